This design comes from an exercise in tuning for small area on the open sky130 flow, not from production work. Where RTL was checked, it was by simulation tests only, not by an equivalence proof against the original. Order is by start time. A run may have started before the one above it ended, and the first run may already hold edits. The series may have gaps, and a smaller design here may also do less where the tests do not look. For runs 1 and 2, only the layout was checked, not whether the RTL still works. Power figures rest on the tool's default switching activity, not on a simulated workload.

### flow/run.sh
#!/bin/bash
# synth_recipe.tcl (not shown) runs the flow's synth.tcl, then flattens the netlist and writes it again
# the make line also repeats each setting of config.mk as NAME=value (left out here)
make -C /OpenROAD-flow-scripts/flow DESIGN_CONFIG=/design/flow/config.mk WORK_HOME=/design/flow/orfs CLKGATE_MAP_FILE= SYNTH_SCRIPT=/design/flow/synth_recipe.tcl finish
### flow/config.mk
export PLATFORM = sky130hd
export DESIGN_NAME = apb_slave
export DESIGN_NICKNAME = apb_slave
export VERILOG_FILES = /design/flow/design.v
export SDC_FILE = /design/flow/constraint.sdc
export NUM_CORES = 8
export LEC_CHECK = 0
export CAP_MARGIN = 35
export CORE_AREA = 2.3 2.72 847.7 845.92
export DIE_AREA = 0 0 850 850
export MAX_ROUTING_LAYER = met4
export SLEW_MARGIN = 35
### flow/constraint.sdc
create_clock -name core_clock -period 12.0 [get_ports {clk}]
set_input_delay 2.4000 -clock core_clock [delete_from_list [all_inputs] [get_ports {clk}]]
set_output_delay 2.4000 -clock core_clock [all_outputs]
set_load 0.01 [all_outputs]
### flow/design.v
`timescale 1ns/1ps
module apb_slave (clk,
                  rst,
                  p_sel,
                  p_en,
                  p_write,
                  addr,
                  rdata,
                  wdata,
                  p_ready);
    input clk,rst,p_sel,p_write,p_en;
    input       [8-1:0]   addr;
    input       [32-1:0]   wdata;
    output reg  [32-1:0]   rdata;
    output reg                  p_ready;
    reg [32-1:0] ram [0:2**8-1];
    integer i;
    always @ (posedge clk or negedge rst)
    begin
        if(!rst) 
        begin
            p_ready <= 0;
            rdata <= 0;
            for(i=0;i<2**8;i=i+1)    ram[i] <= 0;
        end
        else if (p_sel && p_en) 
        begin
            if(p_write) ram[addr] <= wdata;
            else        rdata <= ram[addr];
            p_ready <= 1;
        end
        else    p_ready <= 0;
    end
endmodule
==> results of run 1 <==
-- cells in the final DEF, fill, tap and decap left out, types with 219 or more instances in the layout --
master / instances
clkbuf_16: 880
buf_4: 1244
o22ai_1: 465
nor2_4: 303
clkbuf_1: 219
diode_2: 737
a21oi_1: 321
nand4_1: 317
mux2_2: 8078
a22o_1: 451
dfrtp_1: 8224
clkbuf_8: 231
nand2_1: 510
a22oi_1: 3086
-- registers in the layout (all words and copies together) (netlist names) --
signal,count
ram,8192
p_ready,1
rdata,32
-- power groups by stage --
stage / clock (mW) / sequential (mW) / combinational [mW]
after floorplan: 0 / 28.8 / 0.938
after global placement: 0 / 29.0 / 2.62
after detailed placement: 0 / 29.0 / 2.67
after CTS: 27.9 / 28.5 / 2.68
after global routing: 29.0 / 28.5 / 2.84
final: 28.1 / 28.6 / 2.85
-- worst paths after layout --
check | from | slack (ns) | cells after the start | end
max in group asynchronous | rst | 7.60 | 5 | ram[103][28]$_DFFE_PN0P_
hold / removal | ram[73][28]$_DFFE_PN0P_ | 0.49 | 1 | ram[73][28]$_DFFE_PN0P_
setup / recovery | addr[0] | 2.90 | 14 | rdata[13]$_DFFE_PN0P_
hold reg to reg | ram[73][28]$_DFFE_PN0P_ | 0.49 | 1 | ram[73][28]$_DFFE_PN0P_
min in group asynchronous | rst | 1.02 | 1 | ram[91][24]$_DFFE_PN0P_
setup reg to reg | ram[142][13]$_DFFE_PN0P_ | 7.04 | 8 | rdata[13]$_DFFE_PN0P_
-- cells by family (layout without fill, tap and decap cells) --
logic type             after synthesis  count (layout)  synth area share
AO/OA/AOI/OAI                     5009            5009             0.104
flip-flops                        8225            8225             0.575
buffers and inverters             2764            3306            0.0328
multiplexers                      8193            8193             0.258
other                                0             737                 0
AND/OR/NAND/NOR                   2142            2142            0.0307
-- routing by layer --
metal  share of wire  routed length [um]  up-vias
met1            0.34              744000   155149
met5               0                   0        -
met3            0.18              381000     9368
li1                -                   -    99027
met2            0.37              799000    29558
met4            0.11              244000        0
-- layout make-up --
| class | count | share of cell area |
|---|---|---|
| sequential | 8225 | 0.500 |
| multi-input combinational | 15344 | 0.354 |
| clock buffer | 1326 | 0.0631 |
| timing repair buffer | 1709 | 0.0420 |
| tap | 9516 | 0.0289 |
| clock inverter | 268 | 0.00735 |
| antenna | 737 | 0.00448 |
| inverter | 3 | 0.0000273 |
-- synth_stat cells (17+ instances only) --
master	number
dfrtp_1	8225
mux2_2	8078
a22oi_1	3086
clkbuf_1	1654
buf_2	782
nand2_1	520
o22ai_1	504
a22o_1	451
nor2_1	401
a21oi_1	331
nand4_1	317
nor3_1	302
buf_1	246
nor4_1	220
a221oi_1	190
nand3_1	166
a222oi_1	123
mux2_1	114
o21ai_0	105
buf_4	59
o211ai_1	51
or4_1	50
and3_1	36
a32oi_1	34
o21ai_1	27
nor2_2	21
buf_6	19
a31oi_1	18
o2111ai_1	17
o22a_1	17
-- worst register-to-register path: cells and delay by family (launching register included) --
| family | cells | cell delay, ns |
|---|---|---|
| simple gates | 5 | 3.22 |
| compound gates | 2 | 0.71 |
| buf+inv | 1 | 0.50 |
| flops | 1 | 0.40 |
==> Flow_metrics.wiki, run 1 <==
{| class="wikitable"
! Metric !! Value
|-
| Detail Route Antenna Nets || 0
|-
| First-iteration detailed-routing DRC count || just under 60000
|-
| Proportion of synthesized flip-flops having asynchronous set or reset || 1.00
|-
| Synth-to-layout area growth || 15.1%
|-
| Type of destination of the critical path || register
|-
| Ports placed on the boundary || just under 80
|-
| Share of total power in combinational logic || 0.048
|-
| Total Routed Length || approximately 2200000 um
|-
| Netlist cell types || 70
|-
| Die footprint || slightly above 0.7 mm2
|-
| Final net count || between 20000 and 30000
|-
| Outcome || timing/DRC/antenna clean
|-
| Routed WL per cell || between 50 and 60 um
|-
| Largest incremental delay on the critical path || around 0.9 ns
|-
| Most frequently used flop master after synthesis || dfrtp_1
|-
| Fin crit period || between 9 and 10 ns
|-
| Crit path required time || 13.16 ns
|-
| Data arrival time of the worst path || approximately 10 ns
|-
| Top area cells in the synthesized netlist || dfrtp_1 (58%), mux2_2 (25%), a22oi_1 (6.5%)
|-
| Fin Hold WS || ~0.49 ns
|-
| Synth warn || 2
|-
| Startpoint class of the critical path || primary input
|-
| Finished Layout Cells || 37128
|-
| Post-Synthesis Cells || 26333
|-
| Total GRT Usage || 0.602
|-
| Standard cell area after detailed placement || between 0.3 and 0.4 mm2
|-
| Fraction of met3 tracks used by global routing || 0.377
|-
| Area used by sequential logic in the layout || just over 0.2 mm2
|-
| Sw Pwr || around 15 mW
|-
| Most numerous cell on the critical path || buf_4
|-
| Number of buffers on the longest clock path || 4
|-
| Setup skew after layout || ~0.066 ns
|-
| Critical path class || in2reg
|-
| Count of pins over their slew limit || 0
|-
| Part of the Yosys area used for sequential elements || 0.575
|-
| Buffer cell driving the clock tree root || clkbuf_16
|-
| Clock Sinks || roughly 8200
|-
| Netlist area before placement || roughly 0.36 mm2
|-
| Clock group share of total power || 0.472
|-
| Fin. Hold Viols || 0
|-
| Number of synthesized flops with an enable pin || 0
|-
| Internal power component || between 40 and 50 mW
|-
| Achievable frequency || around 110 MHz
|-
| Detailed-route DRC error count || 0
|-
| Via-per-instance ratio || 7.89
|-
| Mean post-synth cell area || between 10 and 15 um2
|-
| Worst min path class || reg2reg
|-
| Share of Yosys cell area claimed by the top area cell type || 0.575
|-
| Row cnt || 310
|-
| Met2 demand-to-capacity share in global routing || 0.723
|-
| Layout fillers || 57568
|-
| Post-DP HPWL || 1430000 um
|-
| Unrepaired setup endpoints after global routing || false
|-
| Busiest grt layer || met2
|-
| Placed cell count || around 35000
|-
| Period utilisation layout || 0.759
|-
| Multi-input logic area || approximately 0.15 mm2
|-
| Worst path setup slack after routing || roughly 2.9 ns
|-
| Number of setup buffers added after CTS || 0
|-
| Met1 global-route usage || 0.685
|-
| H-tree levels || 6
|-
| Synthesized netlist net count || around 26000
|-
| CP Max Fanout || 39
|-
| Effective utilization at floorplan || 0.502
|-
| Floorplan core area || around 0.7 mm2
|-
| Post-Place Setup Slack || about 2.7 ns
|-
| Share of cells above drive strength 1 || 0.444
|-
| CTS tree || yes
|-
| Overall overflow remaining after global route || 0
|-
| Floorplan die height || roughly 850 um
|-
| Slew at the pin with the worst max-slew slack || between 1 and 1.5 ns
|-
| Leak Pwr || between 150 and 200 nW
|-
| Clock latency on the worst-skew pair || between 1 and 1.5 ns
|-
| Die extent in x || between 800 and 900 um
|-
| Cell type with the largest total area after synthesis || dfrtp_1
|-
| Vias after detailed routing || approximately 300k
|-
| Slowest stage cell on the critical path || and4_1
|-
| Setup violation total in the final timing report || 0
|-
| Clock edge transition at the registers on the reported setup and hold paths || ~0.060 ns
|-
| Number of buffers added on ports || 77
|-
| Total CTS buffers || ~870
|-
| Initial antenna violation count || between 400 and 500
|-
| Placer congestion estimate || around 1.1
|-
| Via count of the first global-routing pass || ~260k
|-
| Post-layout util || 0.578
|-
| Peak supply drop || around 0.00018 V
|-
| Cell class contributing the biggest share of worst-path delay || simple AND/OR/NAND/NOR gates
|-
| Maximum number of pins on one net before global-route repair || around 160
|-
| Worst path bufs/invs || 5
|-
| Non-Filler Cell Area, Final || 0.412 mm2
|-
| Power share of the sequential group || 0.480
|-
| Setup TNS || 0 ns
|-
| Cell area power density || roughly 140 mW/mm2
|-
| Proportion of total power due to net switching || 0.250
|-
| Worst slew margin || 0.163
|-
| Total of cells resized after clock tree synthesis || 0
|-
| Wire length of the first global-routing pass || ~2800000 um
|-
| Maxcap violations || 0
|-
| Hold buffers post-CTS || 0
|-
| Total design power || ~60 mW
|-
| Synth Register Bits || 8225
|-
| First-pass detailed-route iteration total || 10
|-
| Crit-path cells || buf_2 > buf_4 > or4b_4 > buf_4 > nor2_4 > buf_4 > a22oi_1 > nand3_1 > nor3_1 > and4_1 > nand4_1 > buf_4 > nor3_1 > o21ai_1
|}
==> run 2: changes to the inputs <==
==> flow/design.v (replaced) <==
`timescale 1ns/1ps
module apb_slave_hold (q, h, e, d, y);
    input  q, h, e, d;
    output y;
    assign y = (q & h) | (e & d);
endmodule
module apb_slave_rd3 (q, s, y);
    input  [2:0] q, s;
    output       y;
    assign y = ~|(q & s);
endmodule
module apb_slave_rcol (q, s, y);
    input  [255:0] q, s;
    output         y;
    wire   [85:0]  n;
    genvar g;
    generate
        for (g = 0; g < 85; g = g + 1) begin : g_rd
            apb_slave_rd3 u_rd3 (.q(q[3*g+2:3*g]), .s(s[3*g+2:3*g]), .y(n[g]));
        end
    endgenerate
    assign n[85] = ~(q[255] & s[255]);
    assign y = ~&n;
endmodule
module apb_slave (clk,
                  rst,
                  p_sel,
                  p_en,
                  p_write,
                  addr,
                  rdata,
                  wdata,
                  p_ready);
    input clk,rst,p_sel,p_write,p_en;
    input       [7:0]   addr;
    input       [31:0]  wdata;
    output reg  [31:0]  rdata;
    output reg          p_ready;
    wire acc = p_sel & p_en;
    wire wr  = acc & p_write;
    wire rd  = acc & ~p_write;
    reg  [255:0] valid;
    wire [15:0] lo  = 16'd1 << addr[3:0];
    wire [15:0] hi  = 16'd1 << addr[7:4];
    wire [15:0] wlo = lo & {16{wr}};
    wire [255:0] we, hold, rsel;
    genvar w, b;
    generate
        for (w = 0; w < 256; w = w + 1) begin : g_dec
            assign we[w]   = hi[w/16] & wlo[w%16];
            assign hold[w] = ~we[w];
            assign rsel[w] = hi[w/16] & lo[w%16] & valid[w];
        end
    endgenerate
    always @(posedge clk or negedge rst) begin
        if (!rst) valid <= 256'd0;
        else      valid <= valid | we;
    end
    wire [255:0] col [0:31];
    generate
        for (w = 0; w < 256; w = w + 1) begin : g_word
            reg  [31:0] q;
            wire [31:0] nxt;
            for (b = 0; b < 32; b = b + 1) begin : g_bit
                apb_slave_hold u_hold (.q(q[b]), .h(hold[w]), .e(we[w]),
                                       .d(wdata[b]), .y(nxt[b]));
                assign col[b][w] = q[b];
            end
            always @(posedge clk)
                q <= nxt;
        end
    endgenerate
    wire [31:0] rword;
    generate
        for (b = 0; b < 32; b = b + 1) begin : g_rcol
            apb_slave_rcol u_rcol (.q(col[b]), .s(rsel), .y(rword[b]));
        end
    endgenerate
    always @(posedge clk or negedge rst) begin
        if (!rst) begin
            p_ready <= 1'b0;
            rdata   <= 32'd0;
        end else begin
            p_ready <= acc;
            if (rd) rdata <= rword;
        end
    end
endmodule
==> flow/config.mk (replaced) <==
export PLATFORM = sky130hd
export DESIGN_NAME = apb_slave
export DESIGN_NICKNAME = apb_slave
export VERILOG_FILES = /design/flow/design.v
export SDC_FILE = /design/flow/constraint.sdc
export NUM_CORES = 8
export LEC_CHECK = 0
export CAP_MARGIN = 20
export CORE_MARGIN = 2
export CORE_UTILIZATION = 60
export MAX_ROUTING_LAYER = met4
export SLEW_MARGIN = 20
export SYNTH_HIERARCHICAL = 1
==> Flow_metrics.wiki, run 2 <==
{| class="wikitable"
! Metric !! Value
|-
| Startpoint class of the critical path || primary input
|-
| End of the worst register-to-register path || rdata[17]$_DFFE_PN0P_
|-
| Hold buffers post-CTS || 0
|-
| Total CTS buffers || 803
|-
| Detailed-route DRC error count || 0
|-
| Maximum number of pins on one net before global-route repair || 149
|-
| Maxcap violations || 0
|-
| Period utilisation layout || 0.598
|-
| Synth-to-layout area growth || 15.4%
|-
| Peak supply drop || 0.000173 V
|-
| Worst-case register-to-register setup slack || about 7.3 ns
|-
| Multi-input logic area || around 0.12 mm2
|-
| Proportion of total power due to net switching || 0.221
|-
| Cell type with the largest total area after synthesis || dfxtp_1
|-
| Number of synthesized flops with an enable pin || 0
|-
| Met2 demand-to-capacity share in global routing || 0.637
|-
| Most frequently used flop master after synthesis || dfxtp_1
|-
| CTS tree || yes
|-
| Via count of the first global-routing pass || 225360
|-
| WHS Path Cells || 1
|-
| Floorplan die height || approximately 690 um
|-
| Largest incremental delay on the critical path || 1.10 ns
|-
| Top area cells in the synthesized netlist || dfxtp_1 (57%), a22o_1 (25%), a222oi_1 (9.5%)
|-
| Internal power component || about 44 mW
|-
| Fin crit period || approximately 7.2 ns
|-
| Vias after detailed routing || 243567
|-
| Data arrival time of the worst path || just over 8 ns
|-
| Hold Path Sink || valid[136]$_DFF_PN0_
|-
| Row cnt || 253
|-
| Synthesized netlist net count || ~22000
|-
| Synth top cells by count || a22o_1 (8192), dfxtp_1 (8192), a222oi_1 (2720)
|-
| Initial antenna violation count || between 70 and 80
|-
| Effective utilization at floorplan || 0.603
|-
| Synth warn || 7
|-
| Number of buffers on the longest clock path || 4
|-
| Crit path required time || approximately 13 ns
|-
| Placer congestion estimate || about 1
|-
| Wire length of the first global-routing pass || 1660000 um
|-
| Clock edge transition at the registers on the reported setup and hold paths || about 0.060 ns
|-
| Netlist area before placement || approximately 0.29 mm2
|-
| Unrepaired setup endpoints after global routing || false
|-
| Outcome || timing/DRC/antenna clean
|-
| Buffer cell driving the clock tree root || clkbuf_16
|-
| Floorplan core area || around 0.47 mm2
|-
| Count of pins over their slew limit || 0
|-
| Crit-path cells || buf_2 > and4bb_2 > buf_4 > and3_1 > buf_4 > a222oi_1 > nand4_1 > or4_1 > nor4_2 > nand4_1 > mux2_2
|-
| Post-layout util || 0.696
|-
| Total GRT Usage || 0.474
|-
| Critical path class || in2reg
|-
| Mean post-synth cell area || around 13 um2
|-
| Part of the Yosys area used for sequential elements || 0.598
|-
| Overall overflow remaining after global route || 0
|-
| Setup violation total in the final timing report || 0
|-
| Placed cell count || ~29000
|-
| Area used by sequential logic in the layout || 0.171 mm2
|-
| Largest registers || g_word.q (8192), valid (256), rdata (32)
|-
| Max reg flops || between 8000 and 9000
|-
| Fin. Hold Viols || 0
|-
| Fraction of met3 tracks used by global routing || 0.161
|-
| Power share of the sequential group || 0.509
|-
| Setup skew after layout || 0.0326 ns
|-
| Total of cells resized after clock tree synthesis || 0
|-
| Leak Pwr || between 100 and 150 nW
|-
| Clock Sinks || 8481
|-
| Layout fillers || between 30000 and 40000
|-
| Detail Route Antenna Nets || 0
|-
| H-tree levels || 6
|-
| Share of cells above drive strength 1 || 0.133
|-
| Worst hold path startpoint || valid[136]$_DFF_PN0_
|-
| Share of Yosys cell area claimed by the top area cell type || 0.573
|-
| Number of setup buffers added after CTS || 0
|-
| Total Routed Length || 1170000 um
|-
| Post-DP HPWL || 675000 um
|-
| First-pass detailed-route iteration total || 22
|-
| Synth Register Bits || ~8500
|-
| Share of total power in combinational logic || 0.027
|-
| Slew at the pin with the worst max-slew slack || 1.38 ns
|-
| Ports placed on the boundary || approximately 80
|-
| Proportion of synthesized flip-flops having asynchronous set or reset || 0.0341
|-
| First-iteration detailed-routing DRC count || between 40000 and 50000
|-
| Worst slew margin || 0.0742
|-
| Worst min path class || reg2reg
|-
| Busiest grt layer || met2
|-
| Slowest stage cell on the critical path || nor4_2
|-
| Most flops, register || g_word.q
|-
| Achievable frequency || ~140 MHz
|-
| Sw Pwr || ~13 mW
|-
| Number of buffers added on ports || between 70 and 80
|-
| Via-per-instance ratio || roughly 8.1
|-
| Clock latency on the worst-skew pair || around 1.2 ns
|-
| Cell area power density || between 150 and 200 mW/mm2
|-
| Reg2Reg Launch Point || valid[192]$_DFF_PN0_
|-
| FF-to-FF path depth || 8
|-
| Most frequent cells in the layout || a22o_1 (8192), dfxtp_1 (8192), a222oi_1 (2720)
|-
| CP Max Fanout || 48
|-
| Routed WL per cell || 38.8 um
|-
| Finished Layout Cells || between 30000 and 40000
|-
| Setup TNS || 0 ns
|-
| Die extent in x || 695 um
|-
| Die footprint || between 0.4 and 0.5 mm2
|-
| Clock group share of total power || 0.464
|-
| Final net count || ~23000
|-
| Type of destination of the critical path || register
|-
| Netlist cell types || 33
|-
| Post-Synthesis Cells || between 20000 and 25000
|-
| Met1 global-route usage || 0.608
|}
## run 2: cell families (layout without fill, tap and decap cells)
family | count (synthesis) | count (layout) | share of synthesized area
buffers and inverters | 326 | 2413 | 0.00625
other | 0 | 66 | 0
muxes | 32 | 32 | 0.00126
DFF | 8481 | 8481 | 0.598
and+or+nand+nor | 1732 | 1732 | 0.0387
AOI/OAI and AO/OA | 11200 | 11200 | 0.355
## run 2: layer usage
metal,vias to the layer above,part of all wire
met5,-,0
met4,0,0.075
met3,3229,0.15
met2,18484,0.40
met1,122123,0.37
li1,99731,-
## run 2: layout make-up
cell class | count | share of cell area
antenna | 66 | 0.000500
clock buffer | 1230 | 0.0740
clock inverter | 255 | 0.00861
multi-input combinational | 12964 | 0.352
sequential | 8481 | 0.518
tap | 6247 | 0.0237
timing repair buffer | 928 | 0.0227
## run 2: worst max path at each step
| stage | cells after the start | startpoint | end |
|---|---|---|---|
| after floorplan | 12 | addr[1] | rdata[0]$_DFFE_PN0P_ |
| after global placement | 10 | addr[1] | rdata[21]$_DFFE_PN0P_ |
| after detailed placement | 11 | addr[4] | rdata[7]$_DFFE_PN0P_ |
| after CTS | 11 | addr[4] | rdata[7]$_DFFE_PN0P_ |
| after global routing | 11 | addr[5] | rdata[17]$_DFFE_PN0P_ |
| final | 11 | addr[4] | rdata[17]$_DFFE_PN0P_ |
## run 2: critical path, delay by kind of cell
family	cells	cell delay, ns
buffers and inverters	3	1.31
AND/OR/NAND/NOR	6	3.33
AO/OA/AOI/OAI	1	0.69
multiplexers	1	0.33
## run 2: per-module statistics from Yosys, one instance, submodules excluded
| module | times used | cells | flip-flops and latches |
|---|---|---|---|
| apb_slave | 1 | 9931 | 8481 |
| apb_slave_rd3 | 2720 | 1 | 0 |
| apb_slave_hold | 8192 | 1 | 0 |
| apb_slave_rcol | 32 | 29 | 0 |
## run 2: power groups by stage
stage          Clock [mW]  Combinational (mW)  Sequential (mW)
6_report             26.3                1.54             28.9
5_1_grt              27.4                1.56             28.9
4_1_cts              26.3                1.47             28.9
3_5_place_dp            0                1.47             29.5
3_3_place_gp            0                1.44             29.5
2_1_floorplan           0               0.562             29.4
## run 2: through the flow
step	area (um2)	hold slack, ns	power, mW	setup WS, ns
floorplan	286000	0.433	30.0	6.55
global placement	303000	0.439	30.9	4.07
detailed placement	303000	0.444	30.9	4.04
CTS	330000	0.458	56.6	5.22
global route	330000	0.468	57.9	4.88
finish	330000	0.456	56.7	4.82
==> run 3: changes to the inputs <==
==> flow/design.v (replaced) <==
`timescale 1ns/1ps
module apb_slave_ins (qb, h, e1, x1, e2, x2, y);
    input  qb, h, e1, x1, e2, x2;
    output y;
    assign y = ~((qb & h) | (e1 & x1) | (e2 & x2));
endmodule
module apb_slave_rd2 (q, ns, y);
    input  [1:0] q, ns;
    output       y;
    assign y = ~((q[0] | ns[0]) & (q[1] | ns[1]));
endmodule
module apb_slave_rcol (q, ns, y);
    input  [255:0] q, ns;
    output         y;
    wire   [127:0] n;
    genvar g;
    generate
        for (g = 0; g < 128; g = g + 1) begin : g_rd
            apb_slave_rd2 u_rd2 (.q(q[2*g+1:2*g]), .ns(ns[2*g+1:2*g]), .y(n[g]));
        end
    endgenerate
    assign y = |n;
endmodule
module apb_slave (clk,
                  rst,
                  p_sel,
                  p_en,
                  p_write,
                  addr,
                  rdata,
                  wdata,
                  p_ready);
    input clk,rst,p_sel,p_write,p_en;
    input       [7:0]   addr;
    input       [31:0]  wdata;
    output reg  [31:0]  rdata;
    output reg          p_ready;
    wire acc = p_sel & p_en;
    wire wr  = acc & p_write;
    wire rd  = acc & ~p_write;
    reg [1:0] ph;
    always @(posedge clk or negedge rst) begin
        if (!rst) ph <= 2'd0;
        else      ph <= ph + 2'd1;
    end
    wire dir = wr & (addr[0] ^ ph[0]);
    wire dfr = wr & ~(addr[0] ^ ph[0]);
    reg        pv;            
    reg [7:0]  pa;            
    reg [31:0] pd;            
    always @(posedge clk or negedge rst) begin
        if (!rst) pv <= 1'b0;
        else      pv <= dfr;
    end
    always @(posedge clk) begin
        pa <= addr;
        pd <= wdata;
    end
    wire [31:0] x1 = wdata ^ {32{ph[1]}};
    wire [31:0] x2 = pd    ^ {32{ph[1]}};
    wire [127:0] dec_a = 128'd1 << addr[7:1];
    wire [127:0] dec_p = 128'd1 << pa[7:1];
    wire [127:0] e1 = dec_a & {128{dir}};
    wire [127:0] e2 = dec_p & {128{pv}} & ~e1;
    wire [127:0] h  = ~(e1 | e2);
    reg  [127:0] va, vb;
    always @(posedge clk or negedge rst) begin
        if (!rst) begin
            va <= 128'd0;
            vb <= 128'd0;
        end else begin
            va <= vb | e1 | e2;
            vb <= va;
        end
    end
    wire ina = ~(addr[0] ^ ph[0]);      
    wire [255:0] nsel;
    wire [255:0] cq [0:31];
    genvar r, b;
    generate
        for (r = 0; r < 128; r = r + 1) begin : g_ring
            reg  [31:0] qa, qb;
            wire [31:0] na;
            for (b = 0; b < 32; b = b + 1) begin : g_bit
                apb_slave_ins u_ins (.qb(qb[b]), .h(h[r]), .e1(e1[r]), .x1(x1[b]),
                                     .e2(e2[r]), .x2(x2[b]), .y(na[b]));
                assign cq[b][2*r]   = qa[b];
                assign cq[b][2*r+1] = qb[b];
            end
            always @(posedge clk) begin
                qa <= na;
                qb <= qa;
            end
            assign nsel[2*r]   = ~(dec_a[r] &  ina & va[r]);
            assign nsel[2*r+1] = ~(dec_a[r] & ~ina & vb[r]);
        end
    endgenerate
    wire [31:0] zero;
    generate
        for (b = 0; b < 32; b = b + 1) begin : g_rcol
            apb_slave_rcol u_rcol (.q(cq[b]), .ns(nsel), .y(zero[b]));
        end
    endgenerate
    wire vsel = ~&nsel;
    wire pol  = ph[1] ^ (ph[0] & addr[0]);
    wire fwd  = pv & (pa == addr);
    wire [31:0] rval = fwd ? pd : ({32{vsel}} & ~(zero ^ {32{pol}}));
    always @(posedge clk or negedge rst) begin
        if (!rst) begin
            p_ready <= 1'b0;
            rdata   <= 32'd0;
        end else begin
            p_ready <= acc;
            if (rd) rdata <= rval;
        end
    end
endmodule
--- a/flow/config.mk
+++ b/flow/config.mk
@@ -6,8 +6,10 @@
 export NUM_CORES = 8
 export LEC_CHECK = 0
-export CAP_MARGIN = 20
+export CAP_MARGIN = 35
 export CORE_MARGIN = 2
-export CORE_UTILIZATION = 60
-export MAX_ROUTING_LAYER = met4
-export SLEW_MARGIN = 20
+export CORE_UTILIZATION = 62
+export CTS_CLUSTER_DIAMETER = 100
+export CTS_CLUSTER_SIZE = 24
+export MAX_ROUTING_LAYER = met5
+export SLEW_MARGIN = 35
 export SYNTH_HIERARCHICAL = 1
==> Flow_metrics.wiki, run 3 <==
{| class="wikitable"
! Metric !! Value
|-
| Buffer cell driving the clock tree root || clkbuf_16
|-
| Largest registers || g_ring.qa (4096), g_ring.qb (4096)
|-
| Unrepaired setup endpoints after global routing || false
|-
| Startpoint class of the critical path || primary input
|-
| First-pass detailed-route iteration total || 19
|-
| Vias after detailed routing || ~240k
|-
| Multi-input logic area || slightly above 0.09 mm2
|-
| Slew at the pin with the worst max-slew slack || about 1.2 ns
|-
| Netlist cell types || ~70
|-
| Worst path setup slack after routing || 2.91 ns
|-
| Worst min path class || reg2reg
|-
| Layout fillers || 29966
|-
| Routed WL per cell || ~46 um
|-
| Fin crit period || 9.09 ns
|-
| Synth-to-layout area growth || 13.3%
|-
| Total GRT Usage || 0.567
|-
| CTS tree || yes
|-
| Number of buffers added on ports || 77
|-
| Synth top cells by count || dfxtp_1 (8232), o22ai_1 (4108), a222oi_1 (4097)
|-
| Die footprint || around 0.42 mm2
|-
| Top area cells in the synthesized netlist || dfxtp_1 (64%), a222oi_1 (16%), o22ai_1 (10%)
|-
| Post-layout util || 0.706
|-
| Share of Yosys cell area claimed by the top area cell type || 0.640
|-
| Most frequent cells in the layout || dfxtp_1 (8230), o22ai_1 (4106), a222oi_1 (4097)
|-
| Met2 demand-to-capacity share in global routing || 0.762
|-
| Fin. Hold Viols || 0
|-
| Fraction of met3 tracks used by global routing || 0.267
|-
| Row cnt || 236
|-
| Detail Route Antenna Nets || 0
|-
| Placer congestion estimate || around 1.1
|-
| Post-Place Setup Slack || 2.72 ns
|-
| Wire length of the first global-routing pass || ~1700000 um
|-
| Most frequently used flop master after synthesis || dfxtp_1
|-
| Clock group share of total power || 0.328
|-
| Met1 global-route usage || 0.664
|-
| Total of cells resized after clock tree synthesis || 0
|-
| Number of buffers on the longest clock path || 4
|-
| Share of total power in combinational logic || 0.038
|-
| Worst-case register-to-register setup slack || approximately 4.7 ns
|-
| Mean post-synth cell area || 13.0 um2
|-
| Busiest grt layer || met2
|-
| Total design power || about 46 mW
|-
| H-tree levels || 5
|-
| Peak supply drop || ~0.00016 V
|-
| Part of the Yosys area used for sequential elements || 0.668
|-
| Setup skew after layout || between 0.05 and 0.06 ns
|-
| Cell area power density || roughly 160 mW/mm2
|-
| Synthesized netlist net count || roughly 20000
|-
| Power share of the sequential group || 0.633
|-
| Effective utilization at floorplan || 0.623
|-
| Standard cell area after detailed placement || roughly 0.28 mm2
|-
| Overall overflow remaining after global route || 0
|-
| Clock Sinks || 8524
|-
| Hold buffers post-CTS || 0
|-
| First-iteration detailed-routing DRC count || about 61000
|-
| Synth Register Bits || ~8500
|-
| Non-Filler Cell Area, Final || roughly 0.29 mm2
|-
| Clock edge transition at the registers on the reported setup and hold paths || roughly 0.10 ns
|-
| Leak Pwr || about 100 nW
|-
| Via-per-instance ratio || just under 9
|-
| Achievable frequency || 110 MHz
|-
| Period utilisation layout || 0.757
|-
| Most frequent cell after synthesis || dfxtp_1
|-
| Initial antenna violation count || 92
|-
| Worst slew margin || 0.198
|-
| Proportion of total power due to net switching || 0.234
|-
| Maximum number of pins on one net before global-route repair || about 130
|-
| Clock latency on the worst-skew pair || roughly 1.1 ns
|-
| Type of destination of the critical path || register
|-
| Cell type with the largest total area after synthesis || dfxtp_1
|-
| Floorplan die height || about 650 um
|-
| Crit path required time || ~13 ns
|-
| Share of cells above drive strength 1 || 0.122
|-
| CP Max Fanout || 59
|-
| Post-DP HPWL || 761000 um
|-
| Die extent in x || between 600 and 700 um
|-
| Total Routed Length || 1240000 um
|-
| Netlist area before placement || 0.258 mm2
|-
| Data arrival time of the worst path || ~10 ns
|-
| Most common cell after layout, fill and taps aside || dfxtp_1
|-
| Detailed-route DRC error count || 0
|-
| Ports placed on the boundary || between 70 and 80
|-
| Synth warn || 7
|-
| Number of synthesized flops with an enable pin || 0
|-
| Sw Pwr || between 10 and 15 mW
|-
| Maxcap violations || 0
|-
| Total CTS buffers || roughly 400
|-
| Proportion of synthesized flip-flops having asynchronous set or reset || 0.0343
|-
| Count of pins over their slew limit || 0
|-
| Via count of the first global-routing pass || 225127
|-
| Final net count || 21368
|-
| Number of setup buffers added after CTS || 0
|-
| Setup violation total in the final timing report || 0
|-
| Outcome || timing/DRC/antenna clean
|-
| Area used by sequential logic in the layout || 0.172 mm2
|-
| Post-Synthesis Cells || about 20000
|-
| Setup TNS || 0 ns
|-
| Critical path class || in2reg
|-
| Internal power component || approximately 36 mW
|-
| Floorplan core area || 0.413 mm2
|}
==> run 3: changes by cell type after synthesis, moves of 119 or more <==
cell and change:
a21oi_1 +119, nor2_1 +311, a222oi_1 +1377, nor4_1 +971, and3_1 -247, a22o_1 -8185
a31o_2 -256, o22ai_1 +4108, nand4_1 -331
==> run 3: cell families after synthesis <==
logic type | count (synthesis) | share of synthesized area
flip-flops | 8524 | 0.668
AO/OA/AOI/OAI | 8408 | 0.264
AND/OR/NAND/NOR | 2516 | 0.0568
buffers and inverters | 193 | 0.00334
XOR/XNOR | 106 | 0.00360
multiplexers | 100 | 0.00415
adder cells (fa/ha/maj) | 1 | 0.0000486
==> run 3: through the flow <==
step	hold slack [ns]	instances
floorplan	0.332	19848
global placement	0.332	26285
detailed placement	0.337	26370
CTS	0.323	26835
global route	0.334	26874
finish	0.316	26918
==> run 3: layer usage <==
metal | vias up | share of wire
met5 | - | 0.0011
met4 | 80 | 0.12
met3 | 6353 | 0.18
met2 | 24421 | 0.38
met1 | 116073 | 0.31
li1 | 91796 | -
==> run 3: power groups by stage <==
stage	logic (mW)	clock network, mW	registers [mW]
floorplan	0.748	0	29.8
global placement	1.58	0	30.0
detailed placement	1.61	0	30.0
CTS	1.62	15.0	29.3
global route	1.72	16.0	29.4
finish	1.78	15.2	29.4
==> run 3: final cells by class <==
type	count	area share
Tap cell	5474	0.0235
Timing Repair Buffer	1263	0.0376
Clock buffer	440	0.0350
Antenna cell	55	0.000472
Clock inverter	25	0.00139
Inverter	6	0.0000857
Multi-Input combinational cell	11131	0.312
Sequential cell	8524	0.590
==> run 3: modules after synthesis, one instance, submodules excluded <==
module | cell area, um2 | times used | flops+latches
apb_slave_rcol | 273 | 32 | 0
apb_slave_rd2 | 6.26 | 4096 | 0
apb_slave_ins | 10.0 | 4096 | 0
apb_slave | 182000 | 1 | 8524
==> run 3: final timing paths <==
kind,endpoint,cells past startpoint,start
min,g_ring[4].qb[7]$_DFF_P_,0,g_ring[4].qa[7]$_DFF_P_
max reg2reg,rdata[12]$_DFFE_PN0P_,15,ph[0]$_DFF_PN0_
max,rdata[12]$_DFFE_PN0P_,16,addr[0]
min in group asynchronous,p_ready$_DFF_PN0_,1,rst
min reg2reg,g_ring[4].qb[7]$_DFF_P_,0,g_ring[4].qa[7]$_DFF_P_
max in group asynchronous,rdata[22]$_DFFE_PN0P_,3,rst
==> run 3: critical path, stage by stage <==
cell	delay, ns
clkdlybuf4s50_1	0.77
ha_4	0.73
buf_12	0.43
nor3b_2	0.19
nand4_1	0.82
buf_4	0.40
o22ai_1	0.15
nor4_2	0.87
nand4_1	1.16
nor4_2	1.21
nand2_1	0.16
xnor2_1	0.18
mux2i_1	0.15
nor2_1	0.06
a21oi_1	0.14
a21oi_1	0.05
==> run 4: changes to the inputs <==
--- a/flow/design.v
+++ b/flow/design.v
@@ -63,15 +63,10 @@
     wire [127:0] e1 = dec_a & {128{dir}};
     wire [127:0] e2 = dec_p & {128{pv}} & ~e1;
-    wire [127:0] h  = ~(e1 | e2);
-    reg  [127:0] va, vb;
+    reg [1:0] cnt;
     always @(posedge clk or negedge rst) begin
-        if (!rst) begin
-            va <= 128'd0;
-            vb <= 128'd0;
-        end else begin
-            va <= vb | e1 | e2;
-            vb <= va;
-        end
+        if (!rst)         cnt <= 2'd0;
+        else if (!cnt[1]) cnt <= cnt + 2'd1;
     end
+    wire [127:0] h  = ~(e1 | e2) & {128{cnt[1]}};
     wire ina = ~(addr[0] ^ ph[0]);      
     wire [255:0] nsel;
@@ -92,6 +87,6 @@
                 qb <= qa;
             end
-            assign nsel[2*r]   = ~(dec_a[r] &  ina & va[r]);
-            assign nsel[2*r+1] = ~(dec_a[r] & ~ina & vb[r]);
+            assign nsel[2*r]   = ~(dec_a[r] &  ina);
+            assign nsel[2*r+1] = ~(dec_a[r] & ~ina);
         end
     endgenerate
@@ -102,5 +97,5 @@
         end
     endgenerate
-    wire vsel = ~&nsel;
+    wire vsel = cnt[1] | (cnt[0] & ina);
     wire pol  = ph[1] ^ (ph[0] & addr[0]);
     wire fwd  = pv & (pa == addr);
--- a/flow/config.mk
+++ b/flow/config.mk
@@ -8,5 +8,5 @@
 export CAP_MARGIN = 35
 export CORE_MARGIN = 2
-export CORE_UTILIZATION = 62
+export CORE_UTILIZATION = 55
 export CTS_CLUSTER_DIAMETER = 100
 export CTS_CLUSTER_SIZE = 24
==> Flow_metrics.wiki, run 4 <==
{| class="wikitable"
! Metric !! Value
|-
| Share of cells above drive strength 1 || 0.124
|-
| Synth Register Bits || 8270
|-
| Cell area power density || between 150 and 200 mW/mm2
|-
| Wire length of the first global-routing pass || around 1700000 um
|-
| Number of buffers on the longest clock path || 4
|-
| Post-layout util || 0.631
|-
| CTS tree || yes
|-
| Largest registers || g_ring.qa (4096), g_ring.qb (4096)
|-
| Power share of the sequential group || 0.624
|-
| Total GRT Usage || 0.505
|-
| Number of setup buffers added after CTS || 0
|-
| Setup TNS || 0 ns
|-
| Number of buffers added on ports || 77
|-
| Most frequent cells in the layout || dfxtp_1 (8229), o22ai_1 (4096), a222oi_1 (4096)
|-
| Startpoint class of the critical path || primary input
|-
| Most numerous cell on the critical path || buf_4
|-
| Layout fillers || approximately 36000
|-
| Initial antenna violation count || slightly above 100
|-
| Number of synthesized flops with an enable pin || 0
|-
| Proportion of synthesized flip-flops having asynchronous set or reset || 0.00459
|-
| Area used by sequential logic in the layout || 0.166 mm2
|-
| Clock latency on the worst-skew pair || between 1 and 1.5 ns
|-
| Via count of the first global-routing pass || around 210k
|-
| Maximum number of pins on one net before global-route repair || 110
|-
| CP Max Fanout || 22
|-
| First-pass detailed-route iteration total || 17
|-
| Most common cell after layout, fill and taps aside || dfxtp_1
|-
| Floorplan core area || approximately 0.45 mm2
|-
| Floorplan die height || about 680 um
|-
| Internal power component || around 35 mW
|-
| Total CTS buffers || 383
|-
| First-iteration detailed-routing DRC count || around 52000
|-
| Worst path setup slack after routing || approximately 3.3 ns
|-
| WHS Path Cells || 0
|-
| Clock edge transition at the registers on the reported setup and hold paths || around 0.1 ns
|-
| Post-Synthesis Cells || roughly 19000
|-
| Type of destination of the critical path || register
|-
| Total Routed Length || about 1200000 um
|-
| Leak Pwr || between 100 and 150 nW
|-
| H-tree levels || 5
|-
| Achievable frequency || 114 MHz
|-
| Outcome || timing/DRC/antenna clean
|-
| Row cnt || 246
|-
| Overall overflow remaining after global route || 0
|-
| Count of pins over their slew limit || 0
|-
| Critical path class || in2reg
|-
| Via-per-instance ratio || 8.41
|-
| Largest incremental delay on the critical path || around 1.1 ns
|-
| Vias after detailed routing || 225181
|-
| Synth top cells by count || dfxtp_1 (8232), a222oi_1 (4096), o22ai_1 (4096)
|-
| Die footprint || between 0.4 and 0.5 mm2
|-
| Part of the Yosys area used for sequential elements || 0.668
|-
| Finished Layout Cells || approximately 27000
|-
| Hold buffers post-CTS || 0
|-
| FF-to-FF path depth || 14
|-
| Placer congestion estimate || between 1 and 1.5
|-
| Buffer cell driving the clock tree root || clkbuf_16
|-
| Clock group share of total power || 0.324
|-
| Ports placed on the boundary || 78
|-
| Top area cells in the synthesized netlist || dfxtp_1 (66%), a222oi_1 (17%), o22ai_1 (10%)
|-
| Routed WL per cell || roughly 45 um
|-
| Effective utilization at floorplan || 0.553
|-
| Fin crit period || just under 9 ns
|-
| Clock Sinks || 8270
|-
| Synthesized netlist net count || about 19000
|-
| Cell type with the largest total area after synthesis || dfxtp_1
|-
| Unrepaired setup endpoints after global routing || false
|-
| Most frequent cell after synthesis || dfxtp_1
|-
| Post-Place Setup Slack || around 3.0 ns
|-
| Period utilisation layout || 0.728
|-
| Synth-to-layout area growth || 14.1%
|-
| Most frequently used flop master after synthesis || dfxtp_1
|-
| Detailed-route DRC error count || 0
|-
| Fin. Hold Viols || 0
|-
| Worst slew margin || 0.134
|-
| Netlist cell types || between 50 and 60
|-
| Maxcap violations || 0
|-
| Placed cell count || about 26000
|-
| Crit path required time || 12.93 ns
|-
| Proportion of total power due to net switching || 0.241
|-
| Final net count || ~21000
|-
| Die extent in x || 676 um
|-
| Worst min path class || reg2reg
|-
| Slowest stage cell on the critical path || clkdlybuf4s50_1
|-
| Data arrival time of the worst path || 9.67 ns
|-
| Total design power || between 40 and 50 mW
|-
| Peak supply drop || 0.000129 V
|-
| Sw Pwr || 11.0 mW
|-
| Post-DP HPWL || a little over 700000 um
|-
| Mean post-synth cell area || roughly 13 um2
|-
| Multi-input logic area || between 0.08 and 0.09 mm2
|-
| Total of cells resized after clock tree synthesis || 0
|-
| Slew at the pin with the worst max-slew slack || ~1.3 ns
|-
| Setup violation total in the final timing report || 0
|-
| Share of total power in combinational logic || 0.052
|-
| Netlist area before placement || around 0.25 mm2
|-
| Setup skew after layout || a little over 0.05 ns
|-
| Synth warn || 7
|-
| Detail Route Antenna Nets || 0
|-
| Crit-path cells || clkdlybuf4s50_1 > buf_4 > inv_2 > nand2_1 > nor2_2 > buf_4 > nand2_1 > buf_4 > o22ai_1 > nor4_1 > nand4_1 > nor4_4 > buf_4 > buf_4 > nand2_1 > xnor2_1 > o221ai_2
|-
| Share of Yosys cell area claimed by the top area cell type || 0.664
|}
==> run 4: cell families (layout without fill, tap and decap cells) <==
group,Yosys count,after routing,share of synthesized area
DFF,8270,8270,0.668
AOI/OAI and AO/OA,8226,8226,0.270
and+or+nand+nor,2439,2439,0.0546
buffers and inverters,162,1710,0.00308
xor gates and xnor gates,107,107,0.00384
adders and majority gates,1,1,0.0000504
other,0,63,0
==> run 4: path summary, 6_finish.rpt <==
check | start | endpoint | slack, ns
worst min-delay path | g_ring[34].qa[5]$_DFF_P_ | g_ring[34].qb[5]$_DFF_P_ | 0.33
min in group asynchronous | rst | rdata[6]$_DFFE_PN0P_ | 1.48
worst min register to register | g_ring[34].qa[5]$_DFF_P_ | g_ring[34].qb[5]$_DFF_P_ | 0.33
worst max-delay path | addr[5] | rdata[29]$_DFFE_PN0P_ | 3.26
max in group asynchronous | rst | ph[1]$_DFF_PN0_ | 9.81
worst max register to register | ph[0]$_DFF_PN0_ | rdata[24]$_DFFE_PN0P_ | 5.29
==> run 4: power by group through the flow <==
stage	registers, mW	logic [mW]	clock network [mW]
finish	28.4	2.38	14.7
floorplan	28.9	0.866	0
detailed placement	29.1	2.14	0
global route	28.5	2.28	15.5
CTS	28.4	2.15	14.6
global placement	29.0	2.09	0
==> run 4: layout make-up <==
type                            count  share of cell area
Timing Repair Buffer             1253              0.0417
Clock buffer                      406              0.0350
Tap cell                         5952              0.0263
Inverter                           35            0.000464
Sequential cell                  8270               0.585
Clock inverter                     16            0.000751
Multi-Input combinational cell  10773               0.310
Antenna cell                       63            0.000557
==> run 4: metal layers <==
metal | GRT usage | up-vias | part of all wire
met3 | 0.238 | 4226 | 0.18
met4 | 0.394 | 92 | 0.095
met2 | 0.676 | 19574 | 0.39
li1 | - | 88972 | -
met5 | 0.0186 | - | 0.0015
met1 | 0.620 | 112317 | 0.34
==> run 4: worst max-delay path: cells and delay by family <==
kind                   cells  cell delay [ns]
XOR/XNOR                   1             0.21
buffers and inverters      7             2.75
AND/OR/NAND/NOR            7             3.97
AO/OA/AOI/OAI              2             0.26
==> run 4: Yosys stat by module (local to each module, per instance) <==
module	copies in the design	flip-flops and latches	cell area, um2	cells
apb_slave	1	8270	173000	9637
apb_slave_rcol	32	0	273	43
apb_slave_ins	4096	0	10.0	1
apb_slave_rd2	4096	0	6.26	1
==> run 4: per-stage QoR <==
stage          instance area (um2)  hold slack [ns]
5_1_grt                     283000            0.325
4_1_cts                     282000            0.332
6_report                    283000            0.331
3_5_place_dp                272000            0.337
3_3_place_gp                268000            0.332
2_1_floorplan               248000            0.332
==> run 5: changes to the inputs <==
--- a/flow/config.mk
+++ b/flow/config.mk
@@ -10,5 +10,5 @@
 export CORE_UTILIZATION = 55
 export CTS_CLUSTER_DIAMETER = 100
-export CTS_CLUSTER_SIZE = 24
+export CTS_CLUSTER_SIZE = 26
 export MAX_ROUTING_LAYER = met5
 export SLEW_MARGIN = 35
==> Flow_metrics.wiki, run 5 <==
{| class="wikitable"
! Metric !! Value
|-
| Setup skew after layout || 0.0619 ns
|-
| Largest family of logic cells by synthesized area || compound AO/OA/AOI/OAI gates
|-
| Reg2Reg Launch Point || ph[0]$_DFF_PN0_
|-
| Synth top cells by count || dfxtp_1 (8232), a222oi_1 (4096), o22ai_1 (4096)
|-
| Part of the Yosys area used for sequential elements || 0.668
|-
| Length of routed met3 wiring || around 210000 um
|-
| Slew at the pin with the worst max-slew slack || about 1.2 ns
|-
| Crit path required time || around 13 ns
|-
| Synth warn || 7
|-
| Unrepaired setup endpoints after global routing || false
|-
| Initial antenna violation count || 98
|-
| Setup violation total in the final timing report || 0
|-
| Worst path setup slack after routing || around 3.4 ns
|-
| Area used by sequential logic in the layout || 0.166 mm2
|-
| Number of setup buffers added after CTS || 0
|-
| Number of synthesized flops with an enable pin || 0
|-
| Setup TNS || 0 ns
|-
| Synth-to-layout area growth || 13.9%
|-
| Detail Route Antenna Nets || 0
|-
| First-pass detailed-route iteration total || 17
|-
| Post-layout util || 0.630
|-
| Leak Pwr || approximately 100 nW
|-
| Post-Synthesis Cells || between 15000 and 20000
|-
| Most frequent cells in the layout || dfxtp_1 (8229), o22ai_1 (4096), a222oi_1 (4096)
|-
| Peak supply drop || around 0.00012 V
|-
| Netlist area before placement || between 0.2 and 0.25 mm2
|-
| Compound-gate portion of the synthesized area || 0.270
|-
| Data arrival time of the worst path || between 9 and 10 ns
|-
| Wire length of the first global-routing pass || roughly 1700000 um
|-
| Highest metal used || met5
|-
| Synthesized netlist net count || between 15000 and 20000
|-
| Worst slew margin || 0.200
|-
| Largest registers || g_ring.qa (4096), g_ring.qb (4096)
|-
| Clock Sinks || slightly above 8000
|-
| Hold buffers post-CTS || 0
|-
| Placer congestion estimate || between 1 and 1.5
|-
| Via-per-instance ratio || around 8.4
|-
| Worst min path class || reg2reg
|-
| CP Max Fanout || 22
|-
| Routed WL per cell || 45.2 um
|-
| Largest incremental delay on the critical path || between 1 and 1.5 ns
|-
| Finished Layout Cells || 26753
|-
| Total GRT Usage || 0.505
|-
| Most numerous cell on the critical path || buf_4
|-
| Most frequently used flop master after synthesis || dfxtp_1
|-
| Clock edge transition at the registers on the reported setup and hold paths || 0.12 ns
|-
| Via count of the first global-routing pass || between 200k and 250k
|-
| Multi-input logic area || between 0.08 and 0.09 mm2
|-
| Number of buffers on the longest clock path || 4
|-
| Fin Hold WS || 0.325 ns
|-
| Met2 routed wirelength || between 400000 and 500000 um
|-
| FF-to-FF path depth || 14
|-
| Count of pins over their slew limit || 0
|-
| Period utilisation layout || 0.715
|-
| Worst-case register-to-register setup slack || about 5.4 ns
|-
| Netlist cell types || 54
|-
| Most frequent cell after synthesis || dfxtp_1
|-
| Final net count || 20735
|-
| Layout fillers || approximately 36000
|-
| First-iteration detailed-routing DRC count || about 51000
|-
| Critical path class || in2reg
|-
| Slowest stage cell on the critical path || clkdlybuf4s50_1
|-
| Detailed-route DRC error count || 0
|-
| Routed length on met1 || approximately 400000 um
|-
| Worst path bufs/invs || 6
|-
| Cell type with the largest total area after synthesis || dfxtp_1
|-
| Fin crit period || 8.58 ns
|-
| Mean post-synth cell area || roughly 13 um2
|-
| Number of buffers added on ports || just under 80
|-
| Post-DP HPWL || between 700000 and 800000 um
|-
| Overall overflow remaining after global route || 0
|-
| CTS tree || yes
|-
| Most common cell after layout, fill and taps aside || dfxtp_1
|-
| Standard cell area after detailed placement || about 0.27 mm2
|-
| Crit. Startpoint || addr[5]
|-
| Stages on worst setup path || 16
|-
| Die extent in x || 676 um
|-
| Cell area power density || 160 mW/mm2
|-
| End point of the critical path || rdata[29]$_DFFE_PN0P_
|-
| Non-Filler Cell Area, Final || about 0.28 mm2
|-
| Crit-path cells || clkdlybuf4s50_1 > buf_4 > inv_2 > nand2_1 > nor2_2 > buf_4 > nand2_1 > buf_4 > o22ai_1 > nor4_1 > nand4_1 > nor4_4 > buf_4 > nand2_1 > xnor2_1 > o221ai_2
|-
| Synth Register Bits || about 8300
|-
| Xor and xnor fraction of the mapped netlist area || 0.00384
|-
| End of the worst register-to-register path || rdata[24]$_DFFE_PN0P_
|-
| Total CTS buffers || 356
|-
| Outcome || timing/DRC/antenna clean
|-
| Ports placed on the boundary || 78
|-
| Floorplan die height || just under 700 um
|-
| Buffer cell driving the clock tree root || clkbuf_16
|-
| Share of synthesized cell area in and, or, nand and nor gates || 0.0546
|-
| Effective utilization at floorplan || 0.553
|-
| Maximum number of pins on one net before global-route repair || 110
|-
| Total of cells resized after clock tree synthesis || 0
|-
| Placed cell count || between 20000 and 30000
|-
| Multiplexer area fraction after synthesis || 0
|-
| Row cnt || 246
|-
| Total Routed Length || between 1000000 and 1500000 um
|-
| Startpoint class of the critical path || primary input
|-
| Fin. Hold Viols || 0
|-
| Clock latency on the worst-skew pair || about 1.1 ns
|-
| Share of Yosys cell area claimed by the top area cell type || 0.664
|-
| Post-Place Setup Slack || approximately 3 ns
|-
| Floorplan core area || roughly 0.45 mm2
|-
| Share of cells above drive strength 1 || 0.123
|-
| Die footprint || approximately 0.46 mm2
|-
| Cell class contributing the biggest share of worst-path delay || simple AND/OR/NAND/NOR gates
|-
| Adder-cell share of the synthesized area || 0.0000504
|-
| Top area cells in the synthesized netlist || dfxtp_1 (66%), a222oi_1 (17%), o22ai_1 (10%)
|-
| Proportion of synthesized flip-flops having asynchronous set or reset || 0.00459
|-
| Maxcap violations || 0
|-
| Total design power || around 45 mW
|-
| H-tree levels || 5
|-
| Vias after detailed routing || about 220k
|-
| Achievable frequency || roughly 120 MHz
|-
| Type of destination of the critical path || register
|}
run 5: cell counts after synthesis:
No cell type changed its count.
run 5: cell families (layout without fill, tap and decap cells):
group	Yosys count	in the layout
fa+ha+maj	1	1
xor+xnor	107	107
buf+inv	162	1683
compound gates	8226	8226
flops	8270	8270
simple gates	2439	2439
other cells	0	75
run 5: Yosys stat by module, one instance, submodules excluded:
| module | area (um2) | times used | cells inside | flops+latches |
|---|---|---|---|---|
| apb_slave | 173000 | 1 | 9637 | 8270 |
| apb_slave_rcol | 273 | 32 | 43 | 0 |
| apb_slave_ins | 10.0 | 4096 | 1 | 0 |
| apb_slave_rd2 | 6.26 | 4096 | 1 | 0 |
run 5: area by class of cell:
type / count / area share
Sequential cell: 8270 / 0.586
Multi-Input combinational cell: 10773 / 0.311
Timing Repair Buffer: 1253 / 0.0420
Clock buffer: 384 / 0.0331
Tap cell: 5952 / 0.0263
Antenna cell: 75 / 0.000664
Inverter: 35 / 0.000465
Clock inverter: 11 / 0.000381
run 5: worst min path at each step:
stage                          startpoint  cells past startpoint  slack (ns)                    endpoint
2_1_floorplan     g_ring[0].qa[0]$_DFF_P_                      0        0.33     g_ring[0].qb[0]$_DFF_P_
3_3_place_gp    g_ring[10].qa[28]$_DFF_P_                      0        0.33   g_ring[10].qb[28]$_DFF_P_
3_5_place_dp    g_ring[40].qa[13]$_DFF_P_                      0        0.34   g_ring[40].qb[13]$_DFF_P_
4_1_cts        g_ring[102].qa[27]$_DFF_P_                      0        0.34  g_ring[102].qb[27]$_DFF_P_
5_1_grt          g_ring[95].qa[3]$_DFF_P_                      0        0.34    g_ring[95].qb[3]$_DFF_P_
6_report       g_ring[122].qa[30]$_DFF_P_                      0        0.33  g_ring[122].qb[30]$_DFF_P_
run 5: power by group:
part           internal, mW  switching (mW)  leakage, nW
clock                  5.59            8.74         4.66
sequential             28.1           0.395         71.5
combinational         0.617            1.76         26.6
run 5: worst reg2reg max path: stages (launching register included):
cell,delay (ns)
dfrtp_1,0.43
ha_1,0.29
buf_4,0.26
or3_1,0.34
nor2_1,0.27
buf_4,0.32
nand2_1,0.54
buf_4,0.42
o22ai_1,0.16
nor4_1,0.89
nand4_1,0.84
nor4_4,1.02
nand2_1,0.31
xnor2_1,0.30
o221ai_2,0.13
run 5: metal layers:
layer	vias to the layer above	track usage
met2	19380	0.678
li1	88964	-
met5	-	0.0205
met4	70	0.389
met3	4154	0.242
met1	112205	0.616
==> run 6: changes to the inputs <==
--- a/flow/config.mk
+++ b/flow/config.mk
@@ -6,5 +6,5 @@
 export NUM_CORES = 8
 export LEC_CHECK = 0
-export CAP_MARGIN = 35
+export CAP_MARGIN = 30
 export CORE_MARGIN = 2
 export CORE_UTILIZATION = 55
@@ -12,4 +12,4 @@
 export CTS_CLUSTER_SIZE = 26
 export MAX_ROUTING_LAYER = met5
-export SLEW_MARGIN = 35
+export SLEW_MARGIN = 30
 export SYNTH_HIERARCHICAL = 1
==> Flow_metrics.wiki, run 6 <==
{| class="wikitable"
! Metric !! Value
|-
| Slew at the pin with the worst max-slew slack || between 1 and 1.5 ns
|-
| Detailed-route DRC error count || 0
|-
| Ports placed on the boundary || about 80
|-
| Most frequent cells in the layout || dfxtp_1 (8230), o22ai_1 (4096), a222oi_1 (4096)
|-
| First-iteration detailed-routing DRC count || approximately 53000
|-
| Proportion of synthesized flip-flops having asynchronous set or reset || 0.00459
|-
| Fin. Hold Viols || 0
|-
| Number of synthesized flops with an enable pin || 0
|-
| Die footprint || ~0.46 mm2
|-
| First-pass detailed-route iteration total || 17
|-
| Maximum number of pins on one net before global-route repair || 110
|-
| Netlist area before placement || around 0.25 mm2
|-
| Setup TNS || 0 ns
|-
| Peak supply drop || 0.000125 V
|-
| Maxcap violations || 0
|-
| Power share of the sequential group || 0.631
|-
| Post-Place Setup Slack || between 2 and 3 ns
|-
| Period utilisation layout || 0.735
|-
| Fin Hold WS || roughly 0.32 ns
|-
| Number of buffers on the longest clock path || 4
|-
| Clock group share of total power || 0.317
|-
| Total CTS buffers || roughly 360
|-
| Outcome || timing/DRC/antenna clean
|-
| Achievable frequency || approximately 110 MHz
|-
| Via-per-instance ratio || 8.41
|-
| Count of pins over their slew limit || 0
|-
| Synthesized netlist net count || about 19000
|-
| Total design power || ~45 mW
|-
| Floorplan core area || ~0.45 mm2
|-
| Number of buffers added on ports || 77
|-
| CTS tree || yes
|-
| Post-layout util || 0.627
|-
| Sw Pwr || 10.9 mW
|-
| Share of Yosys cell area claimed by the top area cell type || 0.664
|-
| Most frequently used flop master after synthesis || dfxtp_1
|-
| Total GRT Usage || 0.505
|-
| Part of the Yosys area used for sequential elements || 0.668
|-
| Worst slew margin || 0.106
|-
| Detail Route Antenna Nets || 0
|-
| Fin crit period || roughly 8.8 ns
|-
| Data arrival time of the worst path || slightly below 10 ns
|-
| Unrepaired setup endpoints after global routing || false
|-
| Setup violation total in the final timing report || 0
|-
| Clock edge transition at the registers on the reported setup and hold paths || about 0.11 ns
|-
| Proportion of total power due to net switching || 0.241
|-
| Die extent in x || between 600 and 700 um
|-
| Initial antenna violation count || between 100 and 150
|-
| Worst path setup slack after routing || between 3 and 4 ns
|-
| Startpoint class of the critical path || primary input
|-
| Row cnt || approximately 250
|-
| Synth top cells by count || dfxtp_1 (8232), a222oi_1 (4096), o22ai_1 (4096)
|-
| Critical path class || in2reg
|-
| Top area cells in the synthesized netlist || dfxtp_1 (66%), a222oi_1 (17%), o22ai_1 (10%)
|-
| Via count of the first global-routing pass || around 210k
|-
| Internal power component || 34.2 mW
|-
| Effective utilization at floorplan || 0.553
|-
| CP Max Fanout || 22
|-
| Leak Pwr || 102 nW
|-
| Clock Sinks || between 8000 and 9000
|-
| Share of cells above drive strength 1 || 0.119
|-
| Setup skew after layout || between 0.05 and 0.06 ns
|-
| Largest registers || g_ring.qa (4096), g_ring.qb (4096)
|-
| Number of setup buffers added after CTS || 0
|-
| Overall overflow remaining after global route || 0
|-
| Buffer cell driving the clock tree root || clkbuf_16
|-
| Total of cells resized after clock tree synthesis || 0
|-
| Floorplan die height || between 600 and 700 um
|-
| Clock latency on the worst-skew pair || 1.08 ns
|-
| Most frequent cell after synthesis || dfxtp_1
|-
| Post-DP HPWL || about 710000 um
|-
| Synth Register Bits || slightly above 8000
|-
| Synth warn || 7
|-
| Total Routed Length || 1210000 um
|-
| Wire length of the first global-routing pass || between 1500000 and 2000000 um
|-
| Mean post-synth cell area || approximately 13 um2
|-
| Vias after detailed routing || 224706
|-
| Routed WL per cell || between 40 and 50 um
|-
| Synth-to-layout area growth || 13.4%
|-
| Worst min path class || reg2reg
|-
| H-tree levels || 5
|-
| Hold buffers post-CTS || 0
|-
| Netlist cell types || 54
|-
| Most common cell after layout, fill and taps aside || dfxtp_1
|-
| Share of total power in combinational logic || 0.052
|-
| Cell area power density || 160 mW/mm2
|-
| Placer congestion estimate || a little over 1
|-
| Post-Synthesis Cells || approximately 19000
|-
| Final net count || just over 20000
|-
| Crit path required time || 12.91 ns
|-
| Type of destination of the critical path || register
|-
| Cell type with the largest total area after synthesis || dfxtp_1
|}
-- run 6: cell types whose count changed in the layout (fill, tap and decap cells not counted), moves of 4 or more --
cell,before,now
nor4_1,698,751
nor4_2,306,273
nor4_4,85,65
buf_16,79,63
diode_2,75,82
buf_8,17,11
buf_6,23,18
nand2_1,536,541
nand2_2,15,10
buf_12,39,35
-- run 6: routing by layer --
layer  wire, um  up-vias  global-route usage
met5       1620        -              0.0263
met4     112000       82               0.388
met3     211000     4110               0.234
met2     470000    19849               0.675
met1     414000   111767               0.624
li1           -    88898                   -
-- run 6: power by group through the flow --
stage                     clock [mW]  sequential [mW]  combinational [mW]
final                           14.3             28.5                2.36
after global routing            15.1             28.5                2.27
after CTS                       14.2             28.4                2.13
after detailed placement           0             29.1                2.13
after global placement             0             29.0                2.09
after floorplan                    0             28.9               0.866
-- run 6: cell families (layout without fill, tap and decap cells) --
kind of cell / count (synthesis) / in the layout / share of synthesized area
compound gates: 8226 / 8226 / 0.270
xor+xnor: 107 / 107 / 0.00384
fa+ha+maj: 1 / 1 / 0.0000504
buf+inv: 162 / 1649 / 0.00308
flops: 8270 / 8270 / 0.668
other cells: 0 / 82 / 0
simple gates: 2439 / 2439 / 0.0546
-- run 6: cell type report --
cell class	instances	area [um2]
Inverter	35	131
Clock buffer	380	9290
Sequential cell	8270	166000
Fill cell	35965	168000
Multi-Input combinational cell	10773	87300
Timing Repair Buffer	1222	11200
Tap cell	5952	7450
Clock inverter	12	120
Antenna cell	82	205
-- run 6: path summary, 6_finish.rpt --
kind | depth (start not counted) | slack (ns) | to | from
setup / recovery | 16 | 3.19 | rdata[29]$_DFFE_PN0P_ | addr[5]
hold / removal | 0 | 0.32 | g_ring[37].qb[2]$_DFF_P_ | g_ring[37].qa[2]$_DFF_P_
setup reg to reg | 15 | 5.27 | rdata[29]$_DFFE_PN0P_ | ph[0]$_DFF_PN0_
hold reg to reg | 0 | 0.32 | g_ring[37].qb[2]$_DFF_P_ | g_ring[37].qa[2]$_DFF_P_
max in group asynchronous | 2 | 9.81 | ph[1]$_DFF_PN0_ | rst
min in group asynchronous | 2 | 1.51 | rdata[20]$_DFFE_PN0P_ | rst
-- run 6: modules after synthesis (local to each module, per instance) --
module,flops+latches,times used,cells inside,area (um2)
apb_slave_ins,0,4096,1,10.0
apb_slave_rcol,0,32,43,273
apb_slave_rd2,0,4096,1,6.26
apb_slave,8270,1,9637,173000
-- run 6: critical path, stage by stage --
cell and delay (ns):
clkdlybuf4s50_1 1.04, buf_4 0.36, inv_2 0.11, nand2_1 0.44, nor2_2 0.32, buf_4 0.26
nand2_1 0.66, buf_4 0.48, o22ai_1 0.15, nor4_1 0.82, nand4_1 0.88, nor4_2 1.09
buf_4 0.24, nand2_1 0.08, xnor2_1 0.22, o221ai_2 0.12
-- run 6: per-stage QoR --
stage                     instance area (um2)  std cells
after floorplan                        248000      19205
after global placement                 268000      26156
after detailed placement               271000      26230
after CTS                              280000      26622
after global routing                   281000      26658
final                                  281000      26726
==> run 7: changes to the inputs <==
--- a/flow/config.mk
+++ b/flow/config.mk
@@ -6,5 +6,5 @@
 export NUM_CORES = 8
 export LEC_CHECK = 0
-export CAP_MARGIN = 30
+export CAP_MARGIN = 25
 export CORE_MARGIN = 2
 export CORE_UTILIZATION = 55
@@ -12,4 +12,4 @@
 export CTS_CLUSTER_SIZE = 26
 export MAX_ROUTING_LAYER = met5
-export SLEW_MARGIN = 30
+export SLEW_MARGIN = 25
 export SYNTH_HIERARCHICAL = 1
==> Flow_metrics.wiki, run 7 <==
{| class="wikitable"
! Metric !! Value
|-
| Initial antenna violation count || approximately 100
|-
| Period utilisation layout || 0.729
|-
| Layout check fault list || slew limit
|-
| Wire length of the first global-routing pass || 1650000 um
|-
| Post-layout util || 0.624
|-
| Maximum number of pins on one net before global-route repair || around 110
|-
| Number of buffers on the longest clock path || 4
|-
| Total Routed Length || about 1200000 um
|-
| Top area cells in the synthesized netlist || dfxtp_1 (66%), a222oi_1 (17%), o22ai_1 (10%)
|-
| Clock edge transition at the registers on the reported setup and hold paths || approximately 0.11 ns
|-
| Overall overflow remaining after global route || 0
|-
| Most frequent cells in the layout || dfxtp_1 (8232), o22ai_1 (4096), a222oi_1 (4096)
|-
| H-tree levels || 5
|-
| Floorplan core area || 0.449 mm2
|-
| Critical path class || in2reg
|-
| Effective utilization at floorplan || 0.553
|-
| Setup skew after layout || approximately 0.060 ns
|-
| Slew at the pin with the worst max-slew slack || between 1.5 and 2 ns
|-
| Most frequently used flop master after synthesis || dfxtp_1
|-
| Largest registers || g_ring.qa (4096), g_ring.qb (4096)
|-
| Post-Synthesis Cells || 19205
|-
| Synthesized netlist net count || between 15000 and 20000
|-
| Ports placed on the boundary || 78
|-
| Synth warn || 7
|-
| Crit path required time || between 10 and 15 ns
|-
| Most common cell after layout, fill and taps aside || dfxtp_1
|-
| Count of pins over their slew limit || 48
|-
| Die extent in x || 676 um
|-
| Post-DP HPWL || between 700000 and 800000 um
|-
| Detail Route Antenna Nets || 0
|-
| Vias after detailed routing || approximately 220k
|-
| Synth-to-layout area growth || 12.9%
|-
| Proportion of synthesized flip-flops having asynchronous set or reset || 0.00459
|-
| Total CTS buffers || approximately 360
|-
| Routed WL per cell || 45.3 um
|-
| Clock latency on the worst-skew pair || between 1 and 1.5 ns
|-
| Buffer cell driving the clock tree root || clkbuf_16
|-
| Share of Yosys cell area claimed by the top area cell type || 0.664
|-
| Total GRT Usage || 0.505
|-
| Mean post-synth cell area || about 13 um2
|-
| First-iteration detailed-routing DRC count || ~51000
|-
| Die footprint || between 0.4 and 0.5 mm2
|-
| Unrepaired setup endpoints after global routing || false
|-
| Peak supply drop || between 0.0001 and 0.00015 V
|-
| Cell area power density || roughly 160 mW/mm2
|-
| Worst slew margin || -0.259
|-
| CTS tree || yes
|-
| Fin crit period || around 8.8 ns
|-
| Synth Register Bits || about 8300
|-
| Worst min path class || reg2reg
|-
| Leak Pwr || between 100 and 150 nW
|-
| Achievable frequency || 114 MHz
|-
| Netlist area before placement || between 0.2 and 0.25 mm2
|-
| Part of the Yosys area used for sequential elements || 0.668
|-
| Total of cells resized after clock tree synthesis || 0
|-
| Hold buffers post-CTS || 0
|-
| Fin. Hold Viols || 0
|-
| Outcome || failed layout checks
|-
| Final net count || 20673
|-
| Number of setup buffers added after CTS || 0
|-
| Floorplan die height || approximately 680 um
|-
| Clock Sinks || 8270
|-
| CP Max Fanout || 19
|-
| Maxcap violations || 0
|-
| Synth top cells by count || dfxtp_1 (8232), a222oi_1 (4096), o22ai_1 (4096)
|-
| Share of cells above drive strength 1 || 0.115
|-
| Layout fillers || roughly 36000
|-
| First-pass detailed-route iteration total || 15
|-
| Number of buffers added on ports || 77
|-
| Row cnt || 246
|-
| Placer congestion estimate || approximately 1.0
|-
| Netlist cell types || 54
|-
| Setup violation total in the final timing report || 0
|-
| Via count of the first global-routing pass || between 200k and 250k
|-
| Number of synthesized flops with an enable pin || 0
|-
| Type of destination of the critical path || register
|-
| Cell type with the largest total area after synthesis || dfxtp_1
|-
| Setup TNS || 0 ns
|-
| Via-per-instance ratio || 8.42
|-
| Most frequent cell after synthesis || dfxtp_1
|-
| Startpoint class of the critical path || primary input
|-
| Data arrival time of the worst path || 9.68 ns
|-
| Detailed-route DRC error count || 0
|}
-- run 7: area by class of cell --
| type | instances | area [um2] | area share |
|---|---|---|---|
| diodes | 63 | 158 | 0.000563 |
| clock buffers | 380 | 9300 | 0.0332 |
| clock inverters | 11 | 150 | 0.000536 |
| inverters | 35 | 131 | 0.000469 |
| multi-input cells | 10773 | 86800 | 0.310 |
| flip-flops and latches | 8270 | 166000 | 0.592 |
| well taps | 5952 | 7450 | 0.0266 |
| repair buffers | 1191 | 10500 | 0.0373 |
-- run 7: metal layers --
layer / routed length, um / GRT usage / vias to the layer above
met3: 214000 / 0.241 / 3985
met1: 412000 / 0.621 / 112218
met2: 470000 / 0.674 / 19413
met5: 1800 / 0.0180 / -
met4: 111000 / 0.384 / 96
li1: - / - / 88840
-- run 7: report_power, final --
| part | total (mW) | internal (mW) | switching (mW) |
|---|---|---|---|
| clock network | 14.3 | 5.58 | 8.71 |
| registers | 28.5 | 28.1 | 0.396 |
| logic | 2.36 | 0.601 | 1.76 |
-- run 7: per-module statistics from Yosys, one instance, submodules excluded --
module          flip-flops and latches  area (um2)  cells  copies in the design
apb_slave_rd2                        0        6.26      1                  4096
apb_slave_ins                        0        10.0      1                  4096
apb_slave_rcol                       0         273     43                    32
apb_slave                         8270      173000   9637                     1
-- run 7: metrics by stage --
step                setup slack, ns  total power, mW  instances  instance area, um2  hold slack (ns)
global placement               2.29             31.1      26156              268000            0.332
detailed placement             2.74             31.2      26197              270000            0.337
global route                   3.57             45.9      26619              280000            0.329
floorplan                      4.77             29.8      19205              248000            0.332
CTS                            3.84             44.7      26588              279000            0.338
finish                         3.25             45.1      26675              280000            0.330
-- run 7: worst max-delay path: stages --
cell and delay (ns):
clkdlybuf4s50_1 1.01, buf_4 0.36, inv_2 0.11, nand4b_1 0.66, nor2_2 0.03, buf_4 0.27
nand2_1 0.72, buf_4 0.44, o22ai_1 0.17, nor4_2 1.00, nand4_1 0.81, nor4_2 0.96
buf_4 0.25, nand2_1 0.07, xnor2_1 0.22, o221ai_2 0.12
-- run 7: worst paths after layout --
check | slack [ns] | to | cells past startpoint | start
worst max-delay path | 3.25 | rdata[25]$_DFFE_PN0P_ | 16 | addr[5]
worst min-delay path | 0.33 | g_ring[60].qb[5]$_DFF_P_ | 0 | g_ring[60].qa[5]$_DFF_P_
worst max register to register | 5.11 | rdata[25]$_DFFE_PN0P_ | 15 | ph[0]$_DFF_PN0_
worst min register to register | 0.33 | g_ring[60].qb[5]$_DFF_P_ | 0 | g_ring[60].qa[5]$_DFF_P_
max in group asynchronous | 9.82 | ph[1]$_DFF_PN0_ | 2 | rst
min in group asynchronous | 1.51 | rdata[6]$_DFFE_PN0P_ | 2 | rst
-- run 7: kinds of logic after synthesis --
group	count (synthesis)	synth area share
XOR/XNOR	107	0.00384
buffers and inverters	162	0.00308
AND/OR/NAND/NOR	2439	0.0546
flip-flops	8270	0.668
adder cells (fa/ha/maj)	1	0.0000504
AO/OA/AOI/OAI	8226	0.270
==> run 8: changes to the inputs <==
--- a/flow/config.mk
+++ b/flow/config.mk
@@ -6,5 +6,5 @@
 export NUM_CORES = 8
 export LEC_CHECK = 0
-export CAP_MARGIN = 25
+export CAP_MARGIN = 20
 export CORE_MARGIN = 2
 export CORE_UTILIZATION = 55
@@ -12,4 +12,4 @@
 export CTS_CLUSTER_SIZE = 26
 export MAX_ROUTING_LAYER = met5
-export SLEW_MARGIN = 25
+export SLEW_MARGIN = 30
 export SYNTH_HIERARCHICAL = 1
==> Flow_metrics.wiki, run 8 <==
{| class="wikitable"
! Metric !! Value
|-
| Outcome || timing/DRC/antenna clean
|-
| Finished Layout Cells || 26700
|-
| FF-to-FF path depth || 14
|-
| Clock edge transition at the registers on the reported setup and hold paths || around 0.11 ns
|-
| CP Max Fanout || 32
|-
| Cell area power density || roughly 160 mW/mm2
|-
| Via-per-instance ratio || about 8.4
|-
| Setup TNS || 0 ns
|-
| Worst min path class || reg2reg
|-
| Detail Route Antenna Nets || 0
|-
| Netlist area before placement || ~0.25 mm2
|-
| Most frequent cells in the layout || dfxtp_1 (8230), o22ai_1 (4096), a222oi_1 (4096)
|-
| Detailed-route DRC error count || 0
|-
| Most common cell after layout, fill and taps aside || dfxtp_1
|-
| H-tree levels || 5
|-
| Number of synthesized flops with an enable pin || 0
|-
| Total Routed Length || around 1200000 um
|-
| Stages on worst setup path || 13
|-
| Largest incremental delay on the critical path || ~1.4 ns
|-
| Netlist cell types || 54
|-
| Total of cells resized after clock tree synthesis || 0
|-
| Die extent in x || between 600 and 700 um
|-
| First-pass detailed-route iteration total || 15
|-
| Worst slew margin || 0.0975
|-
| Overall overflow remaining after global route || 0
|-
| Clock Sinks || a little over 8000
|-
| Most frequent cell after synthesis || dfxtp_1
|-
| Number of setup buffers added after CTS || 0
|-
| Period utilisation layout || 0.726
|-
| Startpoint class of the critical path || primary input
|-
| End of the worst register-to-register path || rdata[16]$_DFFE_PN0P_
|-
| Top area cells in the synthesized netlist || dfxtp_1 (66%), a222oi_1 (17%), o22ai_1 (10%)
|-
| Maximum number of pins on one net before global-route repair || 110
|-
| Count of pins over their slew limit || 0
|-
| Maxcap violations || 0
|-
| Achievable frequency || about 110 MHz
|-
| Share of cells above drive strength 1 || 0.119
|-
| Synth-to-layout area growth || 13.4%
|-
| Slowest stage cell on the critical path || nor4_4
|-
| Routed WL per cell || approximately 45 um
|-
| CTS tree || yes
|-
| Buffer cell driving the clock tree root || clkbuf_16
|-
| Wire length of the first global-routing pass || 1650000 um
|-
| Worst-case register-to-register setup slack || about 5.2 ns
|-
| Leak Pwr || 102 nW
|-
| Part of the Yosys area used for sequential elements || 0.668
|-
| Number of buffers on the longest clock path || 4
|-
| Number of buffers added on ports || 77
|-
| Hold buffers post-CTS || 0
|-
| Placer congestion estimate || a little over 1
|-
| Area used by sequential logic in the layout || between 0.15 and 0.2 mm2
|-
| Non-Filler Cell Area, Final || ~0.28 mm2
|-
| Total CTS buffers || between 300 and 400
|-
| Die footprint || 0.457 mm2
|-
| Total GRT Usage || 0.505
|-
| Busiest grt layer || met2
|-
| Synth top cells by count || dfxtp_1 (8232), a222oi_1 (4096), o22ai_1 (4096)
|-
| Met2 demand-to-capacity share in global routing || 0.673
|-
| Share of Yosys cell area claimed by the top area cell type || 0.664
|-
| Multi-input logic area || between 0.08 and 0.09 mm2
|-
| Synth Register Bits || 8270
|-
| Placed cell count || roughly 26000
|-
| Worst path bufs/invs || 3
|-
| Most frequently used flop master after synthesis || dfxtp_1
|-
| Post-layout util || 0.627
|-
| Reg2Reg Launch Point || ph[0]$_DFF_PN0_
|-
| Initial antenna violation count || approximately 100
|-
| Fraction of met3 tracks used by global routing || 0.245
|-
| Crit-path cells || clkdlybuf4s50_1 > buf_4 > nand3b_1 > nor2_1 > nand2_1 > buf_4 > o22ai_1 > nor4_1 > nand4_1 > nor4_4 > nand2_1 > xnor2_1 > o221ai_2
|-
| Post-DP HPWL || slightly above 700000 um
|-
| Effective utilization at floorplan || 0.553
|-
| Type of destination of the critical path || register
|-
| Fin. Hold Viols || 0
|-
| Post-Synthesis Cells || approximately 19000
|-
| Final net count || ~21000
|-
| Standard cell area after detailed placement || approximately 0.27 mm2
|-
| Met1 global-route usage || 0.618
|-
| Row cnt || around 250
|-
| Proportion of synthesized flip-flops having asynchronous set or reset || 0.00459
|-
| Vias after detailed routing || 224534
|-
| End point of the critical path || rdata[16]$_DFFE_PN0P_
|-
| Floorplan die height || 676 um
|-
| Synth warn || 7
|-
| Synthesized netlist net count || 19251
|-
| Setup skew after layout || 0.0389 ns
|-
| Critical path class || in2reg
|-
| Ports placed on the boundary || ~80
|-
| Crit path required time || 12.92 ns
|-
| Crit. Startpoint || addr[2]
|-
| Fin crit period || slightly below 9 ns
|-
| Largest registers || g_ring.qa (4096), g_ring.qb (4096)
|-
| Clock latency on the worst-skew pair || ~1.1 ns
|-
| Cell type with the largest total area after synthesis || dfxtp_1
|-
| Cell class contributing the biggest share of worst-path delay || simple AND/OR/NAND/NOR gates
|-
| Slew at the pin with the worst max-slew slack || between 1 and 1.5 ns
|-
| Layout fillers || 36061
|-
| Mean post-synth cell area || 12.9 um2
|-
| Peak supply drop || 0.000148 V
|-
| Unrepaired setup endpoints after global routing || false
|-
| Data arrival time of the worst path || 9.63 ns
|-
| First-iteration detailed-routing DRC count || between 50000 and 60000
|-
| Floorplan core area || 0.449 mm2
|-
| Via count of the first global-routing pass || about 210k
|-
| Setup violation total in the final timing report || 0
|}
==> run 8: report_power, final <==
| part | total, mW | switching [mW] | internal (mW) |
|---|---|---|---|
| registers | 28.5 | 0.393 | 28.1 |
| clock network | 14.4 | 8.74 | 5.64 |
| logic | 2.36 | 1.76 | 0.605 |
==> run 8: cells by family (layout without fill, tap and decap cells) <==
group | Yosys count | in the layout | share of synthesized area
xor+xnor | 107 | 107 | 0.00384
flops | 8270 | 8270 | 0.668
simple gates | 2439 | 2439 | 0.0546
fa+ha+maj | 1 | 1 | 0.0000504
compound gates | 8226 | 8226 | 0.270
other cells | 0 | 54 | 0
buf+inv | 162 | 1651 | 0.00308
==> run 8: layout make-up <==
class                      count  share of cell area
inverter                      35            0.000467
multi-input combinational  10773               0.310
tap                         5952              0.0265
timing repair buffer        1221              0.0399
sequential                  8270               0.589
antenna                       54            0.000480
clock inverter                12            0.000680
clock buffer                 383              0.0331
==> run 8: routing by layer <==
metal,share of wire,vias up,routed length (um)
li1,-,88856,-
met1,0.34,111928,412000
met2,0.39,19538,469000
met3,0.18,4097,214000
met4,0.093,115,112000
met5,0.0014,-,1650
==> run 8: worst min path at each step <==
| stage | depth (start not counted) | end | start |
|---|---|---|---|
| detailed placement | 0 | g_ring[40].qb[13]$_DFF_P_ | g_ring[40].qa[13]$_DFF_P_ |
| floorplan | 0 | g_ring[0].qb[0]$_DFF_P_ | g_ring[0].qa[0]$_DFF_P_ |
| CTS | 0 | g_ring[96].qb[0]$_DFF_P_ | g_ring[96].qa[0]$_DFF_P_ |
| finish | 0 | g_ring[113].qb[4]$_DFF_P_ | g_ring[113].qa[4]$_DFF_P_ |
| global route | 0 | g_ring[64].qb[17]$_DFF_P_ | g_ring[64].qa[17]$_DFF_P_ |
| global placement | 0 | g_ring[10].qb[28]$_DFF_P_ | g_ring[10].qa[28]$_DFF_P_ |
==> run 8: Yosys stat by module, one instance, submodules excluded <==
module | times used | flip-flops and latches | area (um2) | cells
apb_slave_ins | 4096 | 0 | 10.0 | 1
apb_slave_rcol | 32 | 0 | 273 | 43
apb_slave | 1 | 8270 | 173000 | 9637
apb_slave_rd2 | 4096 | 0 | 6.26 | 1
==> run 8: through the flow <==
| stage | setup slack, ns | hold slack (ns) | power, mW |
|---|---|---|---|
| 2_1_floorplan | 4.77 | 0.332 | 29.8 |
| 3_3_place_gp | 2.29 | 0.332 | 31.1 |
| 6_report | 3.29 | 0.327 | 45.2 |
| 3_5_place_dp | 2.71 | 0.337 | 31.2 |
| 5_1_grt | 3.69 | 0.331 | 45.9 |
| 4_1_cts | 3.81 | 0.335 | 44.8 |
==> run 9: changes to the inputs <==
--- a/flow/design.v
+++ b/flow/design.v
@@ -5,20 +5,21 @@
     assign y = ~((qb & h) | (e1 & x1) | (e2 & x2));
 endmodule
-module apb_slave_rd2 (q, ns, y);
-    input  [1:0] q, ns;
+module apb_slave_rd3 (q, s, y);
+    input  [2:0] q, s;
     output       y;
-    assign y = ~((q[0] | ns[0]) & (q[1] | ns[1]));
+    assign y = ~|(q & s);
 endmodule
-module apb_slave_rcol (q, ns, y);
-    input  [255:0] q, ns;
+module apb_slave_rcol (q, s, y);
+    input  [255:0] q, s;
     output         y;
-    wire   [127:0] n;
+    wire   [85:0]  n;
     genvar g;
     generate
-        for (g = 0; g < 128; g = g + 1) begin : g_rd
-            apb_slave_rd2 u_rd2 (.q(q[2*g+1:2*g]), .ns(ns[2*g+1:2*g]), .y(n[g]));
+        for (g = 0; g < 85; g = g + 1) begin : g_rd
+            apb_slave_rd3 u_rd3 (.q(q[3*g+2:3*g]), .s(s[3*g+2:3*g]), .y(n[g]));
         end
     endgenerate
-    assign y = |n;
+    assign n[85] = ~(q[255] & s[255]);
+    assign y = ~&n;
 endmodule
 module apb_slave (clk,
@@ -70,5 +71,5 @@
     wire [127:0] h  = ~(e1 | e2) & {128{cnt[1]}};
     wire ina = ~(addr[0] ^ ph[0]);      
-    wire [255:0] nsel;
+    wire [255:0] rsel;
     wire [255:0] cq [0:31];
     genvar r, b;
@@ -87,12 +88,12 @@
                 qb <= qa;
             end
-            assign nsel[2*r]   = ~(dec_a[r] &  ina);
-            assign nsel[2*r+1] = ~(dec_a[r] & ~ina);
+            assign rsel[2*r]   = dec_a[r] &  ina;
+            assign rsel[2*r+1] = dec_a[r] & ~ina;
         end
     endgenerate
-    wire [31:0] zero;
+    wire [31:0] tree;
     generate
         for (b = 0; b < 32; b = b + 1) begin : g_rcol
-            apb_slave_rcol u_rcol (.q(cq[b]), .ns(nsel), .y(zero[b]));
+            apb_slave_rcol u_rcol (.q(cq[b]), .s(rsel), .y(tree[b]));
         end
     endgenerate
@@ -100,5 +101,5 @@
     wire pol  = ph[1] ^ (ph[0] & addr[0]);
     wire fwd  = pv & (pa == addr);
-    wire [31:0] rval = fwd ? pd : ({32{vsel}} & ~(zero ^ {32{pol}}));
+    wire [31:0] rval = fwd ? pd : ({32{vsel}} & (tree ^ {32{pol}}));
     always @(posedge clk or negedge rst) begin
         if (!rst) begin
--- a/flow/config.mk
+++ b/flow/config.mk
@@ -6,7 +6,8 @@
 export NUM_CORES = 8
 export LEC_CHECK = 0
-export CAP_MARGIN = 20
+export CAP_MARGIN = 30
+export CELL_PAD_IN_SITES_DETAIL_PLACEMENT = 0
 export CORE_MARGIN = 2
-export CORE_UTILIZATION = 55
+export CORE_UTILIZATION = 40
 export CTS_CLUSTER_DIAMETER = 100
 export CTS_CLUSTER_SIZE = 26
==> Flow_metrics.wiki, run 9 <==
{| class="wikitable"
! Metric !! Value
|-
| Worst min path class || reg2reg
|-
| Setup TNS || 0 ns
|-
| Peak supply drop || 0.000124 V
|-
| Overall overflow remaining after global route || 0
|-
| Netlist area before placement || around 0.25 mm2
|-
| Worst-case register-to-register setup slack || 5.62 ns
|-
| Critical path class || in2reg
|-
| Final net count || 18763
|-
| Slowest stage cell on the critical path || nor4_2
|-
| Length of routed met3 wiring || about 240000 um
|-
| Setup skew after layout || around 0.16 ns
|-
| End point of the critical path || rdata[19]$_DFFE_PN0P_
|-
| Vias after detailed routing || 222567
|-
| Data arrival time of the worst path || approximately 9.3 ns
|-
| Cell type with the largest total area after synthesis || dfxtp_1
|-
| First-pass detailed-route iteration total || 23
|-
| Fin crit period || 8.31 ns
|-
| Most frequent cell after synthesis || dfxtp_1
|-
| Crit. Startpoint || addr[6]
|-
| Achievable frequency || roughly 120 MHz
|-
| Period utilisation layout || 0.693
|-
| Placer congestion estimate || between 1 and 1.5
|-
| Wire length of the first global-routing pass || about 1700000 um
|-
| Synth-to-layout area growth || 14.0%
|-
| Crit path required time || around 13 ns
|-
| Detailed-route DRC error count || 0
|-
| Top area cells in the synthesized netlist || dfxtp_1 (67%), a222oi_1 (28%), nand4_1 (1.7%)
|-
| Synth warn || 7
|-
| Total GRT Usage || 0.387
|-
| Unrepaired setup endpoints after global routing || false
|-
| Total CTS buffers || between 300 and 400
|-
| Slew at the pin with the worst max-slew slack || roughly 1.3 ns
|-
| First-iteration detailed-routing DRC count || 72612
|-
| Maxcap violations || 0
|-
| Fin. Hold Viols || 0
|-
| CTS tree || yes
|-
| Stages on worst setup path || 15
|-
| Via count of the first global-routing pass || approximately 200k
|-
| FF-to-FF path depth || 13
|-
| Reg2Reg Launch Point || ph[0]$_DFF_PN0_
|-
| Startpoint class of the critical path || primary input
|-
| Outcome || timing/DRC/antenna clean
|-
| Leak Pwr || 99.9 nW
|-
| Initial antenna violation count || 100
|-
| Routed WL per cell || roughly 48 um
|-
| Type of destination of the critical path || register
|-
| Effective utilization at floorplan || 0.401
|-
| Hold buffers post-CTS || 0
|-
| Total Routed Length || about 1300000 um
|-
| Die footprint || 0.623 mm2
|-
| Netlist cell types || 45
|-
| Setup violation total in the final timing report || 0
|-
| Via-per-instance ratio || a little over 8
|-
| Share of Yosys cell area claimed by the top area cell type || 0.668
|-
| Floorplan die height || a little under 800 um
|-
| Ports placed on the boundary || 78
|-
| Most frequently used flop master after synthesis || dfxtp_1
|-
| Maximum number of pins on one net before global-route repair || approximately 110
|-
| Largest incremental delay on the critical path || around 1.1 ns
|-
| Most common cell after layout, fill and taps aside || dfxtp_1
|-
| Crit-path cells || clkdlybuf4s50_1 > buf_4 > nor2_1 > buf_4 > nand2_4 > buf_4 > nor2_4 > buf_4 > a222oi_1 > nand4_1 > or4_1 > nor4_2 > nand4_1 > xnor2_1 > o221ai_1
|-
| Clock edge transition at the registers on the reported setup and hold paths || between 0.1 and 0.15 ns
|-
| Routed length on met1 || around 440000 um
|-
| Largest registers || g_ring.qa (4096), g_ring.qb (4096)
|-
| Synthesized netlist net count || 17407
|-
| Share of cells above drive strength 1 || 0.123
|-
| Cell area power density || 161 mW/mm2
|-
| Post-Synthesis Cells || around 17000
|-
| CP Max Fanout || 32
|-
| Part of the Yosys area used for sequential elements || 0.672
|-
| Total of cells resized after clock tree synthesis || 0
|-
| Buffer cell driving the clock tree root || clkbuf_16
|-
| Die extent in x || around 790 um
|-
| Met2 routed wirelength || 494000 um
|-
| Row cnt || roughly 290
|-
| Detail Route Antenna Nets || 0
|-
| End of the worst register-to-register path || rdata[19]$_DFFE_PN0P_
|-
| Cell class contributing the biggest share of worst-path delay || simple AND/OR/NAND/NOR gates
|-
| Clock latency on the worst-skew pair || 1.17 ns
|-
| Post-layout util || 0.457
|-
| Mean post-synth cell area || around 14 um2
|-
| Number of buffers on the longest clock path || 4
|-
| Highest metal used || met5
|-
| Most frequent cells in the layout || dfxtp_1 (8232), a222oi_1 (6816), buf_4 (877)
|-
| H-tree levels || 5
|-
| Synth Register Bits || about 8300
|-
| Proportion of synthesized flip-flops having asynchronous set or reset || 0.00459
|-
| Worst slew margin || 0.108
|-
| Number of buffers added on ports || between 70 and 80
|-
| Number of synthesized flops with an enable pin || 0
|-
| Clock Sinks || between 8000 and 9000
|-
| Synth top cells by count || dfxtp_1 (8232), a222oi_1 (6816), nand4_1 (675)
|-
| Count of pins over their slew limit || 0
|-
| Floorplan core area || between 0.6 and 0.7 mm2
|-
| Post-DP HPWL || around 780000 um
|-
| Number of setup buffers added after CTS || 0
|-
| Worst path bufs/invs || 5
|-
| Most numerous cell on the critical path || buf_4
|}
==> run 9: cell count changes in the layout (fill, tap and decap cells not counted), moves of 64 or more <==
cell / previous run / this run
a222oi_1: 4096 / 6816
buf_4: 1017 / 877
nand2_1: 541 / 339
nand4_1: 259 / 675
nor2_2: 230 / 404
nor4_1: 752 / 16
nor4_2: 274 / 41
o22ai_1: 4096 / 0
or4_1: 0 / 64
==> run 9: modules after synthesis, one instance, submodules excluded <==
module | times used | flip-flops and latches | cells inside | area, um2
apb_slave_ins | 4096 | 0 | 1 | 10.0
apb_slave | 1 | 8270 | 9617 | 172000
apb_slave_rd3 | 2720 | 0 | 1 | 10.0
apb_slave_rcol | 32 | 0 | 29 | 193
==> run 9: per-layer routing <==
layer | GRT usage | vias up
met5 | 0.0105 | -
met4 | 0.259 | 68
met3 | 0.176 | 3665
met2 | 0.518 | 21770
met1 | 0.493 | 112247
li1 | - | 84817
==> run 9: logic make-up after synthesis <==
kind of cell    after synthesis  synth area share
buf+inv                     155           0.00273
xor+xnor                    107           0.00380
flops                      8270             0.672
compound gates             6882             0.280
fa+ha+maj                     1         0.0000507
simple gates               1946            0.0413
==> run 9: layout make-up <==
cell class | instances | area, um2
multi-input cells | 8936 | 85100
inverters | 34 | 129
diodes | 74 | 185
flip-flops and latches | 8270 | 166000
fillers | 55197 | 334000
clock inverters | 34 | 642
well taps | 8120 | 10200
repair buffers | 1115 | 9920
clock buffers | 371 | 9140
==> run 9: how the worst min path moves through the flow <==
stage,from,to,cells past startpoint
floorplan,g_ring[0].qa[0]$_DFF_P_,g_ring[0].qb[0]$_DFF_P_,0
global placement,g_ring[66].qa[9]$_DFF_P_,g_ring[66].qb[9]$_DFF_P_,0
detailed placement,g_ring[63].qa[21]$_DFF_P_,g_ring[63].qb[21]$_DFF_P_,0
CTS,g_ring[34].qa[12]$_DFF_P_,g_ring[34].qb[12]$_DFF_P_,0
global route,g_ring[34].qa[12]$_DFF_P_,g_ring[34].qb[12]$_DFF_P_,0
finish,g_ring[85].qa[27]$_DFF_P_,g_ring[85].qb[27]$_DFF_P_,0
==> run 9: per-stage QoR <==
stage               area, um2  worst slack [ns]  hold slack (ns)  std cells  power, mW
finish                 281000              3.69            0.297      26954       45.4
global route           281000              3.79            0.278      26886       46.2
CTS                    280000              4.24            0.284      26824       45.0
detailed placement     270000              3.06            0.334      26419       31.2
global placement       269000              2.78            0.332      26346       31.2
floorplan              247000              4.77            0.330      17361       29.7
==> run 9: power breakdown <==
group	internal [mW]	switching, mW
registers	28.1	0.525
logic	0.569	1.67
clock network	5.59	8.98
total	34.2	11.2
==> run 10: changes to the inputs <==
--- a/flow/config.mk
+++ b/flow/config.mk
@@ -7,9 +7,8 @@
 export LEC_CHECK = 0
 export CAP_MARGIN = 30
-export CELL_PAD_IN_SITES_DETAIL_PLACEMENT = 0
 export CORE_MARGIN = 2
 export CORE_UTILIZATION = 40
 export CTS_CLUSTER_DIAMETER = 100
-export CTS_CLUSTER_SIZE = 26
+export CTS_CLUSTER_SIZE = 24
 export MAX_ROUTING_LAYER = met5
 export SLEW_MARGIN = 30
==> Flow_metrics.wiki, run 10 <==
{| class="wikitable"
! Metric !! Value
|-
| CP Max Fanout || 32
|-
| Overall overflow remaining after global route || 0
|-
| Cell type with the largest total area after synthesis || dfxtp_1
|-
| Cell area power density || roughly 160 mW/mm2
|-
| Setup skew after layout || between 0.15 and 0.2 ns
|-
| Total Routed Length || between 1000000 and 1500000 um
|-
| Netlist area before placement || approximately 0.25 mm2
|-
| Proportion of synthesized flip-flops having asynchronous set or reset || 0.00459
|-
| Clock latency on the worst-skew pair || approximately 1.2 ns
|-
| Peak supply drop || 0.000137 V
|-
| Data arrival time of the worst path || 9.31 ns
|-
| Most frequent cells in the layout || dfxtp_1 (8232), a222oi_1 (6816), buf_4 (877)
|-
| Total CTS buffers || 386
|-
| Via-per-instance ratio || roughly 8.3
|-
| Synthesized netlist net count || around 17000
|-
| Part of the Yosys area used for sequential elements || 0.672
|-
| Share of Yosys cell area claimed by the top area cell type || 0.668
|-
| Period utilisation layout || 0.695
|-
| Post-Synthesis Cells || approximately 17000
|-
| Die footprint || 0.623 mm2
|-
| Fin crit period || approximately 8.3 ns
|-
| Worst slew margin || 0.112
|-
| Vias after detailed routing || roughly 220k
|-
| Power share of the sequential group || 0.624
|-
| Ports placed on the boundary || 78
|-
| Placed cell count || approximately 26000
|-
| Clock edge transition at the registers on the reported setup and hold paths || around 0.11 ns
|-
| Routed WL per cell || about 48 um
|-
| Unrepaired setup endpoints after global routing || false
|-
| Number of buffers added on ports || 77
|-
| Detailed-route DRC error count || 0
|-
| Netlist cell types || 45
|-
| Sw Pwr || ~11 mW
|-
| Final net count || 18798
|-
| Wire length of the first global-routing pass || around 1700000 um
|-
| Floorplan die height || a little under 800 um
|-
| Synth-to-layout area growth || 14.3%
|-
| Die extent in x || around 790 um
|-
| Most frequent cell after synthesis || dfxtp_1
|-
| Synth top cells by count || dfxtp_1 (8232), a222oi_1 (6816), nand4_1 (675)
|-
| Type of destination of the critical path || register
|-
| Startpoint class of the critical path || primary input
|-
| Share of cells above drive strength 1 || 0.125
|-
| Buffer cell driving the clock tree root || clkbuf_16
|-
| Clock Sinks || 8270
|-
| Largest registers || g_ring.qa (4096), g_ring.qb (4096)
|-
| CTS tree || yes
|-
| Total of cells resized after clock tree synthesis || 0
|-
| Number of setup buffers added after CTS || 0
|-
| Floorplan core area || ~0.61 mm2
|-
| Outcome || timing/DRC/antenna clean
|-
| Fin. Hold Viols || 0
|-
| Setup violation total in the final timing report || 0
|-
| Critical path class || in2reg
|-
| Worst min path class || reg2reg
|-
| Clock group share of total power || 0.327
|-
| Post-layout util || 0.458
|-
| Mean post-synth cell area || between 10 and 15 um2
|-
| Synth warn || 7
|-
| Most common cell after layout, fill and taps aside || dfxtp_1
|-
| Crit path required time || ~13 ns
|-
| Maximum number of pins on one net before global-route repair || 105
|-
| Effective utilization at floorplan || 0.401
|-
| Most frequently used flop master after synthesis || dfxtp_1
|-
| Initial antenna violation count || 102
|-
| H-tree levels || 5
|-
| First-pass detailed-route iteration total || 28
|-
| Slew at the pin with the worst max-slew slack || ~1.3 ns
|-
| Share of total power in combinational logic || 0.049
|-
| Top area cells in the synthesized netlist || dfxtp_1 (67%), a222oi_1 (28%), nand4_1 (1.7%)
|-
| Placer congestion estimate || between 1 and 1.5
|-
| Internal power component || between 30 and 40 mW
|-
| Achievable frequency || ~120 MHz
|-
| Post-DP HPWL || between 700000 and 800000 um
|-
| Leak Pwr || about 100 nW
|-
| Hold buffers post-CTS || 0
|-
| Row cnt || between 200 and 300
|-
| Number of synthesized flops with an enable pin || 0
|-
| Maxcap violations || 0
|-
| Finished Layout Cells || around 27000
|-
| Proportion of total power due to net switching || 0.245
|-
| Number of buffers on the longest clock path || 4
|-
| Detail Route Antenna Nets || 0
|-
| Count of pins over their slew limit || 0
|-
| Via count of the first global-routing pass || around 200k
|-
| Setup TNS || 0 ns
|-
| Total GRT Usage || 0.387
|-
| First-iteration detailed-routing DRC count || 72749
|-
| Synth Register Bits || ~8300
|}
==> run 10: cell counts after synthesis <==
No cell type changed its count.
==> run 10: worst paths after layout <==
check	from	endpoint	slack [ns]	cells past startpoint
max in group asynchronous	rst	cnt[1]$_DFF_PN0_	10.10	2
min	g_ring[78].qa[2]$_DFF_P_	g_ring[78].qb[2]$_DFF_P_	0.29	0
min reg2reg	g_ring[78].qa[2]$_DFF_P_	g_ring[78].qb[2]$_DFF_P_	0.29	0
min in group asynchronous	rst	p_ready$_DFF_PN0_	1.30	2
max reg2reg	ph[0]$_DFF_PN0_	rdata[19]$_DFFE_PN0P_	5.61	13
max	addr[6]	rdata[19]$_DFFE_PN0P_	3.67	15
==> run 10: area by class of cell <==
cell class,instances,area (um2)
clock inverters,29,552
repair buffers,1124,10100
flip-flops and latches,8270,166000
fillers,55056,333000
inverters,34,129
well taps,8120,10200
diodes,56,140
multi-input cells,8936,85100
clock buffers,398,9820
==> run 10: logic make-up (layout without fill, tap and decap cells) <==
logic type	count (synthesis)	count (layout)	share of synthesized area
AND/OR/NAND/NOR	1946	1946	0.0413
buffers and inverters	155	1585	0.00273
XOR/XNOR	107	107	0.00380
other	0	56	0
AO/OA/AOI/OAI	6882	6882	0.280
adder cells (fa/ha/maj)	1	1	0.0000507
flip-flops	8270	8270	0.672
==> run 10: power groups by stage <==
stage,Combinational (mW),Sequential (mW),Clock [mW]
floorplan,0.820,28.9,0
global placement,2.01,29.2,0
detailed placement,2.04,29.2,0
CTS,2.04,28.5,14.9
global route,2.16,28.6,15.8
finish,2.25,28.6,15.0
==> run 10: critical path, stage by stage <==
cell and delay (ns):
clkdlybuf4s50_1 0.96, buf_4 0.37, nor2_1 0.06, buf_4 0.19, nand2_4 0.19, buf_4 0.77, nor2_4 0.06, buf_4 0.31
a222oi_1 0.73, nand4_1 0.53, or4_1 0.89, nor4_2 1.11, nand4_1 0.21, xnor2_1 0.28, o221ai_1 0.14
==> run 10: layer usage <==
metal / share of wire / wire (um) / track usage
met5: 0.00084 / 1090 / 0.00847
met2: 0.38 / 492000 / 0.518
met4: 0.088 / 114000 / 0.260
met1: 0.34 / 443000 / 0.491
met3: 0.18 / 236000 / 0.180
==> run 10: per-stage QoR <==
| step | hold slack, ns | instance area, um2 | total power, mW | setup slack, ns |
|---|---|---|---|---|
| global placement | 0.332 | 269000 | 31.2 | 2.78 |
| finish | 0.291 | 282000 | 45.8 | 3.67 |
| detailed placement | 0.334 | 270000 | 31.2 | 3.06 |
| CTS | 0.301 | 281000 | 45.5 | 4.23 |
| global route | 0.302 | 282000 | 46.6 | 3.86 |
| floorplan | 0.330 | 247000 | 29.7 | 4.77 |
==> run 10: modules after synthesis, one instance, submodules excluded <==
module          cells  flops+latches  area, um2  times used
apb_slave_rcol     29              0        193          32
apb_slave        9617           8270     172000           1
apb_slave_rd3       1              0       10.0        2720
apb_slave_ins       1              0       10.0        4096

==> port drivers added, routing unchanged <==
How much do the figures lean on ideal ports? The routed layouts below were timed once more, with nothing changed but the port constraints. Step 1, drivers: a clkbuf_16 drives clk and a buf_2 each remaining input, both assumed. Step 2 moves the port delays by t, midway between the first and last clock arrival at a register: inputs arrive t later, outputs are due t later. That takes back most of the time a late clock gives input paths. Slacks: no drivers / after step 1 / after step 2; pairs: no drivers / after step 1.
run | shift t [ns] | slack for setup (ns) | hold slack, ns
run 1 | 1.459 | 2.898 / 3.028 / 1.569 | 0.486 / 0.486 / 0.486
run 2 | 1.280 | 4.820 / 4.911 / 3.632 | 0.456 / 0.456 / 0.456
run 3 | 1.253 | 2.911 / 3.024 / 1.770 | 0.316 / 0.316 / 0.316
run 4 | 1.188 | 3.261 / 3.366 / 2.178 | 0.331 / 0.331 / 0.331
run 5 | 1.179 | 3.423 / 3.528 / 2.349 | 0.325 / 0.325 / 0.325
run 6 | 1.179 | 3.186 / 3.290 / 2.111 | 0.321 / 0.321 / 0.321
run 7 | 1.185 | 3.247 / 3.358 / 2.173 | 0.330 / 0.330 / 0.330
run 8 | 1.183 | 3.292 / 3.395 / 2.212 | 0.327 / 0.327 / 0.327
run 9 | 1.240 | 3.690 / 3.814 / 2.574 | 0.297 / 0.297 / 0.297
run 10 | 1.225 | 3.665 / 3.789 / 2.564 | 0.291 / 0.291 / 0.291
For run 1, which loses most, drivers alone change the setup slack by +0.130 ns; drivers and shift together by -1.329 ns.
